Context: an optimization exercise on an open-source flow, tuned for small area and a short achievable clock period. The choices shown serve that exercise and are no tape-out recipe.
Function was checked by simulation only, so behaviour that the tests miss may differ from the original.
The runs stand in the order in which they began. Some may have run side by side, so a run need not build on the results above it, and the first need not be the original design.
The series may have gaps, and a smaller design here may also do less where the tests do not look.
Power and IR drop assume default switching activity.

==> design.v <==
module pipelined(
    input  logic        i_clk,
    input  logic        i_reset,
    input  logic [31:0] i_io_sw,
    output logic [31:0] o_imem_addr,
    input  logic [31:0] i_imem_rdata,
    output logic [15:0] o_dmem_addr,
    output logic [31:0] o_dmem_wdata,
    output logic [3:0]  o_dmem_bmask,
    output logic        o_dmem_wren,
    input  logic [31:0] i_dmem_rdata,
    output logic [31:0] o_io_ledr,
    output logic [31:0] o_io_ledg,
    output logic [31:0] o_io_lcd,
    output logic [6:0]  o_io_hex0,
    output logic [6:0]  o_io_hex1,
    output logic [6:0]  o_io_hex2,
    output logic [6:0]  o_io_hex3,
    output logic [6:0]  o_io_hex4,
    output logic [6:0]  o_io_hex5,
    output logic [6:0]  o_io_hex6,
    output logic [6:0]  o_io_hex7,
    output logic [31:0] o_pc_debug,
    output logic        o_insn_vld,
    output logic        o_ctrl,
    output logic        o_mispred
);
localparam logic [6:0] OP_LOAD  = 7'b0000011;
localparam logic [6:0] OP_STORE = 7'b0100011;
localparam logic [6:0] OP_IMM   = 7'b0010011;
localparam logic [6:0] OP_REG   = 7'b0110011;
localparam logic [6:0] OP_LUI   = 7'b0110111;
localparam logic [6:0] OP_AUIPC = 7'b0010111;
localparam logic [6:0] OP_JAL   = 7'b1101111;
localparam logic [6:0] OP_JALR  = 7'b1100111;
localparam logic [6:0] OP_BR    = 7'b1100011;
logic [31:0] pc_if;
logic        id_bub;
logic [31:0] pc_id, ir_id, ppc_id, mpc_id;
logic        pt_id;
logic [3:0]  gs_id;
logic        ex_bub;
logic [31:0] rs1_ex, rs2_ex, imm_ex, pc_ex, ppc_ex, mpc_ex;
logic        pt_ex;
logic [3:0]  gs_ex;
logic [6:0]  op_ex;
logic [4:0]  ra1_ex, ra2_ex, rd_ex;
logic [2:0]  f3_ex;
logic        b30_ex;
logic        asel_ex, bsel_ex;
logic        fa_m, fa_w, fa_r, fb_m, fb_w, fb_r, fd_m;
logic [31:0] pc_mem, alu_mem, st_mem;
logic [3:0]  bm_mem;
logic        wren_mem;
logic [4:0]  rd_mem;
logic [2:0]  f3_mem;
logic        memrw_mem, regwen_mem, wbpc_mem, wbld_mem, vld_mem, misp_mem, isld_mem, isct_mem;
logic [31:0] pc4_wb, alu_wb, ld_wb;
logic [4:0]  rd_wb;
logic        regwen_wb, wbpc_wb, wbld_wb, misp_wb, isct_wb;
logic [1:0]  scnt;
logic        stall_L;
logic [3:0]        ghr;
logic [15:0]       bv;
logic [15:0][25:0] btag;
logic [15:0][31:0] btgt;
logic [15:0][1:0]  bctr;
logic [31:1]       rv;
logic [31:1][31:0] rf;
logic [31:0]       rvw;
logic [31:0][31:0] rfw;
logic [4:0][31:0]  io_reg;
logic [31:0]       sw_reg;
wire [6:0] op_id  = ir_id[6:0];
wire [6:0] opv_id = id_bub ? 7'd0 : op_id;
wire [2:0] f3_id  = ir_id[14:12];
logic d_asel, d_bsel;
logic [31:0] imm_id;
always_comb begin
    d_asel = 1'b0;
    d_bsel = 1'b0;
    case (op_id)
        OP_IMM, OP_JALR, OP_LUI: d_bsel = 1'b1;
        OP_LOAD:  if (~(f3_id[1] & (f3_id[0] | f3_id[2]))) d_bsel = 1'b1;
        OP_AUIPC, OP_JAL: begin d_bsel = 1'b1; d_asel = 1'b1; end
        OP_BR:    if (f3_id[2] | ~f3_id[1]) begin d_bsel = 1'b1; d_asel = 1'b1; end
        OP_STORE: if (~(f3_id[1] & f3_id[0]) & ~f3_id[2]) d_bsel = 1'b1;
        default: ;
    endcase
    case (op_id)
        OP_LUI, OP_AUIPC: imm_id = {ir_id[31:12], 12'b0};
        OP_JAL:   imm_id = {{12{ir_id[31]}}, ir_id[19:12], ir_id[20], ir_id[30:21], 1'b0};
        OP_BR:    imm_id = {{20{ir_id[31]}}, ir_id[7], ir_id[30:25], ir_id[11:8], 1'b0};
        OP_STORE: imm_id = {{20{ir_id[31]}}, ir_id[31:25], ir_id[11:7]};
        default:  imm_id = {{20{ir_id[31]}}, ir_id[31:20]};
    endcase
end
wire [31:0] wd = wbld_wb ? ld_wb : (wbpc_wb ? pc4_wb : alu_wb);
wire        we = regwen_wb & (rd_wb != 5'd0);
wire [4:0] ra1_id = ir_id[19:15];
wire [4:0] ra2_id = ir_id[24:20];
assign rvw = {rv, 1'b0};
assign rfw = {rf, 32'b0};
wire [31:0] rd1 = (we && rd_wb == ra1_id) ? wd : (rvw[ra1_id] ? rfw[ra1_id] : 32'b0);
wire [31:0] rd2 = (we && rd_wb == ra2_id) ? wd : (rvw[ra2_id] ? rfw[ra2_id] : 32'b0);
wire [31:0] rs1_id = (ra1_id == 5'd0) ? 32'b0 : rd1;
wire [31:0] rs2_id = (ra2_id == 5'd0) ? 32'b0 : rd2;
wire [6:0] opv_ex = ex_bub ? 7'd0 : op_ex;
wire isB    = (opv_ex == OP_BR);
wire isJAL  = (opv_ex == OP_JAL);
wire isJALR = (opv_ex == OP_JALR);
wire isJ    = isJAL | isJALR;
wire isLd   = (opv_ex == OP_LOAD);
wire isSt   = (opv_ex == OP_STORE);
wire isRI   = (opv_ex == OP_REG) | (opv_ex == OP_IMM);
wire isU    = (opv_ex == OP_LUI) | (opv_ex == OP_AUIPC);
wire ex_regwen = isRI | isU | isJ | (isLd & ~(f3_ex[1] & (f3_ex[0] | f3_ex[2])));
wire ex_memrw  = isSt & ~f3_ex[2] & ~(f3_ex[1] & f3_ex[0]);
wire ex_vld    = isRI | isU | isJ | isB | isLd | isSt;
wire asel_g    = asel_ex & ~ex_bub;
wire bsel_g    = bsel_ex & ~ex_bub;
wire id_nohaz = (opv_id == OP_JAL) | (opv_id == OP_LUI) | (opv_id == OP_AUIPC);
wire hz3   = ~id_nohaz & isLd;
wire hz2   = ~id_nohaz & ~isLd & isld_mem;
wire stall = (scnt != 2'd0) | hz3 | hz2;
wire [31:0] fwdA = ({32{fa_m}} & alu_mem) | ({32{fa_w}} & alu_wb) | ({32{fa_r}} & rs1_ex);
wire [31:0] fwdB = ({32{fb_m}} & alu_mem) | ({32{fb_w}} & alu_wb) | ({32{fb_r}} & rs2_ex);
wire [31:0] opA  = asel_g ? pc_ex : fwdA;
wire [31:0] opB  = bsel_g ? imm_ex : fwdB;
wire sub = isRI & ((f3_ex == 3'd0 & op_ex[5] & b30_ex) | (f3_ex[2:1] == 2'b01));
wire [32:0] sum33 = {1'b0, opA} + {1'b0, opB ^ {32{sub}}} + {32'b0, sub};
wire [31:0] sum   = sum33[31:0];
wire slt  = (opA[31] ^ opB[31]) ? opA[31] : sum[31];
wire sltu = ~sum33[32];
logic [31:0] sh_in, sh_rev, sh_out, sll_out;
always_comb begin
    for (int i = 0; i < 32; i++) sh_rev[i] = opA[31-i];
    sh_in = (f3_ex == 3'd1) ? sh_rev : opA;
end
wire sh_fill = b30_ex & (f3_ex == 3'd5) & opA[31];
assign sh_out = (sh_in >> opB[4:0]) | (sh_fill ? ~(32'hffffffff >> opB[4:0]) : 32'b0);
always_comb for (int i = 0; i < 32; i++) sll_out[i] = sh_out[31-i];
logic [31:0] alu_out;
always_comb begin
    if (!isRI) alu_out = sum;
    else case (f3_ex)
        3'd0: alu_out = sum;
        3'd1: alu_out = sll_out;
        3'd2: alu_out = {31'b0, slt};
        3'd3: alu_out = {31'b0, sltu};
        3'd4: alu_out = opA ^ opB;
        3'd5: alu_out = sh_out;
        3'd6: alu_out = opA | opB;
        default: alu_out = opA & opB;
    endcase
end
wire br_eq   = (fwdA == fwdB);
wire br_lt31 = (fwdA[30:0] < fwdB[30:0]);
wire br_lt   = (fwdA[31] ^ fwdB[31]) ? (f3_ex[1] ? fwdB[31] : fwdA[31]) : br_lt31;
wire taken_b = isB & (f3_ex[2] ? (br_lt ^ f3_ex[0]) : (~f3_ex[1] & (br_eq ^ f3_ex[0])));
wire taken   = isJ | taken_b;
wire [31:0] ph = pc_ex ^ imm_ex ^ ppc_ex;
wire [31:0] pk = (pc_ex & imm_ex) | ((pc_ex ^ imm_ex) & ph);
wire eq_pc = ~ph[0] & ~|(ph[31:1] ^ pk[30:0]);
wire [31:0] rh = fwdA ^ imm_ex ^ ppc_ex;
wire [31:0] rk = (fwdA & imm_ex) | ((fwdA ^ imm_ex) & rh);
wire eq_rs = ~rh[0] & ~|(rh[31:1] ^ rk[30:0]);
wire mispred = isJAL ? ~eq_pc : isJALR ? ~eq_rs : (isB & (pt_ex ? (~taken_b | ~eq_pc) : taken_b));
wire flush   = mispred;
wire [31:0] st_fwd = fd_m ? alu_mem : rs2_ex;
wire [31:0] st_x   = sum[28] ? st_fwd : (st_fwd << {sum[1:0], 3'b0});
logic [3:0] bm_x;
always_comb begin
    if (f3_ex[1]) bm_x = 4'b1111;
    else if (f3_ex[0]) bm_x = (sum[1:0] == 2'd0) ? 4'b0011 : (sum[1:0] == 2'd2) ? 4'b1100 : 4'b0000;
    else bm_x = 4'b0001 << sum[1:0];
end
wire [3:0]  li     = ghr ^ pc_if[5:2];
wire        hit    = bv[li] & (btag[li] == pc_if[31:6]);
wire [31:0] ptgt   = hit ? btgt[li] : 32'b0;
wire [1:0]  ctr_li = bctr[li];
wire        pt_if  = hit & ctr_li[1];
wire [31:0] pc4    = pc_if + 32'd4;
wire [31:0] pnext  = mispred ? (taken ? sum : mpc_ex) : ((pt_if & taken) ? ptgt : pc4);
wire        upd    = isJ | isB;
wire [3:0]  ui     = gs_ex ^ pc_ex[5:2];
wire        uhit   = bv[ui] & (btag[ui] == pc_ex[31:6]);
wire [1:0]  ctr_ui = bctr[ui];
logic [1:0] ctr_n;
always_comb begin
    if (!uhit) ctr_n = taken ? 2'b10 : 2'b01;
    else case (ctr_ui)
        2'b00: ctr_n = taken ? 2'b01 : 2'b00;
        2'b01: ctr_n = taken ? 2'b10 : 2'b00;
        2'b10: ctr_n = taken ? 2'b11 : 2'b01;
        default: ctr_n = taken ? 2'b11 : 2'b10;
    endcase
end
wire       nE_bub = hz3 | (stall ? ex_bub : id_bub);
wire [4:0] nE_ra1 = stall ? ra1_ex : ra1_id;
wire [4:0] nE_ra2 = stall ? ra2_ex : ra2_id;
wire [6:0] nE_op  = stall ? op_ex  : op_id;
wire [2:0] nE_f3  = stall ? f3_ex  : f3_id;
wire nE_lui   = (nE_op == OP_LUI);
wire nE_exclA = (nE_op == OP_JAL) | nE_lui | (nE_op == OP_AUIPC);
wire nE_exclB = nE_exclA | (nE_op == OP_IMM) | (nE_op == OP_JALR) | (nE_op == OP_LOAD);
wire nE_memrw = (nE_op == OP_STORE) & ~nE_f3[2] & ~(nE_f3[1] & nE_f3[0]);
wire [4:0] nM_rd = stall_L ? rd_mem : rd_ex;
wire       nM_rw = stall_L ? regwen_mem : ex_regwen;
wire       nM_ok = nM_rw & (nM_rd != 5'd0);
wire       nW_ok = regwen_mem & (rd_mem != 5'd0);
wire n_fa_m = ~nE_bub & nM_ok & (nM_rd == nE_ra1) & ~nE_exclA;
wire n_fa_w = ~nE_bub & ~n_fa_m & nW_ok & (rd_mem == nE_ra1) & ~nE_exclA;
wire n_fa_r = ~nE_bub & ~n_fa_m & ~n_fa_w & ~nE_lui;
wire n_fb_m = ~nE_bub & nM_ok & (nM_rd == nE_ra2) & ~nE_exclB;
wire n_fb_w = ~nE_bub & ~n_fb_m & nW_ok & (rd_mem == nE_ra2) & ~nE_exclB;
wire n_fb_r = ~nE_bub & ~n_fb_m & ~n_fb_w;
wire n_fd_m = nM_ok & (nM_rd == nE_ra2) & nE_memrw;
wire [31:0] maddr  = alu_mem;
wire        io_we  = memrw_mem & maddr[28] & ~maddr[16];
wire        st_wd  = f3_mem[1];
wire        st_hw  = f3_mem[0];
logic [31:0] io_v;
always_comb begin
    case (maddr[14:12])
        3'd0: io_v = io_reg[0];
        3'd1: io_v = io_reg[1];
        3'd2: io_v = io_reg[2];
        3'd3: io_v = io_reg[3];
        3'd4: io_v = io_reg[4];
        default: io_v = 32'b0;
    endcase
end
wire [31:0] mem_sh = i_dmem_rdata >> {maddr[1:0], 3'b0};
wire [31:0] ld_raw = maddr[28] ? (maddr[16] ? sw_reg : io_v) : (maddr[16] ? 32'b0 : mem_sh);
wire        ld_sgn = ~f3_mem[2];
wire [31:0] ld_val = f3_mem[1] ? ld_raw :
                     f3_mem[0] ? {{16{ld_sgn & ld_raw[15]}}, ld_raw[15:0]} :
                                 {{24{ld_sgn & ld_raw[7]}}, ld_raw[7:0]};
wire rst_n = i_reset;
always_ff @(posedge i_clk or negedge rst_n)
    if (!rst_n) pc_if <= 32'b0;
    else if (isJ | ~stall) pc_if <= pnext;
always_ff @(posedge i_clk or negedge rst_n)
    if (!rst_n) id_bub <= 1'b1;
    else if (flush) id_bub <= 1'b1;
    else if (!stall) id_bub <= 1'b0;
always_ff @(posedge i_clk)
    if (!stall) begin
        pc_id <= pc_if;
        ir_id <= i_imem_rdata;
    end
always_ff @(posedge i_clk) begin
    ppc_id <= ptgt;
    mpc_id <= pc4;
    pt_id  <= pt_if;
    gs_id  <= ghr;
    ppc_ex <= ppc_id;
    mpc_ex <= mpc_id;
    pt_ex  <= pt_id;
    gs_ex  <= gs_id;
end
always_ff @(posedge i_clk or negedge rst_n)
    if (!rst_n) ex_bub <= 1'b1;
    else if (hz3 | flush) ex_bub <= 1'b1;
    else if (!stall) ex_bub <= id_bub;
always_ff @(posedge i_clk)
    if (!stall) begin
        rs1_ex  <= rs1_id;
        rs2_ex  <= rs2_id;
        pc_ex   <= pc_id;
        imm_ex  <= imm_id;
        op_ex   <= op_id;
        ra1_ex  <= ra1_id;
        ra2_ex  <= ra2_id;
        rd_ex   <= ir_id[11:7];
        f3_ex   <= f3_id;
        b30_ex  <= ir_id[30];
        asel_ex <= d_asel;
        bsel_ex <= d_bsel;
    end
always_ff @(posedge i_clk or negedge rst_n)
    if (!rst_n) begin
        fa_m <= 1'b0; fa_w <= 1'b0; fa_r <= 1'b0;
        fb_m <= 1'b0; fb_w <= 1'b0; fb_r <= 1'b0; fd_m <= 1'b0;
    end else if (flush) begin
        fa_m <= 1'b0; fa_w <= 1'b0; fa_r <= 1'b0;
        fb_m <= 1'b0; fb_w <= 1'b0; fb_r <= 1'b0; fd_m <= 1'b0;
    end else begin
        fa_m <= n_fa_m; fa_w <= n_fa_w; fa_r <= n_fa_r;
        fb_m <= n_fb_m; fb_w <= n_fb_w; fb_r <= n_fb_r; fd_m <= n_fd_m;
    end
always_ff @(posedge i_clk or negedge rst_n)
    if (!rst_n) begin
        pc_mem <= 32'b0; alu_mem <= 32'b0;
        memrw_mem <= 1'b0; regwen_mem <= 1'b0; wbpc_mem <= 1'b0; wbld_mem <= 1'b0;
        vld_mem <= 1'b0; misp_mem <= 1'b0; isld_mem <= 1'b0; isct_mem <= 1'b0; wren_mem <= 1'b0;
    end else if (!stall_L) begin
        if (isJ | ~flush) begin
            pc_mem <= ex_bub ? 32'b0 : pc_ex; alu_mem <= alu_out;
            memrw_mem <= ex_memrw; regwen_mem <= ex_regwen; wbpc_mem <= isJ; wbld_mem <= isLd;
            vld_mem <= ex_vld; misp_mem <= mispred; isld_mem <= isLd; isct_mem <= isJ | isB;
            wren_mem <= ex_memrw & ~sum[28];
        end else begin
            pc_mem <= 32'b0; alu_mem <= 32'b0;
            memrw_mem <= 1'b0; regwen_mem <= 1'b0; wbpc_mem <= 1'b0; wbld_mem <= 1'b0;
            vld_mem <= 1'b0; misp_mem <= 1'b0; isld_mem <= 1'b0; isct_mem <= 1'b0; wren_mem <= 1'b0;
        end
    end
always_ff @(posedge i_clk)
    if (!stall_L) begin
        st_mem <= st_x;
        bm_mem <= bm_x;
        rd_mem <= rd_ex;
        f3_mem <= f3_ex;
    end
always_ff @(posedge i_clk or negedge rst_n)
    if (!rst_n) begin
        regwen_wb <= 1'b0; misp_wb <= 1'b0; isct_wb <= 1'b0;
    end else begin
        regwen_wb <= regwen_mem; misp_wb <= misp_mem; isct_wb <= isct_mem;
    end
always_ff @(posedge i_clk) begin
    pc4_wb  <= pc_mem + 32'd4;
    alu_wb  <= alu_mem;
    ld_wb   <= ld_val;
    rd_wb   <= rd_mem;
    wbpc_wb <= wbpc_mem;
    wbld_wb <= wbld_mem;
end
always_ff @(posedge i_clk or negedge rst_n)
    if (!rst_n) scnt <= 2'd0;
    else if (scnt != 2'd0) scnt <= scnt - 2'd1;
    else if (hz3) scnt <= 2'd3;
    else if (hz2) scnt <= 2'd2;
always_ff @(posedge i_clk) stall_L <= isLd;
always_ff @(posedge i_clk or negedge rst_n)
    if (!rst_n) ghr <= 4'b0;
    else if (upd) ghr <= {ghr[2:0], taken};
for (genvar e = 0; e < 16; e++) begin : g_btb
    wire wr = upd & (ui == 4'(e));
    always_ff @(posedge i_clk or negedge rst_n)
        if (!rst_n) bv[e] <= 1'b0;
        else if (wr) bv[e] <= 1'b1;
    always_ff @(posedge i_clk)
        if (wr) begin
            btag[e] <= pc_ex[31:6];
            btgt[e] <= taken ? sum : 32'b0;
            bctr[e] <= ctr_n;
        end
end
always_ff @(posedge i_clk or negedge rst_n)
    if (!rst_n) rv <= '0;
    else if (we) rv[rd_wb] <= 1'b1;
for (genvar r = 1; r < 32; r++) begin : g_rf
    always_ff @(posedge i_clk)
        if (we && rd_wb == 5'(r)) rf[r] <= wd;
end
for (genvar k = 0; k < 5; k++) begin : g_io
    wire ld = io_we & (maddr[14:12] == 3'(k));
    always_ff @(posedge i_clk or negedge rst_n)
        if (!rst_n) io_reg[k] <= 32'b0;
        else if (ld) begin
            io_reg[k][7:0] <= st_mem[7:0];
            if (st_wd | st_hw) io_reg[k][15:8] <= st_mem[15:8];
            if (st_wd) io_reg[k][31:16] <= st_mem[31:16];
        end
end
always_ff @(posedge i_clk or negedge rst_n)
    if (!rst_n) sw_reg <= 32'b0;
    else sw_reg <= i_io_sw;
assign o_imem_addr  = pc_if;
assign o_dmem_addr  = alu_mem[15:0];
assign o_dmem_wdata = st_mem;
assign o_dmem_bmask = bm_mem;
assign o_dmem_wren  = wren_mem;
assign o_io_ledr    = io_reg[0];
assign o_io_ledg    = io_reg[1];
assign o_io_lcd     = io_reg[4];
assign o_io_hex0    = io_reg[2][6:0];
assign o_io_hex1    = io_reg[2][14:8];
assign o_io_hex2    = io_reg[2][22:16];
assign o_io_hex3    = io_reg[2][30:24];
assign o_io_hex4    = io_reg[3][6:0];
assign o_io_hex5    = io_reg[3][14:8];
assign o_io_hex6    = io_reg[3][22:16];
assign o_io_hex7    = io_reg[3][30:24];
assign o_pc_debug   = pc_mem;
assign o_insn_vld   = vld_mem;
assign o_ctrl       = isct_wb;
assign o_mispred    = misp_wb;
endmodule
==> flow/run.sh <==
#!/bin/bash
set -o pipefail
cp standard.sh standard_sh_copy.txt
cp config.mk config_mk_copy.txt
export SETUP_SLACK_MARGIN=11
bash standard.sh 2>&1 | tee standard_run.log
==> standard.sh <==
#!/bin/bash
# synth_recipe.tcl (not shown) runs the flow's synth.tcl, then flattens the netlist and writes it again
# the make line also repeats each setting of config.mk as NAME=value (left out here)
make -C /OpenROAD-flow-scripts/flow DESIGN_CONFIG=/design/flow/config.mk WORK_HOME=/design/flow/orfs CLKGATE_MAP_FILE= SYNTH_SCRIPT=/design/flow/synth_recipe.tcl "${@:-finish}"
==> config.mk <==
export PLATFORM = sky130hd
export DESIGN_NAME = pipelined
export DESIGN_NICKNAME = pipelined
export VERILOG_FILES = /design/flow/design.v
export SDC_FILE = /design/flow/constraint.sdc
export NUM_CORES = 4
export LEC_CHECK = 0
export CAP_MARGIN = 20
export CORE_MARGIN = 2
export CORE_UTILIZATION = 30
export SLEW_MARGIN = 20
==> constraint.sdc <==
create_clock -name core_clock -period 15.0 [get_ports {i_clk}]
set_input_delay 3.0000 -clock core_clock [delete_from_list [all_inputs] [get_ports {i_clk}]]
set_output_delay 3.0000 -clock core_clock [all_outputs]
set_load 0.01 [all_outputs]
==> results.toml, run 1 <==
[sta]
relSlewSlack = 0.172
period_needed_ns = 4.79
fmax_mhz = 209
worst_pin_slew_ns = 1.24
setup_tns_ns = 0
drv_slew = 0
skew_ns = 0.0666
final_hold_viol_count = 0
period_share = 0.319
rsz0062_at_grt = "yes"
final-setup-viol-count = 0

[routing]
antenna_left = 0
num_vias = 89700
drc = 0
viasPerCell = 5.72
drt_iter0_drc = 12400
routedWlPerCell_microns = 33.8
first_pass_iters = 9
wl_microns = 531000

[floorplanning]
die_area_sq_um = 455000
die_x_microns = 674
coreArea_sq_um = 448000
num_io_pins = 370
core.rowCount = 246
start_util = 0.301
chipHeight_microns = 674

[clock_network]
cts_sinks = 2819
clockRootBuffer = "clkbuf_16"
cts_buffer_depth = 4
tritoncts = "done"
cts_hold_buf = 0
cts.clk_slew.worst_paths_ns = 0.06
clock_latency_ns = 0.94
htree_num_levels = 5
cts_buffers = 301

[global_route]
grt_max_degree = 105
grt_pass1_wl_microns = 724000
grt.total_usage = 0.225
overflow = 0
antenna_found_initial = 42
grt_pass1_vias = 88800

[yosys]
yosysSeqAreaShare = 0.595
async_flop_share = 0.128
syn_area_per_cell_sq_um = 16.0
ys_types = 92
synth_most_common_cell = "edfxtp_1"
synth_cells = 8415
ys_ff_latch = 2819
syn-num-nets = 8717
synth_enable_flop_cells = 2191
synth_area_sq_um = 135000
synth_top_area_cell = "edfxtp_1"
synth_commonest_cells = "edfxtp_1 (2191), mux4_2 (1019), mux2i_1 (390), nand2_1 (379), clkbuf_1 (368)"
yosysWarnings = 1
synth_area_leaders = "edfxtp_1 (49%), mux4_2 (17%), dfrtp_1 (6.7%)"
synth_ff_type = "edfxtp_1"
synth_top_cell_area_share = 0.488

[final_layout]
fin_util = 0.376
largest_reg_flops = 992
max_flop_register = "rf"
biggestRegsByFlops = "rf (992), btgt (512), btag (416)"
drive_gt1_frac = 0.387
areaGrowthSynthToFinish_pct = 24.9
fillers = 41500
final_nets = 9792

[power]
p_clk_frac = 0.200
peakVddDrop_mv = 0.268
seq_power_share = 0.281
internal_power_uw = 22500
combPwrFrac = 0.518
power_density_nw_per_um2 = 225
netSwitchingFraction = 0.405
leakage_uw = 0.0594
power.net_switching_uw = 15400
power.total_uw = 37900

[placed_design]
gp_congestion = 0.975
io_buffers = 369
dp_hpwl_microns = 327000

[setup_path]
crit_fanout = 8
end_kind = "flip-flop"
cp.arrival_ns = 5.40
startpoint_type = "flip-flop"
worst-setup-path-type = "flip-flop to flip-flop"
crit_chain = "buf_12 -> buf_16 -> a222oi_1 -> buf_4 -> nand2_1 -> o21a_1 -> ha_1 -> nand2_1 -> o21ai_4 -> a311o_1 -> a41oi_4 -> o311a_1 -> o31ai_4 -> buf_12 -> xnor2_4 -> clkbuf_16 -> buf_12 -> a31oi_4 -> o221ai_2"
critical-path-max-stage-delay_ns = 0.46
slowest_stage = "dfrtp_2"
required_ns = 15.61
cpMostUsedCell = "buf_12"

[worst_hold_path]
hold_path_class = "flip-flop to flip-flop"

[outcome]
outcome = "complete, no violations"

[job]
maxCapViolCount = 0
==> cell type report <==
class,count,area [sq um],share of cell area
Sequential cell,2819,80300,0.477
Multi-Input combinational cell,4614,53800,0.319
Timing Repair Buffer,1490,15900,0.0944
Clock buffer,375,8220,0.0488
Tap cell,5952,7450,0.0442
Clock inverter,170,1670,0.00994
Inverter,261,1030,0.00609
Antenna cell,11,27.5,0.000163
Timing Repair inverter,3,22.5,0.000134
==> per-layer routing <==
layer / routed length [microns] / share of wire / track usage / vias up
met2: 253000 / 0.48 / 0.368 / 5260
met4: 31800 / 0.060 / 0.112 / 18
met1: 196000 / 0.37 / 0.283 / 47500
li1: - / - / - / 35700
met3: 50100 / 0.094 / 0.0494 / 1222
met5: 122 / 0.00023 / 0 / -
==> final timing paths <==
| kind | startpoint | to | slack (ns) | cells after the start |
|---|---|---|---|---|
| worst max-delay path | fa_m$_DFF_PN0_ | st_mem[23]$_DFFE_PN_ | 10.21 | 19 |
| worst max register to register | fa_m$_DFF_PN0_ | st_mem[23]$_DFFE_PN_ | 10.21 | 19 |
| max in group asynchronous | i_reset | io_reg[136]$_DFFE_PN0P_ | 11.27 | 4 |
| worst min-delay path | ppc_id[3]$_DFF_P_ | ppc_ex[3]$_DFF_P_ | 0.32 | 0 |
| min in group asynchronous | i_reset | pc_if[18]$_DFFE_PN0P_ | 2.01 | 1 |
| worst min register to register | ppc_id[3]$_DFF_P_ | ppc_ex[3]$_DFF_P_ | 0.32 | 0 |
==> what timing repair did <==
| item | CTS | global route |
|---|---|---|
| setup buffers | 577 | 165 |
| resized for setup | 2281 | 202 |
| gates cloned | 71 | 17 |
| pin swaps | 202 | 126 |
| endpoints found under the setup margin | 2229 | 1212 |
==> power groups by stage <==
stage / logic [uW] / registers (uW) / clock network (uW)
floorplan: 9550 / 10500 / 0
global placement: 14900 / 10900 / 0
detailed placement: 15000 / 10900 / 0
CTS: 18600 / 10600 / 7670
global route: 20300 / 10700 / 7980
finish: 19600 / 10700 / 7590
==> worst max-delay path: cells and delay by family (launching register included) <==
family / cells / cell delay (ns)
xor+xnor: 1 / 0.08
fa+ha+maj: 1 / 0.43
buf+inv: 6 / 1.07
flops: 1 / 0.46
compound gates: 9 / 2.15
simple gates: 2 / 0.25
==> kinds of logic (layout without fill, tap and decap cells) <==
| group | Yosys count | in the layout | share of synthesized area |
|---|---|---|---|
| AOI/OAI and AO/OA | 1220 | 1221 | 0.0649 |
| xor gates and xnor gates | 299 | 300 | 0.0195 |
| adders and majority gates | 205 | 205 | 0.0225 |
| buffers and inverters | 993 | 2299 | 0.0337 |
| DFF | 2819 | 2819 | 0.595 |
| muxes | 1682 | 1682 | 0.223 |
| other | 0 | 11 | 0 |
| and+or+nand+nor | 1197 | 1206 | 0.0418 |
==> stage by stage <==
stage	hold WS, ns	cell area, sq um	instances	setup WS [ns]
3_3_place_gp	0.310	146000	14300	7.57
6_report	0.325	168000	15700	10.21
4_1_cts	0.322	166000	15500	10.23
3_5_place_dp	0.312	146000	14300	7.54
2_1_floorplan	0.310	136000	8415	9.68
5_1_grt	0.326	168000	15700	10.10
==> layout by cell type, fill, tap and decap left out, types with 56 or more instances in the layout <==
cell type           n
a21o_1             61
a21oi_1           226
a222oi_1           66
a22o_1             99
buf_12            116
buf_2              98
buf_4             758
buf_6             295
clkbuf_16         323
clkdlybuf4s50_1    96
clkinv_2           59
dfrtp_1           295
dfrtp_2            56
dfxtp_1           260
edfxtp_1         2191
fa_1               62
ha_1              119
inv_1             242
mux2_2            267
mux2i_1           355
mux4_2           1019
nand2_1           365
nand3_1            72
nand4_1            56
nor2_1            275
nor2_4             63
o21ai_0           140
o22a_1             66
xnor2_1           143
xor2_1            104
==> inputs of run 2 (changes only) <==
--- a/design.v
+++ b/design.v
@@ -103,4 +103,13 @@
 assign rfw = {rf, 32'b0};
-wire [31:0] rd1 = (we && rd_wb == ra1_id) ? wd : (rvw[ra1_id] ? rfw[ra1_id] : 32'b0);
-wire [31:0] rd2 = (we && rd_wb == ra2_id) ? wd : (rvw[ra2_id] ? rfw[ra2_id] : 32'b0);
+logic [31:0] rf1, rf2;
+always_comb begin
+    rf1 = 32'b0;
+    rf2 = 32'b0;
+    for (int r = 1; r < 32; r++) begin
+        rf1 = rf1 | ({32{(ra1_id == 5'(r)) & rv[r]}} & rf[r]);
+        rf2 = rf2 | ({32{(ra2_id == 5'(r)) & rv[r]}} & rf[r]);
+    end
+end
+wire [31:0] rd1 = (we && rd_wb == ra1_id) ? wd : rf1;
+wire [31:0] rd2 = (we && rd_wb == ra2_id) ? wd : rf2;
 wire [31:0] rs1_id = (ra1_id == 5'd0) ? 32'b0 : rd1;
@@ -169,4 +178,8 @@
 wire flush   = mispred;
+wire [12:0] a_lo  = {1'b0, fwdA[11:0]} + {1'b0, imm_ex[11:0]};
+wire        a_s   = imm_ex[31];
+wire        a_c28 = a_s ? (a_lo[12] | (|fwdA[27:12])) : (a_lo[12] & (&fwdA[27:12]));
+wire        st_io = fwdA[28] ^ a_s ^ a_c28;
 wire [31:0] st_fwd = fd_m ? alu_mem : rs2_ex;
-wire [31:0] st_x   = sum[28] ? st_fwd : (st_fwd << {sum[1:0], 3'b0});
+wire [31:0] st_x   = st_io ? st_fwd : (st_fwd << {sum[1:0], 3'b0});
 logic [3:0] bm_x;
@@ -178,5 +191,22 @@
 wire [3:0]  li     = ghr ^ pc_if[5:2];
-wire        hit    = bv[li] & (btag[li] == pc_if[31:6]);
-wire [31:0] ptgt   = hit ? btgt[li] : 32'b0;
-wire [1:0]  ctr_li = bctr[li];
+wire [3:0]  ui     = gs_ex ^ pc_ex[5:2];
+logic [25:0] tag_li, tag_ui;
+logic [31:0] tgt_li;
+logic [1:0]  ctr_li, ctr_ui;
+logic        v_li, v_ui;
+always_comb begin
+    tag_li = '0; tgt_li = '0; ctr_li = '0; v_li = 1'b0;
+    tag_ui = '0; ctr_ui = '0; v_ui = 1'b0;
+    for (int e = 0; e < 16; e++) begin
+        if (li == 4'(e)) begin
+            tag_li = tag_li | btag[e]; tgt_li = tgt_li | btgt[e];
+            ctr_li = ctr_li | bctr[e]; v_li = v_li | bv[e];
+        end
+        if (ui == 4'(e)) begin
+            tag_ui = tag_ui | btag[e]; ctr_ui = ctr_ui | bctr[e]; v_ui = v_ui | bv[e];
+        end
+    end
+end
+wire        hit    = v_li & (tag_li == pc_if[31:6]);
+wire [31:0] ptgt   = hit ? tgt_li : 32'b0;
 wire        pt_if  = hit & ctr_li[1];
@@ -185,5 +215,3 @@
 wire        upd    = isJ | isB;
-wire [3:0]  ui     = gs_ex ^ pc_ex[5:2];
-wire        uhit   = bv[ui] & (btag[ui] == pc_ex[31:6]);
-wire [1:0]  ctr_ui = bctr[ui];
+wire        uhit   = v_ui & (tag_ui == pc_ex[31:6]);
 logic [1:0] ctr_n;
@@ -302,3 +330,3 @@
             vld_mem <= ex_vld; misp_mem <= mispred; isld_mem <= isLd; isct_mem <= isJ | isB;
-            wren_mem <= ex_memrw & ~sum[28];
+            wren_mem <= ex_memrw & ~st_io;
         end else begin
@@ -368,5 +396,3 @@
 end
-always_ff @(posedge i_clk or negedge rst_n)
-    if (!rst_n) sw_reg <= 32'b0;
-    else sw_reg <= i_io_sw;
+always_ff @(posedge i_clk) sw_reg <= i_io_sw;
 assign o_imem_addr  = pc_if;
==> flow/run.sh (replaced) <==
#!/bin/bash
# The standard layout (standard.sh), tuned:
#  - timing repair aims at an 11 ns setup margin, i.e. well below the 15 ns
#    period, repairing only the worst path (TNS_END_PERCENT 0 in config.mk);
#  - repair may resize across cell footprints;
#  - larger CTS sink clusters without dummy loads (smaller clock tree).
set -o pipefail
export SETUP_SLACK_MARGIN=11
export CTS_ARGS="-sink_clustering_enable -repair_clock_nets -sink_clustering_size 25 -sink_clustering_max_diameter 100 -dont_use_dummy_load"
bash standard.sh MATCH_CELL_FOOTPRINT=0 finish 2>&1 | tee standard_run.log
--- a/config.mk
+++ b/config.mk
@@ -9,3 +9,4 @@
 export CORE_MARGIN = 2
-export CORE_UTILIZATION = 30
+export CORE_UTILIZATION = 50
 export SLEW_MARGIN = 20
+export TNS_END_PERCENT = 0
==> results.toml, run 2 <==
[yosys]
synth_area_sq_um = 128000
synth_commonest_cells = "edfxtp_1 (2191), a22oi_1 (723), nand2_1 (635), clkbuf_1 (508), nor2_1 (410)"
yosysSeqAreaShare = 0.624
synth_ff_type = "edfxtp_1"
yosys.area_share.simple = 0.0769
ys_ff_latch = 2819
yosysWarnings = 1
synth_top_cell_area_share = 0.513
syn_area_per_cell_sq_um = 13.2
synthXorXnorAreaFrac = 0.0182
synth_enable_flop_cells = 2191
syn-num-nets = 10000
synth_cells = 9707
synth_top_family_by_area = "compound AO/OA/AOI/OAI gates"
synth_area_leaders = "edfxtp_1 (51%), dfrtp_1 (6.4%), dfxtp_1 (4.7%)"
synth-adder-area-share = 0.0248
ys_types = 108
muxShareOfSynthArea = 0.0573
synth_top_area_cell = "edfxtp_1"
synth_most_common_cell = "edfxtp_1"
async_flop_share = 0.117
synth-compound-area-share = 0.160

[routing]
num_vias = 103000
viasPerCell = 7.68
antenna_left = 0
drc = 0
routedWlPerCell_microns = 45.0
drt_iter0_drc = 22600
first_pass_iters = 13
wl_microns = 603000

[power]
peakVddDrop_mv = 0.200
leakage_uw = 0.0534
power_density_nw_per_um2 = 221

[worst_hold_path]
hold_path_class = "flip-flop to flip-flop"
hp-start = "ppc_id[11]$_DFF_P_"

[clock_network]
htree_num_levels = 4
clock_latency_ns = 0.88
cts_sinks = 2819
cts_hold_buf = 0
clockRootBuffer = "clkbuf_16"
cts_buffer_depth = 3
cts_buffers = 138
tritoncts = "done"
cts.clk_slew.worst_paths_ns = 0.11

[setup_path]
cp.arrival_ns = 5.47
required_ns = 15.45
r2r_start = "ir_id[23]$_DFFE_PP_"
critPathLaunch = "ir_id[23]$_DFFE_PP_"
startpoint_type = "flip-flop"
crit_fanout = 17
worst-setup-path-type = "flip-flop to flip-flop"
end_kind = "flip-flop"

[sta]
period_share = 0.335
relSlewSlack = 0.164
rsz0062_at_grt = "yes"
worst_pin_slew_ns = 1.25
period_needed_ns = 5.02
setup_tns_ns = 0
drv_slew = 0
final_hold_viol_count = 0
fmax_mhz = 199
skew_ns = 0.120
final-setup-viol-count = 0

[final_layout]
max_flop_register = "rf"
drive_gt1_frac = 0.158
biggestRegsByFlops = "rf (992), btgt (512), btag (416)"
largest_reg_flops = 992
finalInstanceArea_sq_um = 144000
layout.cells.most_common_list = "edfxtp_1 (2191), a22oi_1 (723), nand2_1 (627), buf_4 (555), a221oi_1 (380)"
areaGrowthSynthToFinish_pct = 12.5
final_common_cell = "edfxtp_1"
stdcell_count = 13400
final_nets = 10300

[global_route]
grt.total_usage = 0.451
grt_pass1_wl_microns = 807000
antenna_found_initial = 66
overflow = 0
grt_pass1_vias = 95100
grt_max_degree = 114

[floorplanning]
coreArea_sq_um = 254000
start_util = 0.504
core.rowCount = 185
die_area_sq_um = 260000
chipHeight_microns = 510
num_io_pins = 370
die_x_microns = 510

[placed_design]
dp_hpwl_microns = 368000
gp_congestion = 1.07
io_buffers = 369
placed_cell_area_sq_um = 136000
dp.cells = 13000

[job]
maxCapViolCount = 0

[outcome]
outcome = "complete, no violations"
run 2: cell types whose count changed in the layout (fill, tap and decap cells not counted), sizes merged, moves of 107 or more:
| cell | before | now |
|---|---|---|
| dlymetal6s2s | 0 | 261 |
| nand4 | 56 | 240 |
| nand2 | 379 | 636 |
| clkbuf | 389 | 158 |
| mux4 | 1023 | 55 |
| nor3 | 60 | 167 |
| a22o | 99 | 335 |
| buf | 1354 | 620 |
| a221oi | 42 | 382 |
| a22oi | 48 | 723 |
| clkinv | 122 | 3 |
run 2: power breakdown:
| group | leakage [uW] | internal (uW) | switching (uW) | total [uW] |
|---|---|---|---|---|
| registers | 0.0258 | 9810 | 880 | 10700 |
| clock network | 0.00170 | 1650 | 2480 | 4130 |
| logic | 0.0259 | 5450 | 11500 | 17000 |
| total | 0.0534 | 16900 | 14900 | 31800 |
run 2: worst paths after layout:
kind                                                end  depth (start not counted)  slack, ns
worst max-delay path            rs2_ex[2]$_SDFFCE_PN0P_                          8       9.98
worst min-delay path                 ppc_ex[11]$_DFF_P_                          0       0.33
worst max register to register  rs2_ex[2]$_SDFFCE_PN0P_                          8       9.98
worst min register to register       ppc_ex[11]$_DFF_P_                          0       0.33
max in group asynchronous         pc_mem[4]$_DFFE_PN0N_                          3      10.63
min in group asynchronous       io_reg[128]$_DFFE_PN0P_                          1       2.22
run 2: worst max-delay path, cell delays in order, from the launching register on:
cell	delay, ns
edfxtp_1	0.96
nor3b_1	0.63
and3_2	0.92
buf_4	0.51
a22oi_1	0.15
nand3_1	0.14
nor3_1	0.05
clkbuf_4	0.20
a211oi_1	0.99
run 2: metrics by stage:
| stage | total power (uW) | util | worst slack, ns | hold WS (ns) |
|---|---|---|---|---|
| 2_1_floorplan | 18500 | - | 10.43 | 0.310 |
| 3_3_place_gp | 25500 | 0.536 | 8.74 | 0.311 |
| 3_5_place_dp | 25500 | 0.536 | 8.77 | 0.312 |
| 4_1_cts | 30500 | 0.563 | 10.29 | 0.331 |
| 5_1_grt | 32400 | 0.566 | 10.08 | 0.338 |
| 6_report | 31800 | 0.567 | 9.98 | 0.326 |
run 2: final cells by class:
cell class	instances	area, sq um
fill	20500	110000
sequential	2819	80100
multi-input combinational	5801	45600
timing repair buffer	1003	9750
tap	3366	4210
clock buffer	138	3450
inverter	235	912
antenna	37	92.6
timing repair inverter	1	7.51
run 2: cells by family (layout without fill, tap and decap cells):
group / after synthesis / count (layout)
AND/OR/NAND/NOR: 2028 / 2031
XOR/XNOR: 261 / 261
other: 0 / 37
multiplexers: 627 / 627
adder cells (fa/ha/maj): 216 / 216
flip-flops: 2819 / 2819
AO/OA/AOI/OAI: 2666 / 2666
buffers and inverters: 1090 / 1377
run 2: timing repair:
item | CTS | global route
pin swaps | 66 | 51
gates resized for setup | 549 | 72
buffers inserted | 181 | 54
cloned | 13 | 0
endpoints found under the setup margin | 2015 | 1677
run 2: routing by layer:
layer  wire length (microns)  share of wire  GRT usage
met1                  217000           0.36      0.605
met2                  246000           0.41      0.630
met3                   97900           0.16      0.172
met4                   42300          0.070      0.242
met5                     418        0.00069    0.00475
==> inputs of run 3 (changes only) <==
--- a/design.v
+++ b/design.v
@@ -50,2 +50,3 @@
 logic        asel_ex, bsel_ex;
+logic        sub_ex, r_sum, r_sl, r_slt, r_slu, r_xor, r_sr, r_or, r_and, sra_ex;
 logic        fa_m, fa_w, fa_r, fb_m, fb_w, fb_r, fd_m;
@@ -78,2 +79,13 @@
 logic [31:0] imm_id;
+wire  d_ri   = (op_id == OP_REG) | (op_id == OP_IMM);
+wire  d_sub  = d_ri & ((f3_id == 3'd0 & op_id[5] & ir_id[30]) | (f3_id[2:1] == 2'b01));
+wire  d_rsum = ~d_ri | (f3_id == 3'd0);
+wire  d_rsl  = d_ri & (f3_id == 3'd1);
+wire  d_rslt = d_ri & (f3_id == 3'd2);
+wire  d_rslu = d_ri & (f3_id == 3'd3);
+wire  d_rxor = d_ri & (f3_id == 3'd4);
+wire  d_rsr  = d_ri & (f3_id == 3'd5);
+wire  d_ror  = d_ri & (f3_id == 3'd6);
+wire  d_rand = d_ri & (f3_id == 3'd7);
+wire  d_sra  = (f3_id == 3'd5) & ir_id[30];
 always_comb begin
@@ -128,4 +140,4 @@
 wire ex_vld    = isRI | isU | isJ | isB | isLd | isSt;
-wire asel_g    = asel_ex & ~ex_bub;
-wire bsel_g    = bsel_ex & ~ex_bub;
+wire asel_g    = asel_ex;
+wire bsel_g    = bsel_ex;
 wire id_nohaz = (opv_id == OP_JAL) | (opv_id == OP_LUI) | (opv_id == OP_AUIPC);
@@ -138,7 +150,8 @@
 wire [31:0] opB  = bsel_g ? imm_ex : fwdB;
-wire sub = isRI & ((f3_ex == 3'd0 & op_ex[5] & b30_ex) | (f3_ex[2:1] == 2'b01));
+wire sub = sub_ex;
 wire [32:0] sum33 = {1'b0, opA} + {1'b0, opB ^ {32{sub}}} + {32'b0, sub};
 wire [31:0] sum   = sum33[31:0];
+wire        sum_co = sum33[32];
 wire slt  = (opA[31] ^ opB[31]) ? opA[31] : sum[31];
-wire sltu = ~sum33[32];
+wire sltu = ~sum_co;
 logic [31:0] sh_in, sh_rev, sh_out, sll_out;
@@ -146,21 +159,11 @@
     for (int i = 0; i < 32; i++) sh_rev[i] = opA[31-i];
-    sh_in = (f3_ex == 3'd1) ? sh_rev : opA;
+    sh_in = r_sl ? sh_rev : opA;
 end
-wire sh_fill = b30_ex & (f3_ex == 3'd5) & opA[31];
+wire sh_fill = sra_ex & opA[31];
 assign sh_out = (sh_in >> opB[4:0]) | (sh_fill ? ~(32'hffffffff >> opB[4:0]) : 32'b0);
 always_comb for (int i = 0; i < 32; i++) sll_out[i] = sh_out[31-i];
-logic [31:0] alu_out;
-always_comb begin
-    if (!isRI) alu_out = sum;
-    else case (f3_ex)
-        3'd0: alu_out = sum;
-        3'd1: alu_out = sll_out;
-        3'd2: alu_out = {31'b0, slt};
-        3'd3: alu_out = {31'b0, sltu};
-        3'd4: alu_out = opA ^ opB;
-        3'd5: alu_out = sh_out;
-        3'd6: alu_out = opA | opB;
-        default: alu_out = opA & opB;
-    endcase
-end
+wire [31:0] alu_out = ({32{r_sum}} & sum) | ({32{r_sl}} & sll_out) | ({32{r_sr}} & sh_out)
+                     | {31'b0, (r_slt & slt) | (r_slu & sltu)}
+                     | ({32{r_xor}} & (opA ^ opB)) | ({32{r_or}} & (opA | opB))
+                     | ({32{r_and}} & (opA & opB));
 wire br_eq   = (fwdA == fwdB);
@@ -192,9 +195,12 @@
 wire [3:0]  ui     = gs_ex ^ pc_ex[5:2];
-logic [25:0] tag_li, tag_ui;
+wire        upd    = isJ | isB;
+wire [31:0] nE_pc = stall ? pc_ex : pc_id;
+wire [3:0]  nui   = gs_id ^ nE_pc[5:2];
+logic [25:0] tag_li, tag_nu;
 logic [31:0] tgt_li;
 logic [1:0]  ctr_li, ctr_ui;
-logic        v_li, v_ui;
+logic        v_li, v_nu;
 always_comb begin
     tag_li = '0; tgt_li = '0; ctr_li = '0; v_li = 1'b0;
-    tag_ui = '0; ctr_ui = '0; v_ui = 1'b0;
+    tag_nu = '0; ctr_ui = '0; v_nu = 1'b0;
     for (int e = 0; e < 16; e++) begin
@@ -204,4 +210,5 @@
         end
-        if (ui == 4'(e)) begin
-            tag_ui = tag_ui | btag[e]; ctr_ui = ctr_ui | bctr[e]; v_ui = v_ui | bv[e];
+        if (ui == 4'(e)) ctr_ui = ctr_ui | bctr[e];
+        if (nui == 4'(e)) begin
+            tag_nu = tag_nu | btag[e]; v_nu = v_nu | bv[e];
         end
@@ -209,2 +216,6 @@
 end
+wire uhit_n = (upd & (ui == nui)) ? (pc_ex[31:6] == nE_pc[31:6])
+                                  : (v_nu & (tag_nu == nE_pc[31:6]));
+logic uhit;
+always_ff @(posedge i_clk) uhit <= uhit_n;
 wire        hit    = v_li & (tag_li == pc_if[31:6]);
@@ -213,5 +224,6 @@
 wire [31:0] pc4    = pc_if + 32'd4;
-wire [31:0] pnext  = mispred ? (taken ? sum : mpc_ex) : ((pt_if & taken) ? ptgt : pc4);
-wire        upd    = isJ | isB;
-wire        uhit   = v_ui & (tag_ui == pc_ex[31:6]);
+wire [31:0] tgt_pc = pc_ex + imm_ex;
+wire [31:0] tgt_rs = fwdA + imm_ex;
+wire [31:0] tgt    = isJALR ? tgt_rs : tgt_pc;
+wire [31:0] pnext  = mispred ? (taken ? tgt : mpc_ex) : ((pt_if & taken) ? ptgt : pc4);
 logic [1:0] ctr_n;
@@ -291,5 +303,9 @@
 always_ff @(posedge i_clk or negedge rst_n)
-    if (!rst_n) ex_bub <= 1'b1;
-    else if (hz3 | flush) ex_bub <= 1'b1;
-    else if (!stall) ex_bub <= id_bub;
+    if (!rst_n) begin
+        ex_bub <= 1'b1; asel_ex <= 1'b0; bsel_ex <= 1'b0;
+    end else if (hz3 | flush) begin
+        ex_bub <= 1'b1; asel_ex <= 1'b0; bsel_ex <= 1'b0;
+    end else if (!stall) begin
+        ex_bub <= id_bub; asel_ex <= d_asel & ~id_bub; bsel_ex <= d_bsel & ~id_bub;
+    end
 always_ff @(posedge i_clk)
@@ -306,4 +322,12 @@
         b30_ex  <= ir_id[30];
-        asel_ex <= d_asel;
-        bsel_ex <= d_bsel;
+        sub_ex  <= d_sub;
+        r_sum   <= d_rsum;
+        r_sl    <= d_rsl;
+        r_slt   <= d_rslt;
+        r_slu   <= d_rslu;
+        r_xor   <= d_rxor;
+        r_sr    <= d_rsr;
+        r_or    <= d_ror;
+        r_and   <= d_rand;
+        sra_ex  <= d_sra;
     end
@@ -375,3 +399,3 @@
             btag[e] <= pc_ex[31:6];
-            btgt[e] <= taken ? sum : 32'b0;
+            btgt[e] <= taken ? tgt : 32'b0;
             bctr[e] <= ctr_n;
==> results.toml, run 3 <==
[outcome]
outcome = "complete, no violations"

[final_layout]
fillers = 21000
finalInstanceArea_sq_um = 147000
areaGrowthSynthToFinish_pct = 13.0
drive_gt1_frac = 0.158
biggestRegsByFlops = "rf (992), btgt (512), btag (416)"
final_common_cell = "edfxtp_1"
final_nets = 10800
largest_reg_flops = 992
layout.cells.most_common_list = "edfxtp_1 (2168), a22oi_1 (797), nand2_1 (606), buf_4 (492), nor2_1 (434)"
max_flop_register = "rf"

[setup_path]
r2r_setup_slack_ns = 9.95
required_ns = 15.79
startpoint_type = "flip-flop"
cp.arrival_ns = 5.85
end_kind = "flip-flop"
crit_fanout = 32
worst-setup-path-type = "flip-flop to flip-flop"

[yosys]
yosysSeqAreaShare = 0.615
async_flop_share = 0.117
synth_top_area_cell = "edfxtp_1"
ys_types = 107
synth_cells = 10100
ys_ff_latch = 2829
synth_top_cell_area_share = 0.501
synth_area_leaders = "edfxtp_1 (50%), dfrtp_1 (6.3%), dfxtp_1 (5.1%)"
synth_enable_flop_cells = 2168
synth_commonest_cells = "edfxtp_1 (2168), a22oi_1 (801), nand2_1 (627), clkbuf_1 (535), nor2_1 (528)"
yosysWarnings = 1
synth_ff_type = "edfxtp_1"
syn-num-nets = 10500
synth_area_sq_um = 130000
synth_most_common_cell = "edfxtp_1"
syn_area_per_cell_sq_um = 12.8

[sta]
period_share = 0.337
fmax_mhz = 198
period_needed_ns = 5.05
worst_pin_slew_ns = 1.27
setup_tns_ns = 0
final_hold_viol_count = 0
skew_ns = 0.149
rsz0062_at_grt = "yes"
relSlewSlack = 0.147
final-setup-viol-count = 0
setup_ws_ns = 9.95
drv_slew = 0

[placed_design]
post-place-ws_ns = 7.26
dp_hpwl_microns = 372000
io_buffers = 369
placed_cell_area_sq_um = 138000
gp_congestion = 1.06

[routing]
num_vias = 105000
drt_iter0_drc = 22600
wl_microns = 613000
viasPerCell = 7.61
first_pass_iters = 9
drc = 0
routedWlPerCell_microns = 44.3
antenna_left = 0

[clock_network]
clock_latency_ns = 0.94
cts_buffer_depth = 3
cts_buffers = 143
cts_sinks = 2829
clockRootBuffer = "clkbuf_16"
cts_hold_buf = 0
htree_num_levels = 4
tritoncts = "done"
cts.clk_slew.worst_paths_ns = 0.10

[global_route]
grt_pass1_wl_microns = 816000
grt_pass1_vias = 96300
antenna_found_initial = 34
grt_max_degree = 142
overflow = 0
grt.total_usage = 0.447

[floorplanning]
num_io_pins = 370
core.rowCount = 187
die_x_microns = 514
die_area_sq_um = 264000
coreArea_sq_um = 259000
start_util = 0.502
chipHeight_microns = 514

[power]
power.total_uw = 32500
power_density_nw_per_um2 = 221
power.net_switching_uw = 15200
internal_power_uw = 17300
netSwitchingFraction = 0.467
seq_power_share = 0.336
combPwrFrac = 0.534
leakage_uw = 0.0516
peakVddDrop_mv = 0.190
p_clk_frac = 0.130

[worst_hold_path]
hold_path_class = "flip-flop to flip-flop"

[job]
maxCapViolCount = 0
==> run 3: changes by cell type after synthesis, sizes merged, moves of 31 or more <==
| cell | previous run | this run |
|---|---|---|
| a211oi | 81 | 137 |
| a21oi | 222 | 323 |
| a222oi | 167 | 131 |
| a22oi | 723 | 801 |
| dfxtp | 299 | 330 |
| ha | 153 | 184 |
| mux2i | 303 | 256 |
| nand3 | 183 | 264 |
| nor2 | 411 | 531 |
| o21a | 87 | 17 |
| o21ai | 243 | 300 |
| xor2 | 99 | 140 |
==> run 3: power by group through the flow <==
| stage | combinational, uW | sequential [uW] | clock, uW |
|---|---|---|---|
| finish | 17400 | 10900 | 4220 |
| global route | 17700 | 10900 | 4430 |
| CTS | 15800 | 10900 | 4190 |
| detailed placement | 14600 | 11100 | 0 |
| global placement | 14500 | 11100 | 0 |
| floorplan | 8490 | 10600 | 0 |
==> run 3: final cells by class <==
type / count / area [sq um] / share of cell area
Tap cell: 3402 / 4260 / 0.0290
Sequential cell: 2829 / 80100 / 0.546
Clock buffer: 143 / 3580 / 0.0244
Timing Repair inverter: 2 / 16.3 / 0.000111
Inverter: 266 / 1050 / 0.00715
Multi-Input combinational cell: 6190 / 47800 / 0.325
Timing Repair Buffer: 994 / 9980 / 0.0679
Antenna cell: 27 / 67.6 / 0.000460
==> run 3: path summary, 6_finish.rpt <==
path                                      startpoint                      to  cells after the start
worst max-delay path            pc_if[5]$_DFFE_PN0P_   pc_if[21]$_DFFE_PN0P_                     19
worst min-delay path               mpc_id[0]$_DFF_P_       mpc_ex[0]$_DFF_P_                      0
worst max register to register  pc_if[5]$_DFFE_PN0P_   pc_if[21]$_DFFE_PN0P_                     19
worst min register to register     mpc_id[0]$_DFF_P_       mpc_ex[0]$_DFF_P_                      0
max in group asynchronous                    i_reset  pc_mem[18]$_DFFE_PN0N_                      2
min in group asynchronous                    i_reset  io_reg[50]$_DFFE_PN0P_                      1
==> run 3: cells by family (layout without fill, tap and decap cells) <==
logic type,Yosys count,count (layout),synth area share
flops,2829,2829,0.615
simple gates,2179,2181,0.0799
xor+xnor,301,303,0.0206
other cells,0,27,0
buf+inv,1131,1405,0.0384
mux,562,562,0.0520
compound gates,2896,2896,0.166
fa+ha+maj,248,248,0.0276
==> run 3: per-layer routing <==
layer | GRT usage | part of all wire | up-vias
li1 | - | - | 40200
met1 | 0.608 | 0.37 | 52800
met2 | 0.625 | 0.41 | 10100
met3 | 0.170 | 0.16 | 2353
met4 | 0.222 | 0.066 | 20
met5 | 0.00164 | 0.00025 | -
==> run 3: critical path, cell delays in order (launching register included) <==
cell and delay, ns:
dfrtp_2 0.51, xor2_4 0.20, buf_8 0.28, buf_8 0.32
nor2_1 0.17, buf_4 0.23, a21oi_1 0.19, o21ai_0 0.09
a211oi_1 0.67, xnor2_1 0.19, a2111oi_2 0.61, nand4_4 0.29
nor3_4 0.24, buf_8 0.21, nor2_4 0.06, buf_4 0.13
buf_4 0.13, a21oi_1 0.13, nor2_1 0.05, nor3_1 0.16
==> run 3: per-stage QoR <==
stage	cells	util	hold WS [ns]
after floorplan	10100	-	0.310
after global placement	13400	0.531	0.310
after detailed placement	13400	0.532	0.312
after CTS	13700	0.559	0.301
after global routing	13800	0.567	0.323
final	13900	0.567	0.308
==> run 3: what timing repair did <==
action                                  in CTS  in global routing
cloned                                      14                 14
pin swaps                                   69                104
gates resized for setup                    437                209
setup buffers                              191                 84
endpoints found under the setup margin    1294               1343
==> inputs of run 4 (changes only) <==
--- a/flow/run.sh
+++ b/flow/run.sh
@@ -5,5 +5,7 @@
 #  - repair may resize across cell footprints;
-#  - larger CTS sink clusters without dummy loads (smaller clock tree).
+#  - larger CTS sink clusters without dummy loads (smaller clock tree);
+#  - every port still gets a buffer, a buf_2 (repair may resize it).
 set -o pipefail
 export SETUP_SLACK_MARGIN=11
+export BUFFER_PORTS_ARGS="-buffer_cell sky130_fd_sc_hd__buf_2"
 export CTS_ARGS="-sink_clustering_enable -repair_clock_nets -sink_clustering_size 25 -sink_clustering_max_diameter 100 -dont_use_dummy_load"
==> results.toml, run 4 <==
[yosys]
syn-num-nets = 10500
async_flop_share = 0.117
yosysSeqAreaShare = 0.615
synth_top_cell_area_share = 0.501
ys_types = 107
synth_ff_type = "edfxtp_1"
synth_cells = 10100
synth_enable_flop_cells = 2168
synth_area_leaders = "edfxtp_1 (50%), dfrtp_1 (6.3%), dfxtp_1 (5.1%)"
synth_commonest_cells = "edfxtp_1 (2168), a22oi_1 (801), nand2_1 (627), clkbuf_1 (535), nor2_1 (528)"
syn_area_per_cell_sq_um = 12.8
ys_ff_latch = 2829
yosysWarnings = 1
synth_most_common_cell = "edfxtp_1"
synth_area_sq_um = 130000
synth_top_area_cell = "edfxtp_1"

[routing]
viasPerCell = 7.65
num_vias = 106000
first_pass_iters = 13
drt_iter0_drc = 22000
routedWlPerCell_microns = 45.4
wl_microns = 629000
drc = 0
antenna_left = 0

[floorplanning]
die_area_sq_um = 264000
coreArea_sq_um = 259000
die_x_microns = 514
chipHeight_microns = 514
core.rowCount = 187
start_util = 0.502
num_io_pins = 370

[power]
peakVddDrop_mv = 0.169
power.total_uw = 33200
leakage_uw = 0.0516
power_density_nw_per_um2 = 228

[sta]
drv_slew = 0
relSlewSlack = 0.158
final-setup-viol-count = 0
fmax_mhz = 200
worst_pin_slew_ns = 1.25
setup_tns_ns = 0
rsz0062_at_grt = "yes"
final_hold_viol_count = 0
skew_ns = 0.127
period_share = 0.334
period_needed_ns = 5.01

[placed_design]
dp_hpwl_microns = 384000
io_buffers = 369
gp_congestion = 1.05

[global_route]
grt_pass1_wl_microns = 840000
antenna_found_initial = 46
grt_pass1_vias = 97700
overflow = 0
grt.total_usage = 0.462
grt_max_degree = 108

[clock_network]
cts_buffers = 152
cts_hold_buf = 0
cts_sinks = 2829
tritoncts = "done"
clockRootBuffer = "clkbuf_16"
cts_buffer_depth = 4
htree_num_levels = 4
clock_latency_ns = 0.92
cts.clk_slew.worst_paths_ns = 0.10

[setup_path]
worst-setup-path-type = "flip-flop to flip-flop"
cp.arrival_ns = 5.75
end_kind = "flip-flop"
startpoint_type = "flip-flop"
crit_fanout = 13
required_ns = 15.75

[final_layout]
seq_area_sq_um = 80100
biggestRegsByFlops = "rf (992), btgt (512), btag (416)"
max_flop_register = "rf"
fillers = 21200
largest_reg_flops = 992
final_nets = 10800
final_common_cell = "edfxtp_1"
drive_gt1_frac = 0.192
layout.cells.most_common_list = "edfxtp_1 (2168), a22oi_1 (800), nand2_1 (602), buf_4 (493), nor2_1 (438)"
areaGrowthSynthToFinish_pct = 11.8
multiInputGateArea_sq_um = 47800

[outcome]
outcome = "complete, no violations"

[job]
maxCapViolCount = 0

[worst_hold_path]
hold_path_class = "flip-flop to flip-flop"
## run 4: metrics by stage
| step | cell area, sq um | setup WS, ns | utilization | hold slack (ns) | std cells |
|---|---|---|---|---|---|
| CTS | 144000 | 10.13 | 0.555 | 0.316 | 13800 |
| global route | 145000 | 9.91 | 0.561 | 0.328 | 13800 |
| finish | 145000 | 9.99 | 0.561 | 0.321 | 13900 |
| floorplan | 130000 | 10.44 | - | 0.310 | 10100 |
| global placement | 136000 | 7.56 | 0.525 | 0.310 | 13400 |
| detailed placement | 136000 | 7.91 | 0.525 | 0.312 | 13400 |
## run 4: cells by family (layout without fill, tap and decap cells)
| logic type | Yosys count | after routing | share of synthesized area |
|---|---|---|---|
| flops | 2829 | 2829 | 0.615 |
| mux | 562 | 562 | 0.0520 |
| compound gates | 2896 | 2896 | 0.166 |
| xor+xnor | 301 | 302 | 0.0206 |
| fa+ha+maj | 248 | 248 | 0.0276 |
| simple gates | 2179 | 2181 | 0.0799 |
| buf+inv | 1131 | 1419 | 0.0384 |
| other cells | 0 | 26 | 0 |
## run 4: what timing repair did
action | 4_1_cts | 5_1_grt
buffers inserted | 167 | 67
setup endpoints to repair | 1376 | 1442
pin swaps | 85 | 62
gates resized for setup | 449 | 121
gates cloned | 35 | 5
## run 4: critical path, stage by stage, from the launching register on
cell	delay [ns]
dfrtp_1	0.40
inv_1	0.06
ha_1	0.28
nor2b_2	0.24
o21ai_4	0.10
and2_1	0.18
and2_1	0.22
or3_4	0.50
o211ai_1	0.17
buf_6	0.29
nor2_1	0.08
buf_4	0.21
a221oi_1	0.43
o22ai_1	0.13
o21ai_0	0.20
o2111a_1	0.37
nand4_1	0.31
or4_1	0.55
o21ai_1	0.16
## run 4: final timing paths
kind,cells past startpoint,slack (ns),endpoint,start
min in group asynchronous,1,2.22,io_reg[50]$_DFFE_PN0P_,i_reset
min,0,0.32,mpc_ex[24]$_DFF_P_,mpc_id[24]$_DFF_P_
min reg2reg,0,0.32,mpc_ex[24]$_DFF_P_,mpc_id[24]$_DFF_P_
max,18,9.99,uhit$_DFF_P_,scnt[0]$_DFFE_PN0P_
max in group asynchronous,3,10.45,ghr[2]$_DFFE_PN0N_,i_reset
max reg2reg,18,9.99,uhit$_DFF_P_,scnt[0]$_DFFE_PN0P_
## run 4: cell type report
cell class | instances | area share
sequential | 2829 | 0.551
multi-input combinational | 6189 | 0.329
inverter | 266 | 0.00729
timing repair inverter | 1 | 0.0000344
tap | 3402 | 0.0293
timing repair buffer | 1000 | 0.0566
antenna | 26 | 0.000448
clock buffer | 152 | 0.0262
## run 4: routing by layer
layer  vias to the layer above  global-route usage  part of all wire  wire length (microns)
met5                         -                   0           0.00041                    261
met4                        26               0.241             0.069                  43100
met3                      2430               0.176              0.15                  97300
met2                     10200               0.645              0.41                 257000
met1                     53200               0.623              0.37                 232000
li1                      40200                   -                 -                      -
## run 4: report_power, final
| part | switching [uW] | internal [uW] |
|---|---|---|
| sequential | 1140 | 9850 |
| combinational | 11900 | 5860 |
| clock | 2560 | 1820 |
| total | 15600 | 17500 |
==> inputs of run 5 (changes only) <==
--- a/config.mk
+++ b/config.mk
@@ -9,3 +9,3 @@
 export CORE_MARGIN = 2
-export CORE_UTILIZATION = 50
+export CORE_UTILIZATION = 35
 export SLEW_MARGIN = 20
==> results.toml, run 5 <==
[setup_path]
r2r_start = "ir_id[1]$_DFFE_PP_"
crit_buf_inv = 5
critical-path-max-stage-delay_ns = 0.60
startpoint_type = "flip-flop"
end_kind = "flip-flop"
crit_chain = "and4bb_4 -> and3_4 -> buf_12 -> o21ai_4 -> nand3_2 -> a21boi_4 -> buf_12 -> o22ai_1 -> clkbuf_8 -> buf_4 -> nor3_4 -> buf_4 -> a22oi_2 -> o211ai_1 -> mux2_2 -> and4_1 -> nand4_1 -> or4_4 -> o21ai_1"
crit_family = "simple AND/OR/NAND/NOR gates"
slowest_stage = "or4_4"
cp.arrival_ns = 5.77
reg2reg_to = "uhit$_DFF_P_"
worstRegToRegCells = 19
worst-setup-path-type = "flip-flop to flip-flop"
crit_fanout = 6
r2r_setup_slack_ns = 10.02
required_ns = 15.78

[sta]
drv_slew = 0
fmax_mhz = 201
rsz0062_at_grt = "yes"
period_needed_ns = 4.98
worst_pin_slew_ns = 1.40
relSlewSlack = 0.0606
setup_tns_ns = 0
skew_ns = 0.184
setup_ws_ns = 10.02
period_share = 0.332
final_hold_viol_count = 0
final-setup-viol-count = 0
hold_ws_ns = 0.323

[placed_design]
io_buffers = 369
post-place-ws_ns = 8.18
dp_hpwl_microns = 391000
gp_congestion = 0.998

[yosys]
synth_top_cell_area_share = 0.501
yosysSeqAreaShare = 0.615
ys_types = 107
synth_top_area_cell = "edfxtp_1"
synth_cells = 10100
synth_enable_flop_cells = 2168
synth_ff_type = "edfxtp_1"
ys_ff_latch = 2829
synth_most_common_cell = "edfxtp_1"
yosysWarnings = 1
synth_area_sq_um = 130000
synth_area_leaders = "edfxtp_1 (50%), dfrtp_1 (6.3%), dfxtp_1 (5.1%)"
synth_commonest_cells = "edfxtp_1 (2168), a22oi_1 (801), nand2_1 (627), clkbuf_1 (535), nor2_1 (528)"
async_flop_share = 0.117
syn_area_per_cell_sq_um = 12.8
syn-num-nets = 10500

[power]
peakVddDrop_mv = 0.154
leakage_uw = 0.0510
power.total_uw = 32400
power_density_nw_per_um2 = 221

[floorplanning]
num_io_pins = 370
coreArea_sq_um = 369000
die_area_sq_um = 376000
die_x_microns = 613
chipHeight_microns = 613
start_util = 0.352
core.rowCount = 223

[final_layout]
areaGrowthSynthToFinish_pct = 12.7
max_flop_register = "rf"
biggestRegsByFlops = "rf (992), btgt (512), btag (416)"
layout.cells.most_common_list = "edfxtp_1 (2168), a22oi_1 (796), nand2_1 (604), buf_4 (447), nor2_1 (441)"
fillers = 34700
final_nets = 10700
drive_gt1_frac = 0.187
final_common_cell = "edfxtp_1"
largest_reg_flops = 992
fin_util = 0.397

[outcome]
outcome = "complete, no violations"

[routing]
drt_iter0_drc = 21400
num_vias = 104000
drc = 0
wl_microns = 630000
viasPerCell = 6.77
routedWlPerCell_microns = 41.1
antenna_left = 0
first_pass_iters = 14

[global_route]
grt_max_degree = 94
grt.total_usage = 0.321
grt_pass1_vias = 97000
antenna_found_initial = 41
grt_pass1_wl_microns = 837000
overflow = 0

[clock_network]
htree_num_levels = 4
clockRootBuffer = "clkbuf_16"
tritoncts = "done"
cts_buffer_depth = 4
cts_sinks = 2829
clock_latency_ns = 1.00
cts_hold_buf = 0
cts.clk_slew.worst_paths_ns = 0.11
cts_buffers = 149

[worst_hold_path]
hp-start = "ppc_id[25]$_DFF_P_"
hold_path_class = "flip-flop to flip-flop"
holdPathEnd = "ppc_ex[25]$_DFF_P_"
worstHoldPathCells = 0

[job]
maxCapViolCount = 0
run 5: cell counts after synthesis:
No cell type changed its count.
run 5: how the worst max path moves through the flow:
| stage | startpoint | end | slack [ns] | cells after the start |
|---|---|---|---|---|
| 2_1_floorplan | ex_bub$_DFF_PN1_ | pc_if[28]$_DFFE_PN0P_ | 10.44 | 22 |
| 3_3_place_gp | pc_if[4]$_DFFE_PN0P_ | pc_if[17]$_DFFE_PN0P_ | 8.11 | 18 |
| 3_5_place_dp | pc_if[4]$_DFFE_PN0P_ | pc_if[17]$_DFFE_PN0P_ | 8.18 | 18 |
| 4_1_cts | pc_if[2]$_DFFE_PN0P_ | o_imem_addr[2] | 10.06 | 3 |
| 5_1_grt | ex_bub$_DFF_PN1_ | btgt[156]$_DFFE_PP_ | 9.97 | 20 |
| 6_report | ir_id[1]$_DFFE_PP_ | uhit$_DFF_P_ | 10.02 | 19 |
run 5: logic make-up after synthesis:
logic type | Yosys count | share of synthesized area
muxes | 562 | 0.0520
DFF | 2829 | 0.615
adders and majority gates | 248 | 0.0276
xor gates and xnor gates | 301 | 0.0206
buffers and inverters | 1131 | 0.0384
and+or+nand+nor | 2179 | 0.0799
AOI/OAI and AO/OA | 2896 | 0.166
run 5: layout make-up:
| class | count | area (sq um) | area share |
|---|---|---|---|
| flip-flops and latches | 2829 | 80100 | 0.547 |
| inverters | 266 | 1040 | 0.00712 |
| repair inverters | 2 | 16.3 | 0.000111 |
| diodes | 21 | 52.6 | 0.000359 |
| clock buffers | 149 | 3730 | 0.0254 |
| multi-input cells | 6190 | 47800 | 0.326 |
| repair buffers | 938 | 7640 | 0.0521 |
| well taps | 4950 | 6190 | 0.0423 |
run 5: report_power, final:
| group | leakage (uW) | internal [uW] | total (uW) | switching [uW] |
|---|---|---|---|---|
| clock network | 0.00184 | 1780 | 4340 | 2560 |
| logic | 0.0227 | 5620 | 17100 | 11400 |
| registers | 0.0265 | 9850 | 11100 | 1210 |
run 5: layer usage:
layer / track usage / up-vias / share of wire
met5: 0.00207 / - / 0.00053
met1: 0.400 / 52000 / 0.36
met4: 0.214 / 32 / 0.085
li1: - / 40100 / -
met2: 0.483 / 9216 / 0.43
met3: 0.0939 / 2518 / 0.13
run 5: stage by stage:
| stage | area, sq um | std cells |
|---|---|---|
| 2_1_floorplan | 130000 | 10100 |
| 6_report | 147000 | 15300 |
| 3_5_place_dp | 138000 | 14900 |
| 4_1_cts | 145000 | 15200 |
| 5_1_grt | 146000 | 15300 |
| 3_3_place_gp | 138000 | 14900 |
run 5: what timing repair did:
item / CTS / global route
gates resized for setup: 404 / 122
pin swaps: 69 / 79
setup endpoints to repair: 1744 / 1719
setup buffers: 130 / 81
gates cloned: 23 / 10
run 5: worst register-to-register path, delay by kind of cell, from the launching register on:
family	cells	cell delay (ns)
AO/OA/AOI/OAI	6	1.11
buffers and inverters	5	0.92
flip-flops	1	0.47
multiplexers	1	0.23
AND/OR/NAND/NOR	7	2.15
==> inputs of run 6 (changes only) <==
--- a/flow/run.sh
+++ b/flow/run.sh
@@ -3,3 +3,3 @@
 #  - timing repair aims at an 11 ns setup margin, i.e. well below the 15 ns
-#    period, repairing only the worst path (TNS_END_PERCENT 0 in config.mk);
+#    period, repairing the worst 20% of failing endpoints (TNS_END_PERCENT in config.mk);
 #  - repair may resize across cell footprints;
--- a/config.mk
+++ b/config.mk
@@ -11,2 +11,2 @@
 export SLEW_MARGIN = 20
-export TNS_END_PERCENT = 0
+export TNS_END_PERCENT = 20
==> results.toml, run 6 <==
[yosys]
synth_top_area_cell = "edfxtp_1"
yosys.area_share.simple = 0.0799
ys_types = 107
synth_cells = 10100
synth_area_leaders = "edfxtp_1 (50%), dfrtp_1 (6.3%), dfxtp_1 (5.1%)"
synth-adder-area-share = 0.0276
synth_enable_flop_cells = 2168
async_flop_share = 0.117
syn_area_per_cell_sq_um = 12.8
synth_top_family_by_area = "compound AO/OA/AOI/OAI gates"
synth_most_common_cell = "edfxtp_1"
yosysSeqAreaShare = 0.615
synth_commonest_cells = "edfxtp_1 (2168), a22oi_1 (801), nand2_1 (627), clkbuf_1 (535), nor2_1 (528)"
syn-num-nets = 10500
ys_ff_latch = 2829
muxShareOfSynthArea = 0.0520
synth_top_cell_area_share = 0.501
synth_ff_type = "edfxtp_1"
synth_area_sq_um = 130000
synthXorXnorAreaFrac = 0.0206
yosysWarnings = 1
synth-compound-area-share = 0.166

[clock_network]
tritoncts = "done"
cts.clk_slew.worst_paths_ns = 0.10
cts_hold_buf = 0
htree_num_levels = 4
cts_sinks = 2829
clockRootBuffer = "clkbuf_16"
cts_buffers = 148
clock_latency_ns = 0.97
cts_buffer_depth = 4

[floorplanning]
start_util = 0.352
die_area_sq_um = 376000
chipHeight_microns = 613
coreArea_sq_um = 369000
core.rowCount = 223
die_x_microns = 613
num_io_pins = 370

[sta]
period_needed_ns = 4.97
relSlewSlack = 0.115
setup_tns_ns = 0
rsz0062_at_grt = "yes"
final-setup-viol-count = 0
drv_slew = 0
period_share = 0.331
worst_pin_slew_ns = 1.32
skew_ns = 0.196
final_hold_viol_count = 0
fmax_mhz = 201

[setup_path]
required_ns = 15.68
endpoint = "btgt[126]$_DFFE_PP_"
reg2reg_to = "btgt[126]$_DFFE_PP_"
end_kind = "flip-flop"
critPathLaunch = "ex_bub$_DFF_PN1_"
worst-setup-path-type = "flip-flop to flip-flop"
worstRegToRegCells = 25
slowest_stage = "or3_4"
crit_family = "compound AO/OA/AOI/OAI gates"
crit_fanout = 16
r2r_start = "ex_bub$_DFF_PN1_"
critical-path-max-stage-delay_ns = 0.44
path_depth = 25
startpoint_type = "flip-flop"
cpMostUsedCell = "buf_6"
cp.arrival_ns = 5.65
r2r_setup_slack_ns = 10.03
crit_buf_inv = 8

[routing]
routedWlPerCell_microns = 41.6
antenna_left = 0
num_vias = 106000
viasPerCell = 6.80
drc = 0
drt_iter0_drc = 21700
first_pass_iters = 13
wl_microns = 651000

[global_route]
grt.total_usage = 0.333
antenna_found_initial = 59
grt_pass1_wl_microns = 865000
grt_pass1_vias = 99500
overflow = 0
grt_max_degree = 85

[worst_hold_path]
hold_path_class = "flip-flop to flip-flop"
worstHoldPathCells = 0

[final_layout]
biggestRegsByFlops = "rf (992), btgt (512), btag (416)"
max_flop_register = "rf"
areaGrowthSynthToFinish_pct = 16.6
final_nets = 11000
largest_reg_flops = 992
layout.cells.most_common_list = "edfxtp_1 (2168), a22oi_1 (797), nand2_1 (592), buf_4 (554), nor2_1 (422)"
fillers = 34300
final_common_cell = "edfxtp_1"
stdcell_count = 15600
drive_gt1_frac = 0.227

[power]
power_density_nw_per_um2 = 228
peakVddDrop_mv = 0.155
leakage_uw = 0.0532

[outcome]
outcome = "complete, no violations"

[job]
maxCapViolCount = 0

[placed_design]
gp_congestion = 0.984
dp_hpwl_microns = 398000
dp.cells = 15000
io_buffers = 369
## run 6: kinds of logic (layout without fill, tap and decap cells)
group,Yosys count,after routing
XOR/XNOR,301,302
AO/OA/AOI/OAI,2896,2896
AND/OR/NAND/NOR,2179,2189
adder cells (fa/ha/maj),248,248
flip-flops,2829,2829
multiplexers,562,562
other,0,31
buffers and inverters,1131,1630
## run 6: layout make-up
| cell class | instances | area (sq um) | share of cell area |
|---|---|---|---|
| Sequential cell | 2829 | 80100 | 0.529 |
| Antenna cell | 31 | 77.6 | 0.000512 |
| Multi-Input combinational cell | 6197 | 49300 | 0.326 |
| Tap cell | 4950 | 6190 | 0.0409 |
| Timing Repair Buffer | 1214 | 11000 | 0.0729 |
| Clock buffer | 148 | 3700 | 0.0244 |
| Timing Repair inverter | 2 | 16.3 | 0.000107 |
| Inverter | 266 | 1070 | 0.00705 |
## run 6: metrics by stage
step | area [sq um] | total power [uW] | hold slack, ns | util | worst slack [ns]
final | 152000 | 34500 | 0.334 | 0.410 | 10.03
after global routing | 151000 | 35200 | 0.341 | 0.410 | 9.92
after CTS | 150000 | 33100 | 0.333 | 0.406 | 10.09
after detailed placement | 138000 | 25900 | 0.312 | 0.374 | 7.31
after global placement | 138000 | 25800 | 0.310 | 0.374 | 7.35
after floorplan | 130000 | 19100 | 0.310 | - | 10.44
## run 6: how the worst min path moves through the flow
stage	startpoint	to
finish	wbpc_mem$_DFFE_PN0N_	wbpc_wb$_DFF_P_
global route	mpc_id[13]$_DFF_P_	mpc_ex[13]$_DFF_P_
CTS	wbpc_mem$_DFFE_PN0N_	wbpc_wb$_DFF_P_
detailed placement	mpc_id[24]$_DFF_P_	mpc_ex[24]$_DFF_P_
global placement	mpc_id[10]$_DFF_P_	mpc_ex[10]$_DFF_P_
floorplan	mpc_id[0]$_DFF_P_	mpc_ex[0]$_DFF_P_
## run 6: metal layers
layer / share of wire / GRT usage
met1: 0.36 / 0.416
met3: 0.13 / 0.100
met2: 0.43 / 0.498
met4: 0.083 / 0.219
met5: 0.00053 / 0.000258
## run 6: repair_timing
item                       4_1_cts  5_1_grt
gates cloned                    62        3
setup endpoints to repair     1927     1919
buffers inserted               365       77
pin swaps                      261      163
resized for setup              835      204
## run 6: where the power goes
part	internal, uW	switching [uW]
combinational	6720	12400
clock	1770	2590
sequential	9850	1210
total	18300	16200
==> inputs of run 7 (changes only) <==
--- a/flow/run.sh
+++ b/flow/run.sh
@@ -3,3 +3,3 @@
 #  - timing repair aims at an 11 ns setup margin, i.e. well below the 15 ns
-#    period, repairing the worst 20% of failing endpoints (TNS_END_PERCENT in config.mk);
+#    period, repairing only the worst path (TNS_END_PERCENT 0 in config.mk);
 #  - repair may resize across cell footprints;
--- a/config.mk
+++ b/config.mk
@@ -9,4 +9,4 @@
 export CORE_MARGIN = 2
-export CORE_UTILIZATION = 35
+export CORE_UTILIZATION = 30
 export SLEW_MARGIN = 20
-export TNS_END_PERCENT = 20
+export TNS_END_PERCENT = 0
==> results.toml, run 7 <==
[outcome]
outcome = "complete, no violations"

[power]
internal_power_uw = 17000
peakVddDrop_mv = 0.164
leakage_uw = 0.0511
netSwitchingFraction = 0.464
power_density_nw_per_um2 = 216
p_clk_frac = 0.137
combPwrFrac = 0.519
seq_power_share = 0.344
power.net_switching_uw = 14700

[final_layout]
seq_area_sq_um = 80100
multiInputGateArea_sq_um = 47400
biggestRegsByFlops = "rf (992), btgt (512), btag (416)"
layout.cells.most_common_list = "edfxtp_1 (2168), a22oi_1 (799), nand2_1 (603), buf_4 (495), nor2_1 (448)"
final_common_cell = "edfxtp_1"
stdcell_count = 16100
fillers = 42200
max_flop_register = "rf"
largest_reg_flops = 992
areaGrowthSynthToFinish_pct = 12.9
final_nets = 10700
drive_gt1_frac = 0.186

[setup_path]
startpoint_type = "flip-flop"
cpMostUsedCell = "nand2_1"
required_ns = 15.49
crit_fanout = 45
slowest_stage = "buf_4"
crit_chain = "nand3b_1 -> nor4_1 -> nand2_1 -> nand2_1 -> nand3_1 -> nor2_4 -> buf_4"
critPathLaunch = "ex_bub$_DFF_PN1_"
critical-path-max-stage-delay_ns = 1.04
r2r_start = "ex_bub$_DFF_PN1_"
worst-setup-path-type = "flip-flop to flip-flop"
cp.arrival_ns = 5.43
end_kind = "flip-flop"

[yosys]
synth_top_area_cell = "edfxtp_1"
synth_most_common_cell = "edfxtp_1"
syn-num-nets = 10500
ys_ff_latch = 2829
syn_area_per_cell_sq_um = 12.8
synth_enable_flop_cells = 2168
yosysWarnings = 1
ys_types = 107
synth_area_leaders = "edfxtp_1 (50%), dfrtp_1 (6.3%), dfxtp_1 (5.1%)"
synth_cells = 10100
synth_ff_type = "edfxtp_1"
synth_commonest_cells = "edfxtp_1 (2168), a22oi_1 (801), nand2_1 (627), clkbuf_1 (535), nor2_1 (528)"
async_flop_share = 0.117
synth_top_cell_area_share = 0.501
yosysSeqAreaShare = 0.615
synth_area_sq_um = 130000

[floorplanning]
start_util = 0.301
die_x_microns = 662
core.rowCount = 241
die_area_sq_um = 439000
num_io_pins = 370
coreArea_sq_um = 431000
chipHeight_microns = 662

[clock_network]
clockRootBuffer = "clkbuf_16"
cts_hold_buf = 0
clock_latency_ns = 0.96
cts_buffers = 147
cts_sinks = 2829
tritoncts = "done"
htree_num_levels = 4
cts_buffer_depth = 4
cts.clk_slew.worst_paths_ns = 0.10

[global_route]
grt_pass1_wl_microns = 818000
grt_pass1_vias = 96000
overflow = 0
grt_max_degree = 82
grt.total_usage = 0.267
antenna_found_initial = 37

[routing]
antenna_left = 0
drc = 0
first_pass_iters = 12
routedWlPerCell_microns = 38.1
drt_iter0_drc = 21000
num_vias = 104000
wl_microns = 615000
viasPerCell = 6.47

[worst_hold_path]
hp-start = "ppc_id[13]$_DFF_P_"
hold_path_class = "flip-flop to flip-flop"

[sta]
worst_pin_slew_ns = 1.34
final_hold_viol_count = 0
drv_slew = 0
setup_tns_ns = 0
rsz0062_at_grt = "yes"
period_share = 0.330
relSlewSlack = 0.0970
skew_ns = 0.153
period_needed_ns = 4.94
fmax_mhz = 202
hold_ws_ns = 0.278
final-setup-viol-count = 0

[placed_design]
gp_congestion = 1.02
dp.cells = 15700
io_buffers = 369
dp_hpwl_microns = 383000

[job]
maxCapViolCount = 0
## run 7: changes by cell type in the layout (fill, tap and decap cells not counted), moves of 32 or more
| cell | change |
|---|---|
| and3_2 | +32 |
| buf_4 | -59 |
| o21ai_0 | +48 |
| buf_12 | -62 |
| and3_4 | -34 |
| a21oi_1 | +46 |
| buf_6 | -99 |
| a21oi_2 | -37 |
## run 7: layout make-up
cell class              instances  area share
inverters                     266     0.00713
diodes                         27    0.000460
repair inverters                1   0.0000341
repair buffers                954      0.0500
clock buffers                 147      0.0251
multi-input cells            6190       0.323
flip-flops and latches       2829       0.546
well taps                    5710      0.0487
## run 7: routing by layer
layer / up-vias / share of wire / GRT usage
li1: 40100 / - / -
met1: 51900 / 0.35 / 0.324
met2: 9674 / 0.42 / 0.397
met3: 2620 / 0.14 / 0.0971
met4: 26 / 0.088 / 0.180
met5: - / 0.00093 / 0.00779
## run 7: stage by stage
stage	utilization	total power, uW	worst slack (ns)	cell area (sq um)
finish	0.340	31700	10.06	147000
global route	0.340	32400	9.93	147000
CTS	0.338	30600	10.23	146000
detailed placement	0.322	25200	7.64	139000
global placement	0.322	25200	7.51	139000
floorplan	-	19100	10.44	130000
## run 7: final timing paths
kind,endpoint,slack (ns),cells after the start
setup / recovery,btgt[467]$_DFFE_PP_,10.06,7
hold / removal,ppc_ex[13]$_DFF_P_,0.28,0
setup reg to reg,btgt[467]$_DFFE_PP_,10.06,7
hold reg to reg,ppc_ex[13]$_DFF_P_,0.28,0
max in group asynchronous,pc_if[15]$_DFFE_PN0P_,10.48,4
min in group asynchronous,alu_mem[15]$_DFFE_PN0N_,2.06,1
## run 7: kinds of logic after synthesis
logic type	Yosys count	synth area share
buffers and inverters	1131	0.0384
flip-flops	2829	0.615
AND/OR/NAND/NOR	2179	0.0799
XOR/XNOR	301	0.0206
AO/OA/AOI/OAI	2896	0.166
multiplexers	562	0.0520
adder cells (fa/ha/maj)	248	0.0276
## run 7: worst max-delay path, delay by kind of cell (launching register included)
family	cells	cell delay [ns]
DFF	1	0.40
and+or+nand+nor	6	3.03
buffers and inverters	1	1.04
## run 7: timing repair
action / CTS / global route
pin swaps: 94 / 41
cloned: 20 / 3
setup endpoints to repair: 1766 / 1704
resized for setup: 405 / 63
setup buffers: 179 / 38
## run 7: power by group through the flow
stage                     Combinational [uW]  Clock, uW  Sequential (uW)
after floorplan                         8490          0            10600
after global placement                 14100          0            11100
after detailed placement               14200          0            11100
after CTS                              15400       4330            10800
after global routing                   16900       4560            10900
final                                  16400       4340            10900

## port drivers added, routing unchanged
The results above use ideal ports. As a check the final layouts listed here were re-extracted and re-timed, cells and wires unchanged. Step 1 sets driving cells, clkbuf_16 on the clock port and buf_2 on the other inputs (assumed; they add their load-dependent delay and slew). Step 2 times the ports against the registers' clock, not the clock port: input delays grow and output delays shrink by t, the midpoint of the rising clock arrivals with the driver on. a / b / c = ideal / step 1 / step 2; a / b = the first two.
| run | t, ns | setup slack, ns | worst setup path after step 2 |
|---|---|---|---|
| run 1 | 1.018 | 10.215 / 10.215 / 10.104 | input to register |
| run 2 | 0.922 | 9.977 / 9.977 / 9.632 | input to register |
| run 3 | 0.956 | 9.947 / 9.947 / 9.661 | input to register |
| run 4 | 0.970 | 9.995 / 9.984 / 9.532 | input, reset recovery |
| run 5 | 1.008 | 10.016 / 9.949 / 9.613 | input, reset recovery |
| run 6 | 0.986 | 10.034 / 9.964 / 9.901 | input to register |
| run 7 | 1.012 | 10.056 / 10.056 / 9.541 | input, reset recovery |
After both steps every run listed still meets setup and hold. For run 7, which loses most, drivers alone change the setup slack by 0.000 ns; drivers and shift together by -0.515 ns. The worst setup slack also covers recovery checks on asynchronous resets.
